This design comes from an exercise in tuning for small area, a short achievable clock period and few clock cycles per item on the open sky130 flow, not from production work. At most, simulation tests tie the RTL to the original design; equivalence was not proved. Runs are listed by start time; runs that overlapped did not see each other's results, and the first one shown may already differ from the original design. Some runs may be left out. An edit can pass the tests and still lose a function that they never use. No functional check of the RTL was part of runs 6 to 12 and 15 to 17.

[flow/run.sh]
#!/bin/bash
# synth_recipe.tcl (not shown) runs the flow's synth.tcl, then flattens the netlist and writes it again
# the make line also repeats each setting of config.mk as NAME=value (left out here)
make -C /OpenROAD-flow-scripts/flow DESIGN_CONFIG=/design/flow/config.mk WORK_HOME=/design/flow/orfs CLKGATE_MAP_FILE= SYNTH_SCRIPT=/design/flow/synth_recipe.tcl finish
[flow/config.mk]
export PLATFORM = sky130hd
export DESIGN_NAME = ELA
export DESIGN_NICKNAME = ELA
export VERILOG_FILES = /design/flow/design.v
export SDC_FILE = /design/flow/constraint.sdc
export NUM_CORES = 4
export LEC_CHECK = 0
export CAP_MARGIN = 20
export CORE_MARGIN = 2
export CORE_UTILIZATION = 40
export SLEW_MARGIN = 20
[flow/constraint.sdc]
create_clock -name core_clock -period 6.0 [get_ports {clk}]
set_input_delay 1.2000 -clock core_clock [delete_from_list [all_inputs] [get_ports {clk}]]
set_output_delay 1.2000 -clock core_clock [all_outputs]
set_load 0.01 [all_outputs]
[flow/design.v]
`timescale 1ns/10ps
module ELA(clk, rst, in_data, data_rd, req, wen, addr, data_wr, done);
	input				clk;
	input				rst;
	input		[7:0]	in_data;
	input		[7:0]	data_rd;
	output				req;
	output				wen;
	output		[9:0]	addr;
	output		[7:0]	data_wr;
	output				done;
	reg ready, req, wen, done;
	reg [3:0] save_num;
	reg [4:0] count;
	reg [7:0] data_wr, a, b, c, d, e, f, d1, d2, d3, min, result;
	reg [9:0] addr, addr_count, addr_read;
	reg [1:0] currentstate, nextstate;
	parameter [1:0] req_high = 0, save_data = 1, read_data = 2, output_data = 3;
	always @(posedge clk or posedge rst) begin
		if (rst) begin
			currentstate <= req_high;
		end
		else begin
			currentstate <= nextstate;
		end
	end
	always @(*) begin
		case(currentstate)
			req_high: begin
				nextstate = save_data;
			end
			save_data: begin
				if(count == 31 && addr_count != 991)
					nextstate = req_high;
				else if (addr_count == 991)
					nextstate = read_data;
				else
					nextstate = save_data;
			end
			read_data: begin
				if (ready==1) begin
					nextstate = output_data;
				end
				else
					nextstate = read_data;
			end
			output_data:begin
				nextstate = read_data;
			end
		endcase
	end
	always @(posedge clk or posedge rst) begin
		if (rst) begin
			req <= 1'b0;
			wen <= 1'b0;
			done <= 1'b0;
			addr <= 10'b0;
			count <= 4'b0;
			save_num <= 0;
			addr_count <= 10'b0;
			addr_read <= 10'd32;
			data_wr <= 8'b0;
			ready <= 1'b0;
		end
		else begin
			case(currentstate)
				req_high: begin
					req <= 1'b1;
					wen <= 1'b0;
					done <= 1'b0;
					data_wr <= 8'b0;
					if(addr_count!=0)
						addr_count <= addr_count + 32;
				end
				save_data: begin
					req <= 1'b0;
					wen <= 1'b1;
					done <= 1'b0;
					data_wr <= in_data;
					addr <= addr_count;
					addr_count <= addr_count + 1;
					count <= count + 1;
				end
				read_data: begin
					wen <= 1'b0;
					req <= 1'b0;
					done <= 1'b0;
					if(count == 0) begin
						if (save_num == 0) begin
							ready <= 0;
							save_num <= 1;
							addr <= addr_read - 32;
						end
						else if (save_num == 1) begin
							ready <= 0;
							b <= data_rd;
							save_num <= 2;
							addr <= addr_read + 32;
						end
						else if (save_num == 2) begin
							ready <= 0;
							e <= data_rd;
							save_num <=3;
							addr <= addr_read - 31;
						end
						else if (save_num == 3) begin
							ready <= 1;
							c <= data_rd;
							save_num <= 4;
							addr <= addr_read + 33;
						end
						else if (save_num == 4) begin
							ready <= 0;
							f <= data_rd;
							save_num <= 0;
						end
					end
					else begin
						case(save_num)
							0: begin
								a <= b;
								d <= e;
								b <= c;
								e <= f;
								ready <= 0;
								save_num <= 1;
								addr <= addr_read - 31;
							end
							1: begin
								ready <= 1;
								c <= data_rd;
								save_num <= 2;
								addr <= addr_read + 33;
							end
							2:begin
								ready <= 0;
								f <= data_rd;
								save_num <= 0;
							end
						endcase
					end
				end
				output_data: begin
					req <= 1'b0;
					wen <= 1'b1;
					ready <= 1'b0;
					addr <= addr_read;
					if (addr_read > 959) begin
						done <= 1'b1;
					end
					if (count==0 || count==31)
						data_wr <= (b+e)/2;
					else begin
						data_wr <= result;
					end
					if (count == 31) begin
						addr_read <= addr_read + 33;
					end
					else begin
						addr_read <= addr_read + 1;
					end
					count <= count + 1;
				end
			endcase
		end
	end
always@(*) begin
	d1 = (a < f) ? f - a : a - f;
	d2 = (b < e) ? e - b : b - e;
	d3 = (c < d) ? d - c : c - d;
	min = d1<d2 ? d1<d3 ? d1:d3 : d2<d3 ? d2:d3;
	result = min == d2 ? (b+e) / 2 : min == d1 ? (a+f) / 2 : (c+d) / 2;
end
endmodule
==> metrics.md, run 1 <==
| Metric | Value |
|---|---|
| Status | complete, no violations |
| Worst setup EP type | flop |
| RSZ-0062 raised after global routing | false |
| Unique cell type count in the Yosys netlist | 84 |
| Worst-Margin Slew | 1.05 ns |
| H-tree depth | 3 |
| Vias | between 7000 and 8000 |
| Vias per inst | approximately 5.6 |
| Synth top area share | 0.158 |
| All-Layer GR Usage | 0.211 |
| Synthesis-stage register bit count | 100 |
| FF-to-FF Start | b[0] |
| Grt total ovfl | 0 |
| Fillers | 2239 |
| Gpl congestion | between 0.9 and 1 |
| Proportion of layout cells with a drive suffix above 1 | 0.0622 |
| Startpoint Class | flop |
| Reg2reg end | data_wr[6] |
| First-pass DRT Iterations | 7 |
| Final setup fails | 0 |
| Area grow syn2layout | 10.5% |
| Avg Cell Area, Syn | approximately 9.0 um2 |
| Final hold vios | 0 |
| WHS Endpoint | addr[2] |
| Ys flop type | dfrtp_1 |
| Number of DRC markers in iteration 0 | between 500 and 600 |
| Max Root-Sink Buffers | 2 |
| Syn Nets | 1153 |
| # DRC | 0 |
| Clock Latency Late Sink | approximately 0.36 ns |
| CTS hold repair buffers | 0 |
| Nets@finish | around 1200 |
| CTS buffer count | 9 |
| Yosys warning total | 1 |
| Busiest grt layer | met2 |
| Worst slew margin | 0.291 |
| Crit path kind | reg -> reg |
| Worst-path maximum fanout | 8 |
| GRT met3 Usage | 0.0376 |
| Port bufs | 38 |
| IO Pins | 39 |
| Post-DRT Antenna Nets | 0 |
| Fin. max-slew vios | 0 |
| Clock tree root buffer cell | clkbuf_16 |
| Hold Crit Depth | 2 |
| Clock Pin Slew Worst Setup and Hold Paths | roughly 0.080 ns |
| Synth top area cells | edfxtp_1, ha_1, dfrtp_1 |
| M2 GR Usage | 0.339 |
| Worst Path Buf+Inv | 2 |
| Synth async-reset ratio | 0.520 |
| Met1 Usage GRT | 0.277 |
| Final min period | roughly 5.6 ns |
| CTS tree | built |
| EDFF count, synth | 48 |
| Vias in the first global route | 7284 |
| Routed wire length | approximately 25 mm |
| Slowest cell on the critical path | a21oi_1 |
| Post-synth top area cell | edfxtp_1 |
| Max Clock Skew | around 0.012 ns |
| CTS Sinks | 100 |
| ANT cells | 0 |
| Die height | 155 um |
| Die Wd | around 160 um |
| Post-Syn Area | 9150 um2 |
| Post-Synthesis Cells | about 1000 |
| Critical-path cell list | inv_1 -> ha_1 -> inv_1 -> fa_1 -> a211o_1 -> a21oi_2 -> a21o_1 -> mux2i_2 -> xnor2_4 -> ha_1 -> nand3_1 -> a21boi_0 -> o211ai_1 -> a21oi_1 -> mux2i_1 -> xnor2_1 -> o41a_1 -> or2_1 -> a2111o_1 -> nand3_1 |
| DP HPWL | between 15 and 20 mm |
| Fin Setup TNS | 0 ns |
| Core footprint | ~23000 um2 |
| Post-cts gate resize count | 0 |
| Critical path's top delay family | compound AO/OA/AOI/OAI gates |
| Seq/Total Area, Yosys | 0.300 |
| F_max | between 150 and 200 MHz |
| Hold Crit Class | reg -> reg |
| R2R depth | 20 |
| Hold Startpoint | addr[2] |
| Largest net degree at the start of global routing | between 50 and 60 |
| Period utilisation layout | 0.938 |
| # rows | 55 |
| Area of the die | 24100 um2 |
| Crit path DAT | 5.91 ns |
| DR WL/cell | between 15 and 20 um |
| Post-CTS Setup Inserts | 0 |
| R2r setup slk | about 0.37 ns |
| Critical Path Max Stage Delay | between 0.5 and 0.6 ns |
| Initial antenna violation count | 0 |
| First-pass GRT wire length | ~40 mm |
| Critical path data required time | between 6 and 7 ns |
| Max-cap viol count | 0 |
| Starting Density | 0.405 |
## worst max-delay path by stage
stage	cells past startpoint	slack (ns)	from	to
floorplan	22	1.08	b[0]	data_wr[6]
global route	24	0.03	c[0]	data_wr[4]
CTS	20	0.43	b[0]	data_wr[3]
detailed placement	20	0.48	b[0]	data_wr[3]
global placement	19	0.57	b[0]	data_wr[6]
finish	20	0.37	b[0]	data_wr[6]
## synth_stat cells, types with 13 or more instances
library cell and number:
mux2i_1 15, nand2_1 81, clkbuf_1 28, nand3_1 19, edfxtp_1 48, ha_1 104
nor2_1 52, o21ai_0 68, a21o_1 13, a21oi_1 74, nand4_1 15, o21bai_1 13
xnor2_1 67, inv_1 101, nor3_1 17, xor2_1 21, dfrtp_1 51
## routing by layer
layer	up-vias	wire length, um
met3	44	1340
met1	3531	10900
met4	0	1060
li1	3672	-
met5	-	0
met2	210	11600
## state kept, by name, indices dropped and copies added (netlist names), 2 cells and up
register / cells
a: 8
addr: 10
addr_count: 10
addr_read: 10
b: 8
c: 8
count: 5
currentstate: 2
d: 8
data_wr: 8
e: 8
f: 8
save_num: 3
## per-stage QoR
step	area, um2	worst slack, ns	hold slack, ns	std cells	util
after floorplan	9150	1.08	0.450	1022	-
after global placement	9800	0.568	0.464	1314	0.434
after detailed placement	9800	0.482	0.469	1314	0.434
after CTS	10100	0.432	0.484	1330	0.448
after global routing	10100	0.0298	0.519	1330	0.448
final	10100	0.373	0.477	1330	0.448
## tightest hold or removal path, cell delays in order, from the launching register on
cell	delay, ns
dfrtp_1	0.34
nand2_1	0.05
o21ai_0	0.06
## kinds of logic (layout without fill, tap and decap cells)
logic type,count (synthesis),in the layout,share of synthesized area
xor+xnor,94,94,0.0975
fa+ha+maj,114,114,0.163
compound gates,298,298,0.219
flops,100,100,0.300
buf+inv,149,172,0.0655
simple gates,248,248,0.133
mux,19,19,0.0216
## placed cells by master (no fill, tap or decap), types with 15 or more instances in the layout
cell type,instances
ha_1,104
inv_1,100
nand2_1,81
a21oi_1,74
o21ai_0,68
xnor2_1,67
nor2_1,52
dfrtp_1,51
edfxtp_1,48
clkdlybuf4s50_1,38
xor2_1,21
nand3_1,19
buf_4,17
nor3_1,16
nand4_1,15
mux2i_1,15
## cell type report
type,count,area (um2),share of cell area
clock buffer,9,225,0.0223
clock inverter,7,80.1,0.00792
inverter,101,379,0.0375
multi-input combinational,773,5820,0.575
sequential,100,2740,0.271
tap,285,357,0.0353
timing repair buffer,55,508,0.0502
Testbench counts, summed over its fixed seeds: cycles 119,280, frames 48.
Power of run 1 is not shown: the default activity estimate is doubtful for this run.
==> run 2, diff against run 1 <==
==> flow/design.v (replaced) <==
`timescale 1ns/10ps
module ELA(clk, rst, in_data, data_rd, req, wen, addr, data_wr, done);
	input				clk;
	input				rst;
	input		[7:0]	in_data;
	input		[7:0]	data_rd;
	output	reg			req;
	output	reg			wen;
	output	reg	[9:0]	addr;
	output	reg	[7:0]	data_wr;
	output	reg			done;
	reg interp;		 
	reg rdD;		 
	reg [7:0] x;	 
	reg [7:0] a, b, d, e;	 
	wire [8:0] v = {addr[9:6], addr[4:0]};
	reg  [8:0] inc;
	always @(*) begin
		if (!interp)
			inc = (wen) ? 9'd1 : 9'd0;
		else if (wen)
			inc = 9'd2;			 
		else if (rdD)
			inc = 9'd479;		 
		else
			inc = 9'd32;		 
	end
	wire [9:0] vsum = {1'b0, v} + {1'b0, inc};
	wire [7:0] c = x;
	wire [7:0] f = data_rd;
	wire [7:0] d1 = (a < f) ? f - a : a - f;
	wire [7:0] d2 = (b < e) ? e - b : b - e;
	wire [7:0] d3 = (c < d) ? d - c : c - d;
	wire edge_col = (addr[4:1] == 4'd0);	 
	wire sel2 = edge_col || (d2 <= d1 && d2 <= d3);
	wire sel1 = d1 <= d3;
	wire [8:0] sum = sel2 ? {1'b0, b} + {1'b0, e} :
	                 sel1 ? {1'b0, a} + {1'b0, f} : {1'b0, c} + {1'b0, d};
	always @(posedge clk or posedge rst) begin
		if (rst) begin
			req <= 1'b0;
			wen <= 1'b0;
			interp <= 1'b0;
			rdD <= 1'b0;
			done <= 1'b0;
			addr <= 10'd0;
		end else begin
			req <= 1'b1;
			done <= done | (addr == 10'd959);
			if (!interp) begin
				if (req) wen <= 1'b1;
				addr <= {vsum[8:5], 1'b0, vsum[4:0]};
				if (vsum[9]) begin
					interp <= 1'b1;
					wen <= 1'b0;
				end
			end else begin
				addr <= {vsum[8:5], rdD, vsum[4:0]};
				wen <= rdD;
				rdD <= !wen && !rdD;
			end
		end
	end
	always @(posedge clk) begin
		x <= data_rd;
		data_wr <= interp ? sum[8:1] : in_data;
		if (rdD) begin
			a <= b;
			b <= x;
			d <= e;
			e <= data_rd;
		end
	end
endmodule
==> metrics.md, run 2 <==
| Metric | Value |
|---|---|
| F_max | ~180 MHz |
| Crit path DAT | roughly 5.7 ns |
| Proportion of layout cells with a drive suffix above 1 | 0.0589 |
| Worst-Margin Slew | ~0.93 ns |
| Crit path kind | in -> reg |
| Max Root-Sink Buffers | 2 |
| Post-CTS Setup Inserts | 0 |
| Period utilisation layout | 0.915 |
| Slowest cell on the critical path | a211oi_1 |
| Vias in the first global route | about 4500 |
| # DRC | 0 |
| Vias per inst | around 5.3 |
| RSZ-0062 raised after global routing | false |
| Crit-path most repeated cell | o21ai_0 |
| Worst slack at placement | between 0.2 and 0.3 ns |
| Routed wire length | ~14 mm |
| Hold Crit Class | reg -> reg |
| Clock tree root buffer cell | clkbuf_16 |
| Fin Setup TNS | 0 ns |
| Area grow syn2layout | 15.7% |
| Final setup fails | 0 |
| Grt total ovfl | 0 |
| Critical Path Max Stage Delay | around 0.8 ns |
| Die height | 123 um |
| CTS Sinks | 63 |
| Post-Synthesis Cells | 583 |
| Starting Density | 0.409 |
| Unique cell type count in the Yosys netlist | between 50 and 60 |
| Largest net degree at the start of global routing | 37 |
| First-pass DRT Iterations | 4 |
| Post-cts gate resize count | 0 |
| Core footprint | around 14000 um2 |
| Syn Nets | 713 |
| Final hold vios | 0 |
| EDFF count, synth | 32 |
| Synth top area cells | ha_1, edfxtp_1, dfrtp_1 |
| Post-Syn Area | around 5700 um2 |
| Post-synth top area cell | ha_1 |
| Post-synth top cells | ha_1, inv_1, a21oi_1 |
| Reg with most FFs | addr |
| Max Clock Skew | 0.00762 ns |
| Initial antenna violation count | 0 |
| Worst-path maximum fanout | 8 |
| Critical path data required time | 6.22 ns |
| Clock Pin Slew Worst Setup and Hold Paths | around 0.050 ns |
| Ys flop type | edfxtp_1 |
| H-tree depth | 3 |
| Most frequent cells in the layout | ha_1, inv_1, a21oi_1 |
| CTS hold repair buffers | 0 |
| Gpl congestion | just under 0.9 |
| Number of DRC markers in iteration 0 | between 200 and 250 |
| Area of the die | approximately 15000 um2 |
| Clock Latency Late Sink | ~0.34 ns |
| CTS buffer count | 9 |
| Status | complete, no violations |
| # rows | 43 |
| Final min period | 5.49 ns |
| DP HPWL | roughly 11 mm |
| IO Pins | 39 |
| Number of flip-flops in the largest register | 10 |
| DR WL/cell | ~17 um |
| Yosys warning total | 1 |
| ANT cells | 0 |
| CTS tree | built |
| Seq/Total Area, Yosys | 0.293 |
| All-Layer GR Usage | 0.196 |
| Worst setup EP type | flop |
| Fin. max-slew vios | 0 |
| Avg Cell Area, Syn | approximately 9.7 um2 |
| Cell with the most instances after synthesis | ha_1 |
| Die Wd | about 120 um |
| Fillers | between 1000 and 1500 |
| Nets@finish | around 750 |
| Port bufs | 38 |
| Most common cell after layout, fill and taps aside | ha_1 |
| Synth top area share | 0.226 |
| Synthesis-stage register bit count | 63 |
| Worst slew margin | 0.377 |
| Max-cap viol count | 0 |
| First-pass GRT wire length | roughly 22 mm |
| Vias | around 4200 |
| Startpoint Class | input port |
| Synth async-reset ratio | 0.238 |
| Post-DRT Antenna Nets | 0 |
| Critical-path cell list | clkdlybuf4s50_1 -> inv_1 -> fa_1 -> a21o_1 -> a21oi_2 -> o21ai_2 -> o41ai_4 -> buf_4 -> mux2i_1 -> xor2_1 -> ha_1 -> nand4_1 -> or2_2 -> o21ai_0 -> a211oi_1 -> o21ai_0 -> o221a_2 |
| Fin worst setup slack | 0.509 ns |
run 2: cell types whose count changed after synthesis, sizes merged, moves of 18 or more:
cell / previous run / this run
xnor2: 71 / 34
dfrtp: 51 / 15
buf: 20 / 2
clkbuf: 28 / 10
o21ai: 70 / 17
nand3: 19 / 0
nand2: 82 / 18
a21oi: 79 / 47
nor2: 52 / 27
run 2: worst paths after layout:
path                            start    endpoint  slack (ns)  cells past startpoint
hold / removal                   done        done        0.47                      1
setup reg to reg                 b[0]  data_wr[7]        0.85                     17
hold reg to reg                  done        done        0.47                      1
setup / recovery           data_rd[1]  data_wr[7]        0.51                     17
max in group asynchronous         rst     addr[2]        4.35                      2
min in group asynchronous         rst         req        1.24                      2
run 2: metal layers:
| metal | track usage | share of wire | wire [um] | up-vias |
|---|---|---|---|---|
| met5 | 0 | 0 | 0 | - |
| met3 | 0.0358 | 0.040 | 558 | 14 |
| met2 | 0.323 | 0.46 | 6350 | 73 |
| li1 | - | - | - | 2114 |
| met1 | 0.264 | 0.48 | 6680 | 2046 |
| met4 | 0.0546 | 0.016 | 215 | 0 |
run 2: layout make-up:
cell class	instances	area, um2	area share
Clock buffer	13	272	0.0415
Clock inverter	3	38.8	0.00594
Inverter	86	323	0.0494
Multi-Input combinational cell	422	3620	0.554
Sequential cell	63	1660	0.253
Tap cell	180	225	0.0345
Timing Repair Buffer	41	403	0.0617
run 2: kinds of logic after synthesis:
kind of cell             count (synthesis)  share of synthesized area
AO/OA/AOI/OAI                          136                      0.173
XOR/XNOR                                43                     0.0667
adder cells (fa/ha/maj)                112                      0.261
buffers and inverters                   98                     0.0667
flip-flops                              63                      0.293
multiplexers                            25                     0.0450
other                                    1                   0.000664
AND/OR/NAND/NOR                        105                     0.0937
run 2: critical path, delay by kind of cell:
kind	cells	cell delay [ns]
and+or+nand+nor	2	0.23
muxes	1	0.32
xor gates and xnor gates	1	0.19
adders and majority gates	2	0.71
buffers and inverters	3	0.97
AOI/OAI and AO/OA	8	2.11
run 2: metrics by stage:
step	std cells	util	instance area, um2	hold WS (ns)
6_report	808	0.473	6540	0.466
5_1_grt	808	0.473	6540	0.507
4_1_cts	808	0.473	6540	0.473
3_5_place_dp	792	0.450	6220	0.456
3_3_place_gp	792	0.450	6220	0.458
2_1_floorplan	583	-	5650	0.443
Testbench counts for the RTL of run 2, summed over its fixed seeds: cycles 93,984, frames 48.
Power of run 2 is not shown: the default activity estimate is doubtful for this run.
==> run 3, diff against run 2 <==
==> flow/design.v (replaced) <==
`timescale 1ns/10ps
module ELA(clk, rst, in_data, data_rd, req, wen, addr, data_wr, done);
	input				clk;
	input				rst;
	input		[7:0]	in_data;
	input		[7:0]	data_rd;
	output	reg			req;
	output	reg			wen;
	output	reg	[9:0]	addr;
	output	reg	[7:0]	data_wr;
	output	reg			done;
	reg interp;		 
	reg rdD;		 
	reg [7:0] x;	 
	reg [7:0] a, b, d, e, f;	 
	reg [7:0] m, hs;
	reg edg;		 
	wire ru = interp & ~wen & ~rdD;
	wire [8:0] v = {addr[9:6], addr[4:0]};
	reg  [8:0] inc;
	always @(*) begin
		if (!interp)
			inc = (!wen) ? 9'd0 : (&v) ? 9'd33 : 9'd1;
		else if (wen)
			inc = 9'd2;			 
		else if (rdD)
			inc = 9'd478;		 
		else
			inc = 9'd33;		 
	end
	wire [8:0] vn = v + inc;
	wire [7:0] P = wen ? b : rdD ? x : a;
	wire [7:0] Q = wen ? e : rdD ? d : f;
	wire [8:0] t = {1'b0, P} - {1'b0, Q};
	wire [7:0] ad = t[8] ? -t[7:0] : t[7:0];
	wire [8:0] sm = {1'b0, P} + {1'b0, Q};
	wire ge = ({1'b0, P} >= {1'b0, Q} + {1'b0, m}) | ({1'b0, Q} >= {1'b0, P} + {1'b0, m});	 
	wire le = ge | edg;
	wire edge_col = &addr[4:1];		 
	always @(posedge clk or posedge rst) begin
		if (rst) begin
			req <= 1'b0;
			wen <= 1'b0;
			interp <= 1'b0;
			rdD <= 1'b0;
			done <= 1'b0;
			addr <= 10'd0;
		end else begin
			req <= 1'b1;
			done <= done | (addr == 10'd959);
			if (!interp) begin
				if (req) wen <= 1'b1;
				addr <= {vn[8:5], 1'b0, vn[4:0]};
				if (wen && (&v)) begin
					interp <= 1'b1;
					wen <= 1'b0;
					rdD <= 1'b1;
				end
			end else begin
				addr <= {vn[8:5], rdD, vn[4:0]};
				wen <= rdD;
				rdD <= ru;
			end
		end
	end
	always @(posedge clk) begin
		x <= data_rd;
		data_wr <= !interp ? in_data : le ? hs : sm[8:1];
		if (wen || !le) begin
			m <= ad;
			hs <= sm[8:1];
		end
		if (wen) edg <= edge_col;
		if (rdD) begin
			a <= b;
			b <= x;
			d <= e;
			e <= f;
			f <= data_rd;
		end
	end
endmodule
==> metrics.md, run 3 <==
| Metric | Value |
|---|---|
| Hold Crit Class | reg -> reg |
| Worst slew margin | 0.418 |
| Core footprint | between 10000 and 15000 um2 |
| Critical Path Max Stage Delay | between 0.6 and 0.7 ns |
| Initial antenna violation count | 0 |
| # DRC | 0 |
| Synthesis-stage register bit count | between 80 and 90 |
| Fin area | between 6000 and 7000 um2 |
| Yosys warning total | 1 |
| Largest family of logic cells by synthesized area | adder cells |
| First-pass GRT wire length | 18.0 mm |
| Vias in the first global route | 3638 |
| # rows | 41 |
| DR WL/cell | between 15 and 20 um |
| F_max | approximately 200 MHz |
| Critical path data required time | between 5 and 6 ns |
| Final min period | ~5 ns |
| Worst-Margin Slew | 0.874 ns |
| Final hold slack | approximately 0.44 ns |
| Final setup fails | 0 |
| Port bufs | 38 |
| Synth Area in Adders | 0.154 |
| IO Pins | 39 |
| Slowest cell on the critical path | or2_1 |
| Ys flop type | edfxtp_1 |
| CP Launch Point | rdD |
| DP HPWL | about 8.4 mm |
| Simple-gate share of the synthesized area | 0.112 |
| Status | complete, no violations |
| Max Clock Skew | roughly 0.0090 ns |
| CTS Sinks | between 80 and 90 |
| Worst setup EP type | flop |
| Crit path DAT | roughly 5.0 ns |
| Area post-placement | 5840 um2 |
| Critical path's top delay family | compound AO/OA/AOI/OAI gates |
| Post-DRT Antenna Nets | 0 |
| Proportion of layout cells with a drive suffix above 1 | 0.0785 |
| Clock Latency Late Sink | approximately 0.35 ns |
| Complex-gate fraction of the synthesized area | 0.143 |
| Nets@finish | a little under 600 |
| Synth Area in XOR/XNOR | 0.0548 |
| Startpoint Class | flop |
| Post-CTS Setup Inserts | 0 |
| Gpl congestion | about 0.85 |
| CTS hold repair buffers | 0 |
| Fillers | ~1200 |
| Avg Cell Area, Syn | about 11 um2 |
| Post-cts gate resize count | 0 |
| Syn Nets | around 560 |
| Starting Density | 0.414 |
| Post-synth top area cell | edfxtp_1 |
| Post-Synthesis Cells | between 400 and 500 |
| Final core utilization | 0.484 |
| Most frequent cells in the layout | ha_1, edfxtp_1, inv_1 |
| Fin Setup TNS | 0 ns |
| Die Wd | around 120 um |
| All-Layer GR Usage | 0.163 |
| CTS tree | built |
| Synth top area cells | edfxtp_1, ha_1, dfrtp_1 |
| Routed wire length | approximately 11 mm |
| Period utilisation layout | 0.836 |
| EDFF count, synth | 57 |
| Mux contribution to synthesized area | 0.0347 |
| Number of DRC markers in iteration 0 | between 150 and 200 |
| RSZ-0062 raised after global routing | false |
| Vias per inst | slightly above 5 |
| Final hold vios | 0 |
| Max-cap viol count | 0 |
| Seq/Total Area, Yosys | 0.457 |
| Number of flip-flops in the largest register | 10 |
| Area grow syn2layout | 16.7% |
| Crit path kind | reg -> reg |
| Post-Syn Area | between 5000 and 6000 um2 |
| Reg with most FFs | addr |
| First-pass DRT Iterations | 4 |
| ANT cells | 0 |
| Unique cell type count in the Yosys netlist | 61 |
| H-tree depth | 3 |
| Die height | 119 um |
| Worst-path maximum fanout | 18 |
| Hold Startpoint | x[4] |
| Vias | 3502 |
| Synth async-reset ratio | 0.170 |
| FF-to-FF Start | rdD |
| Area of the die | around 14000 um2 |
| Post-synth top cells | edfxtp_1, ha_1, inv_1 |
| Largest net degree at the start of global routing | 31 |
| Clock tree root buffer cell | clkbuf_16 |
| Synth top area share | 0.325 |
| Fin. max-slew vios | 0 |
| Clock Pin Slew Worst Setup and Hold Paths | about 0.060 ns |
| Worst Path Buf+Inv | 1 |
| CTS buffer count | 9 |
| Critical-path cell list | mux2i_1 -> o21a_1 -> inv_1 -> ha_1 -> a21o_1 -> a21oi_1 -> nor2b_1 -> o21a_1 -> o41ai_2 -> xor2_1 -> ha_1 -> and3_1 -> a221oi_2 -> o21ai_1 -> and3_4 -> nor2_4 -> or2_1 |
| Grt total ovfl | 0 |
| Max Root-Sink Buffers | 2 |
## run 3: cell count changes after synthesis, sizes merged, moves of 6 or more
| cell | previous run | this run |
|---|---|---|
| ha | 102 | 57 |
| o21bai | 16 | 4 |
| inv | 86 | 42 |
| a221oi | 8 | 1 |
| mux2i | 22 | 16 |
| nor3 | 19 | 8 |
| xnor2 | 34 | 22 |
| a21oi | 47 | 21 |
| o21a | 2 | 16 |
| nand2 | 18 | 32 |
| nand3 | 0 | 9 |
| a21o | 16 | 9 |
| edfxtp | 32 | 57 |
| buf | 2 | 8 |
## run 3: final timing paths
check | to | depth (start not counted) | slack (ns)
max in group asynchronous | rdD | 2 | 4.33
worst max register to register | m[3] | 17 | 0.99
min in group asynchronous | done | 2 | 1.23
worst max-delay path | m[3] | 17 | 0.99
worst min register to register | b[4] | 0 | 0.44
worst min-delay path | b[4] | 0 | 0.44
## run 3: layout make-up
cell class	count	area, um2	area share
multi-input cells	332	2630	0.428
clock buffers	10	229	0.0372
flip-flops and latches	88	2410	0.391
repair buffers	44	425	0.0691
inverters	42	158	0.0256
clock inverters	6	83.8	0.0136
well taps	172	215	0.0350
## run 3: kinds of logic after synthesis
family / after synthesis
buf+inv: 57
simple gates: 117
mux: 18
flops: 88
xor+xnor: 33
fa+ha+maj: 62
other cells: 1
compound gates: 101
## run 3: stage by stage
stage          instances  setup WS, ns
2_1_floorplan        477         0.669
3_3_place_gp         678          1.17
3_5_place_dp         678         0.992
4_1_cts              694         0.941
5_1_grt              694         0.515
6_report             694         0.987
## run 3: metal layers
metal / GRT usage / wire length [um] / vias to the layer above
met5: 0 / 0 / -
met2: 0.256 / 4840 / 47
met1: 0.210 / 5150 / 1649
met4: 0.0789 / 344 / 0
li1: - / - / 1783
met3: 0.0396 / 307 / 23
Testbench counts for the RTL of run 3, summed over its fixed seeds: cycles 94,080, frames 48.
Power of run 3 is not shown: the default activity estimate is doubtful for this run.
==> run 4, diff against run 3 <==
--- a/flow/config.mk
+++ b/flow/config.mk
@@ -8,4 +8,5 @@
 export CAP_MARGIN = 20
 export CORE_MARGIN = 2
 export CORE_UTILIZATION = 40
+export SETUP_SLACK_MARGIN = 2.5
 export SLEW_MARGIN = 20
==> metrics.md, run 4 <==
| Metric | Value |
|---|---|
| Slowest cell on the critical path | dfrtp_4 |
| Unique cell type count in the Yosys netlist | 61 |
| H-tree depth | 3 |
| Clock tree root buffer cell | clkbuf_16 |
| Area grow syn2layout | 24.7% |
| Clock Latency Late Sink | around 0.34 ns |
| CTS Sinks | 88 |
| Fin. max-slew vios | 0 |
| Worst-Margin Slew | 0.887 ns |
| Fillers | around 1200 |
| Nets@finish | ~630 |
| Worst slack at placement | 1.19 ns |
| Period utilisation layout | 0.643 |
| Final setup fails | 0 |
| Startpoint Class | flop |
| Post-synth top area cell | edfxtp_1 |
| Largest family of logic cells by synthesized area | adder cells |
| Max Root-Sink Buffers | 2 |
| Synth top area cells | edfxtp_1, ha_1, dfrtp_1 |
| DP HPWL | about 8 mm |
| Crit-path most repeated cell | and3_4 |
| Grt total ovfl | 0 |
| All-Layer GR Usage | 0.171 |
| Gpl congestion | between 0.8 and 0.9 |
| Placed cell count | between 600 and 700 |
| CTS buffer count | 9 |
| CTS hold repair buffers | 0 |
| Critical-path cell list | mux2i_1 -> o21a_2 -> inv_2 -> ha_4 -> a21o_1 -> a21oi_2 -> nor2b_1 -> o21a_1 -> o41ai_2 -> xor2_1 -> ha_1 -> and3_4 -> a221oi_4 -> o21ai_2 -> and3_4 -> nor2_4 -> or2_4 |
| Post-synth top cells | edfxtp_1, ha_1, inv_1 |
| Critical path's top delay family | compound AO/OA/AOI/OAI gates |
| First-pass DRT Iterations | 5 |
| Status | complete, no violations |
| Critical Path Max Stage Delay | around 0.53 ns |
| RSZ-0062 raised after global routing | true |
| Number of flip-flops in the largest register | 10 |
| # rows | 41 |
| First-pass GRT wire length | about 19 mm |
| Most common cell after layout, fill and taps aside | edfxtp_1 |
| Vias per inst | 5.05 |
| Critical path data required time | 6.05 ns |
| Simple-gate share of the synthesized area | 0.112 |
| Most frequent cells in the layout | edfxtp_1, ha_1, clkdlybuf4s50_1 |
| Hold Crit Class | reg -> reg |
| Complex-gate fraction of the synthesized area | 0.143 |
| Synth Area in Adders | 0.154 |
| Die Wd | ~120 um |
| Final hold vios | 0 |
| Synth Area in XOR/XNOR | 0.0548 |
| Worst-path maximum fanout | 8 |
| Largest net degree at the start of global routing | 31 |
| CTS tree | built |
| Worst Path Buf+Inv | 1 |
| Max Clock Skew | between 0.008 and 0.009 ns |
| EDFF count, synth | 57 |
| Fin worst setup slack | between 2 and 2.5 ns |
| Synthesis-stage register bit count | 88 |
| Worst setup EP type | flop |
| Area of the die | 14100 um2 |
| Routed wire length | ~11 mm |
| Syn Nets | roughly 560 |
| Clock Pin Slew Worst Setup and Hold Paths | about 0.06 ns |
| Finished Layout Cells | 725 |
| Fin Setup TNS | 0 ns |
| Post-Syn Area | 5270 um2 |
| Synth top area share | 0.325 |
| Avg Cell Area, Syn | around 11 um2 |
| Starting Density | 0.414 |
| Crit path kind | reg -> reg |
| Post-Synthesis Cells | 477 |
| Initial antenna violation count | 0 |
| Ys flop type | edfxtp_1 |
| Die height | between 100 and 150 um |
| Max-cap viol count | 0 |
| Seq/Total Area, Yosys | 0.457 |
| Core footprint | about 13000 um2 |
| Crit path DAT | 3.91 ns |
| F_max | ~260 MHz |
| Post-DRT Antenna Nets | 0 |
| Port bufs | 38 |
| Yosys warning total | 1 |
| Vias in the first global route | around 3600 |
| Worst slew margin | 0.409 |
| Number of DRC markers in iteration 0 | 187 |
| Reg with most FFs | addr |
| # DRC | 0 |
| Proportion of layout cells with a drive suffix above 1 | 0.203 |
| DR WL/cell | 15.8 um |
| IO Pins | 39 |
| Final min period | slightly below 4 ns |
| Vias | roughly 3700 |
| Final hold slack | ~0.43 ns |
| Mux contribution to synthesized area | 0.0347 |
| Synth async-reset ratio | 0.170 |
| ANT cells | 0 |
run 4: worst register-to-register path: cells and delay by family, from the launching register on:
| family | cells | cell delay, ns |
|---|---|---|
| xor+xnor | 1 | 0.18 |
| flops | 1 | 0.53 |
| fa+ha+maj | 2 | 0.48 |
| simple gates | 5 | 0.80 |
| mux | 1 | 0.14 |
| compound gates | 7 | 1.35 |
| buf+inv | 1 | 0.07 |
run 4: what timing repair did:
| item | CTS | global route |
|---|---|---|
| setup buffers | 27 | 8 |
| gates cloned | 1 | 0 |
| endpoints found under the setup margin | 27 | 24 |
| gates resized for setup | 42 | 6 |
| pin swaps | 28 | 3 |
run 4: logic make-up after synthesis:
logic type / Yosys count
AO/OA/AOI/OAI: 101
other: 1
XOR/XNOR: 33
AND/OR/NAND/NOR: 117
adder cells (fa/ha/maj): 62
buffers and inverters: 57
flip-flops: 88
multiplexers: 18
run 4: per-stage QoR:
step	instance area [um2]	util
after global routing	6570	0.517
after floorplan	5310	-
after detailed placement	5830	0.458
after CTS	6480	0.510
final	6570	0.517
after global placement	5830	0.458
run 4: routing by layer:
metal  GRT usage  routed length [um]
met2       0.280                5590
met5           0                   0
met4      0.0692                 257
met1       0.221                5390
met3      0.0352                 247
run 4: path summary, 6_finish.rpt:
kind	start	endpoint	slack [ns]	cells after the start
max in group asynchronous	rst	rdD	4.32	2
min in group asynchronous	rst	req	1.22	2
hold reg to reg	x[2]	b[2]	0.43	0
hold / removal	x[2]	b[2]	0.43	0
setup reg to reg	rdD	m[0]	2.14	17
setup / recovery	rdD	m[0]	2.14	17
run 4: layout make-up:
type | count | area (um2) | share of cell area
clock buffers | 11 | 253 | 0.0384
clock inverters | 5 | 31.3 | 0.00476
inverters | 42 | 160 | 0.0244
multi-input cells | 333 | 2820 | 0.429
flip-flops and latches | 88 | 2410 | 0.367
well taps | 172 | 215 | 0.0327
repair buffers | 74 | 679 | 0.103
Power of run 4 is not shown: the default activity estimate is doubtful for this run.
==> run 5, diff against run 4 <==
--- a/flow/config.mk
+++ b/flow/config.mk
@@ -8,5 +8,5 @@
 export CAP_MARGIN = 20
 export CORE_MARGIN = 2
 export CORE_UTILIZATION = 40
-export SETUP_SLACK_MARGIN = 2.5
+export SETUP_SLACK_MARGIN = 3.5
 export SLEW_MARGIN = 20
==> metrics.md, run 5 <==
| Metric | Value |
|---|---|
| Number of DRC markers in iteration 0 | 150 |
| Worst setup EP type | flop |
| Worst-path maximum fanout | 8 |
| F_max | around 260 MHz |
| Hold Crit Class | reg -> reg |
| First-pass GRT wire length | roughly 20 mm |
| Number of flip-flops in the largest register | 10 |
| Ys flop type | edfxtp_1 |
| Reg with most FFs | addr |
| Clock Pin Slew Worst Setup and Hold Paths | 0.06 ns |
| Area grow syn2layout | 34.7% |
| Max-cap viol count | 0 |
| EDFF count, synth | 57 |
| Slowest cell on the critical path | dfrtp_4 |
| Worst-Margin Slew | ~0.7 ns |
| Critical path data required time | ~6.1 ns |
| Final hold vios | 0 |
| Crit-path most repeated cell | and3_4 |
| Final min period | slightly below 4 ns |
| First-pass DRT Iterations | 4 |
| Post-synth top cells | edfxtp_1, ha_1, inv_1 |
| Critical Path Max Stage Delay | 0.53 ns |
| Critical-path cell list | mux2i_1 -> o21a_2 -> inv_2 -> ha_4 -> a21o_1 -> a21oi_2 -> nor2b_1 -> o21a_1 -> o41ai_2 -> xor2_1 -> ha_1 -> and3_4 -> a221oi_2 -> o21ai_2 -> and3_4 -> nor2_4 -> or2_4 |
| CTS buffer count | 9 |
| Synth top area cells | edfxtp_1, ha_1, dfrtp_1 |
| Complex-gate fraction of the synthesized area | 0.143 |
| Core footprint | roughly 13000 um2 |
| Fin Setup TNS | 0 ns |
| Vias per inst | 5.08 |
| Routed wire length | 12.2 mm |
| Fillers | approximately 1100 |
| Status | complete, no violations |
| Avg Cell Area, Syn | about 11 um2 |
| Most frequent cells in the layout | edfxtp_1, buf_4, ha_1 |
| Starting Density | 0.414 |
| Port bufs | 38 |
| Synth Area in XOR/XNOR | 0.0548 |
| IO Pins | 39 |
| Post-synth top area cell | edfxtp_1 |
| Clock tree root buffer cell | clkbuf_16 |
| Die height | between 100 and 150 um |
| Most common cell after layout, fill and taps aside | edfxtp_1 |
| RSZ-0062 raised after global routing | true |
| Area taken by multi-input logic gates | 3110 um2 |
| Unique cell type count in the Yosys netlist | a little over 60 |
| Synth Area in Adders | 0.154 |
| CTS hold repair buffers | 0 |
| Max Clock Skew | a little over 0.009 ns |
| Worst slew margin | 0.516 |
| Max Root-Sink Buffers | 2 |
| Area of the die | between 10000 and 15000 um2 |
| Synth top area share | 0.325 |
| CTS Sinks | slightly below 90 |
| ANT cells | 0 |
| Seq/Total Area, Yosys | 0.457 |
| Gpl congestion | roughly 0.9 |
| CTS tree | built |
| Synth async-reset ratio | 0.170 |
| Die Wd | 119 um |
| Post-Synthesis Cells | 477 |
| # rows | 41 |
| Initial antenna violation count | 0 |
| Largest net degree at the start of global routing | 31 |
| Area post-placement | 5830 um2 |
| Proportion of layout cells with a drive suffix above 1 | 0.315 |
| H-tree depth | 3 |
| All-Layer GR Usage | 0.180 |
| Yosys warning total | 1 |
| Period utilisation layout | 0.650 |
| DP HPWL | 8.13 mm |
| Fin area | a little over 7000 um2 |
| Clock Latency Late Sink | between 0.3 and 0.4 ns |
| # DRC | 0 |
| Reg area | 2420 um2 |
| Vias | between 3000 and 4000 |
| Mux contribution to synthesized area | 0.0347 |
| DR WL/cell | roughly 16 um |
| Vias in the first global route | between 3000 and 4000 |
| Startpoint Class | flop |
| Nets@finish | 653 |
| Synthesis-stage register bit count | 88 |
| Grt total ovfl | 0 |
| Crit path kind | reg -> reg |
| Final setup fails | 0 |
| Fin. max-slew vios | 0 |
| Simple-gate share of the synthesized area | 0.112 |
| Post-Syn Area | between 5000 and 6000 um2 |
| Post-DRT Antenna Nets | 0 |
| Crit path DAT | between 3 and 4 ns |
| Syn Nets | ~560 |
| Largest family of logic cells by synthesized area | adder cells |
run 5: cell count changes in the layout (fill, tap and decap cells not counted), sizes merged:
cell           change
clkdlybuf4s50      -9
dlymetal6s2s       +6
buf               +26
clkbuf             -1
clkinvlp           +1
dlygate4sd2        +2
run 5: what timing repair did:
action,in CTS,in global routing
hold endpoints to repair,0,0
pin swaps,47,20
cloned,1,0
gates resized for setup,98,35
setup buffers,46,14
setup endpoints to repair,48,50
run 5: worst max-delay path: cells and delay by family (launching register included):
family,cells,cell delay (ns)
compound gates,7,1.37
simple gates,5,0.83
flops,1,0.53
fa+ha+maj,2,0.47
xor+xnor,1,0.19
mux,1,0.14
buf+inv,1,0.08
run 5: worst paths after layout:
check	startpoint	end	slack (ns)	depth (start not counted)
worst max-delay path	rdD	m[0]	2.10	17
worst min-delay path	x[7]	b[7]	0.44	0
worst max register to register	rdD	m[0]	2.10	17
worst min register to register	x[7]	b[7]	0.44	0
max in group asynchronous	rst	rdD	4.30	2
min in group asynchronous	rst	done	1.23	2
run 5: per-stage QoR:
| stage | setup slack [ns] | hold WS (ns) | std cells | utilization |
|---|---|---|---|---|
| global placement | 1.31 | 0.418 | 673 | 0.458 |
| finish | 2.10 | 0.437 | 750 | 0.558 |
| CTS | 2.17 | 0.438 | 736 | 0.538 |
| global route | 1.97 | 0.454 | 750 | 0.558 |
| floorplan | 1.76 | 0.408 | 477 | - |
| detailed placement | 1.18 | 0.422 | 673 | 0.458 |
run 5: area by class of cell:
class,instances,area share
multi-input cells,333,0.438
flip-flops and latches,88,0.341
repair buffers,99,0.130
clock buffers,10,0.0337
well taps,172,0.0303
inverters,42,0.0226
clock inverters,6,0.00494
run 5: cell families (layout without fill, tap and decap cells):
group           after synthesis  after routing
buf+inv                      57            157
other cells                   1              1
fa+ha+maj                    62             62
compound gates              101            101
mux                          18             18
xor+xnor                     33             33
simple gates                117            118
flops                        88             88
run 5: layer usage:
metal / vias to the layer above / wire length, um / track usage
met2: 59 / 5870 / 0.288
met4: 0 / 348 / 0.0841
li1: 1895 / - / -
met3: 21 / 456 / 0.0391
met1: 1836 / 5550 / 0.232
met5: - / 0 / 0
Power of run 5 is not shown: the default activity estimate is doubtful for this run.
==> run 6, diff against run 5 <==
--- a/flow/design.v
+++ b/flow/design.v
@@ -15,7 +15,7 @@
 	reg [7:0] a, b, d, e, f;	 
 	reg [7:0] m, hs;
 	reg edg;		 
-	wire ru = interp & ~wen & ~rdD;
+	reg ru;			 
 	wire [8:0] v = {addr[9:6], addr[4:0]};
 	reg  [8:0] inc;
 	always @(*) begin
@@ -29,12 +29,17 @@
 			inc = 9'd33;		 
 	end
 	wire [8:0] vn = v + inc;
-	wire [7:0] P = wen ? b : rdD ? x : a;
-	wire [7:0] Q = wen ? e : rdD ? d : f;
+	wire [7:0] P = ({8{wen}} & b) | ({8{ru}} & a) | ({8{rdD}} & x);
+	wire [7:0] Q = ({8{wen}} & e) | ({8{ru}} & f) | ({8{rdD}} & d);
 	wire [8:0] t = {1'b0, P} - {1'b0, Q};
 	wire [7:0] ad = t[8] ? -t[7:0] : t[7:0];
 	wire [8:0] sm = {1'b0, P} + {1'b0, Q};
-	wire ge = ({1'b0, P} >= {1'b0, Q} + {1'b0, m}) | ({1'b0, Q} >= {1'b0, P} + {1'b0, m});	 
+	wire [7:0] cs_s = P ^ Q ^ m;
+	wire [7:0] cs_1 = (P & ~Q) | (P & ~m) | (~Q & ~m);
+	wire [7:0] cs_2 = (Q & ~P) | (Q & ~m) | (~P & ~m);
+	wire [9:0] r1 = {2'b0, cs_s} + {1'b0, cs_1, 1'b0} + 10'd2;
+	wire [9:0] r2 = {2'b0, cs_s} + {1'b0, cs_2, 1'b0} + 10'd2;
+	wire ge = r1[9] | r2[9];
 	wire le = ge | edg;
 	wire edge_col = &addr[4:1];		 
 	always @(posedge clk or posedge rst) begin
@@ -43,6 +48,7 @@
 			wen <= 1'b0;
 			interp <= 1'b0;
 			rdD <= 1'b0;
+			ru <= 1'b0;
 			done <= 1'b0;
 			addr <= 10'd0;
 		end else begin
@@ -60,6 +66,7 @@
 				addr <= {vn[8:5], rdD, vn[4:0]};
 				wen <= rdD;
 				rdD <= ru;
+				ru <= wen;
 			end
 		end
 	end
==> metrics.md, run 6 <==
| Metric | Value |
|---|---|
| Cell with the most instances after synthesis | edfxtp_1 |
| Vias in the first global route | between 3000 and 4000 |
| Initial antenna violation count | 0 |
| Fin area | 6920 um2 |
| Largest net degree at the start of global routing | 31 |
| Routed wire length | 11.5 mm |
| Complex-gate fraction of the synthesized area | 0.139 |
| Final hold vios | 0 |
| Max Clock Skew | between 0.007 and 0.008 ns |
| Worst setup EP type | flop |
| Proportion of layout cells with a drive suffix above 1 | 0.335 |
| Crit path DAT | between 3 and 4 ns |
| EDFF count, synth | 57 |
| CTS hold repair buffers | 0 |
| Number of DRC markers in iteration 0 | ~240 |
| Ys flop type | edfxtp_1 |
| Post-DRT Antenna Nets | 0 |
| Syn Nets | about 500 |
| Status | complete, no violations |
| Yosys warning total | 1 |
| Startpoint Class | flop |
| Met1 Usage GRT | 0.255 |
| Fin Setup TNS | 0 ns |
| RSZ-0062 raised after global routing | true |
| CTS buffer count | 9 |
| DP HPWL | around 7.3 mm |
| Nets@finish | about 620 |
| Post-synth top area cell | edfxtp_1 |
| ANT cells | 0 |
| Final min period | about 3.7 ns |
| Synth top area share | 0.349 |
| Vias per inst | roughly 5.2 |
| Clock Latency Late Sink | ~0.34 ns |
| Mux contribution to synthesized area | 0.0222 |
| Fillers | 977 |
| Post-Syn Area | between 4000 and 5000 um2 |
| Fin. max-slew vios | 0 |
| Port bufs | 38 |
| Final setup fails | 0 |
| DR WL/cell | 16.6 um |
| Worst-path maximum fanout | 6 |
| IO Pins | 39 |
| First-pass DRT Iterations | 5 |
| Period utilisation layout | 0.619 |
| CTS tree | built |
| Synth Area in XOR/XNOR | 0.0517 |
| H-tree depth | 3 |
| Worst slew margin | 0.586 |
| M2 GR Usage | 0.294 |
| Post-Synthesis Cells | roughly 420 |
| Number of flip-flops in the largest register | 10 |
| Simple-gate share of the synthesized area | 0.0803 |
| Die height | 115 um |
| Vias | 3607 |
| Synthesis-stage register bit count | between 80 and 90 |
| Seq/Total Area, Yosys | 0.495 |
| Max Root-Sink Buffers | 2 |
| First-pass GRT wire length | ~19 mm |
| Area of the die | 13200 um2 |
| Gpl congestion | between 0.8 and 0.9 |
| Final core utilization | 0.576 |
| Crit path kind | reg -> reg |
| Starting Density | 0.409 |
| Reg with most FFs | addr |
| Hold Crit Class | reg -> reg |
| Unique cell type count in the Yosys netlist | 53 |
| Max-cap viol count | 0 |
| Largest family of logic cells by synthesized area | adder cells |
| Area post-placement | between 5000 and 6000 um2 |
| GRT met3 Usage | 0.0332 |
| Worst slack at placement | ~1.1 ns |
| Hold Crit Depth | 0 |
| Avg Cell Area, Syn | around 12 um2 |
| # DRC | 0 |
| Critical path data required time | 6.23 ns |
| Synth top area cells | edfxtp_1, ha_1, dfrtp_1 |
| R2R depth | 15 |
| Area grow syn2layout | 41.0% |
| Die Wd | about 110 um |
| Worst-Margin Slew | between 0.6 and 0.7 ns |
| Synth Area in Adders | 0.166 |
| All-Layer GR Usage | 0.183 |
| Post-synth top cells | edfxtp_1, ha_1, inv_1 |
| Synth async-reset ratio | 0.180 |
| Fin worst setup slack | 2.28 ns |
| # rows | 40 |
| Grt total ovfl | 0 |
| Core footprint | about 12000 um2 |
| Most common cell after layout, fill and taps aside | buf_4 |
| F_max | roughly 270 MHz |
| CTS Sinks | just under 90 |
| Busiest grt layer | met2 |
| Most frequent cells in the layout | buf_4, edfxtp_1, inv_1 |
| Clock tree root buffer cell | clkbuf_16 |
| Clock Pin Slew Worst Setup and Hold Paths | approximately 0.070 ns |
## run 6: cell types whose count changed in the layout (fill, tap and decap cells not counted), sizes merged, moves of 6 or more
| cell | delta |
|---|---|
| nand4 | -6 |
| o221ai | -7 |
| inv | +7 |
| buf | +18 |
| nand2 | -18 |
| a222oi | +12 |
| ha | -8 |
| a21o | -6 |
| o21a | -13 |
| o21ai | -6 |
| mux2i | -10 |
## run 6: critical path: stages, from the launching register on
cell and delay [ns]:
dfrtp_4 0.52, a222oi_1 0.40, inv_1 0.16, buf_4 0.17, nand2_1 0.14, a21oi_2 0.08, ha_1 0.30, ha_1 0.30
o21a_1 0.17, o211ai_1 0.25, nor2_1 0.07, o31a_1 0.14, nor3_4 0.23, buf_12 0.14, mux2_4 0.29, mux2_4 0.25
## run 6: final timing paths
kind / startpoint / slack, ns / to
min reg2reg: x[2] / 0.44 / b[2]
max reg2reg: rdD / 2.28 / data_wr[2]
max in group asynchronous: rst / 4.30 / rdD
min in group asynchronous: rst / 1.23 / req
max: rdD / 2.28 / data_wr[2]
min: x[2] / 0.44 / b[2]
## run 6: repair_timing
item / CTS / global route
gates resized for setup: 66 / 36
setup endpoints to repair: 46 / 47
setup buffers: 59 / 18
pin swaps: 60 / 35
cloned: 1 / 0
## run 6: per-stage QoR
stage,std cells,hold WS (ns)
finish,694,0.444
CTS,676,0.444
global route,694,0.466
floorplan,421,0.408
detailed placement,600,0.422
global placement,600,0.427
## run 6: area by class of cell
type	count	area (um2)	share of cell area
tap	147	184	0.0266
timing repair buffer	118	1080	0.156
inverter	47	186	0.0269
sequential	89	2440	0.352
clock inverter	5	87.6	0.0127
clock buffer	11	233	0.0336
multi-input combinational	277	2710	0.392
## run 6: kinds of logic (layout without fill, tap and decap cells)
| kind of cell | after synthesis | after routing |
|---|---|---|
| compound gates | 95 | 95 |
| flops | 89 | 89 |
| simple gates | 82 | 83 |
| fa+ha+maj | 59 | 59 |
| buf+inv | 56 | 181 |
| xor+xnor | 29 | 29 |
| mux | 10 | 10 |
| other cells | 1 | 1 |
## run 6: layer usage
| metal | vias to the layer above | part of all wire |
|---|---|---|
| met2 | 74 | 0.50 |
| met3 | 12 | 0.033 |
| met5 | - | 0 |
| li1 | 1754 | - |
| met1 | 1767 | 0.46 |
| met4 | 0 | 0.013 |
Power of run 6 is not shown: the default activity estimate is doubtful for this run.
==> run 7, diff against run 6 <==
--- a/flow/config.mk
+++ b/flow/config.mk
@@ -8,5 +8,5 @@
 export CAP_MARGIN = 20
 export CORE_MARGIN = 2
 export CORE_UTILIZATION = 40
-export SETUP_SLACK_MARGIN = 3.5
+export SETUP_SLACK_MARGIN = 2.5
 export SLEW_MARGIN = 20
==> metrics.md, run 7 <==
| Metric | Value |
|---|---|
| Status | complete, no violations |
| Area grow syn2layout | 31.3% |
| Fin area | approximately 6400 um2 |
| Number of flip-flops in the largest register | 10 |
| Ys flop type | edfxtp_1 |
| F_max | 267 MHz |
| Post-synth top cells | edfxtp_1, ha_1, inv_1 |
| # DRC | 0 |
| Critical path data required time | between 6 and 7 ns |
| Worst slew margin | 0.590 |
| Hold Crit Class | reg -> reg |
| FF-to-FF Start | rdD |
| Unique cell type count in the Yosys netlist | 53 |
| Worst-path maximum fanout | 7 |
| Clock Latency Late Sink | around 0.35 ns |
| Area post-placement | roughly 5500 um2 |
| Syn Nets | approximately 500 |
| Grt total ovfl | 0 |
| Die height | between 100 and 150 um |
| Vias in the first global route | approximately 3500 |
| EDFF count, synth | 57 |
| Post-DRT Antenna Nets | 0 |
| Die Wd | about 110 um |
| Most frequent cells in the layout | edfxtp_1, buf_4, inv_1 |
| Synth top area share | 0.349 |
| Routed wire length | between 10 and 15 mm |
| Synth top area cells | edfxtp_1, ha_1, dfrtp_1 |
| H-tree depth | 3 |
| Post-Synthesis Cells | around 420 |
| Clock tree root buffer cell | clkbuf_16 |
| Vias | ~3500 |
| Startpoint Class | flop |
| Proportion of layout cells with a drive suffix above 1 | 0.230 |
| RSZ-0062 raised after global routing | true |
| Worst slack at placement | around 1.4 ns |
| Port bufs | 38 |
| Gpl congestion | roughly 0.83 |
| IO Pins | 39 |
| CTS tree | built |
| Fin worst setup slack | around 2.3 ns |
| Final setup fails | 0 |
| Max-cap viol count | 0 |
| Nets@finish | 594 |
| Area of the die | ~13000 um2 |
| Largest net degree at the start of global routing | 31 |
| First-pass GRT wire length | roughly 18 mm |
| Fin. max-slew vios | 0 |
| CTS hold repair buffers | 0 |
| CP Launch Point | rdD |
| Synthesis-stage register bit count | 89 |
| Post-synth top area cell | edfxtp_1 |
| Seq/Total Area, Yosys | 0.495 |
| Yosys warning total | 1 |
| Core footprint | roughly 12000 um2 |
| CTS buffer count | 9 |
| Cell with the most instances after synthesis | edfxtp_1 |
| Crit path DAT | just under 4 ns |
| Fin Setup TNS | 0 ns |
| Final min period | between 3 and 4 ns |
| Most common cell after layout, fill and taps aside | edfxtp_1 |
| ANT cells | 0 |
| Reg with most FFs | addr |
| Final hold vios | 0 |
| All-Layer GR Usage | 0.173 |
| Number of DRC markers in iteration 0 | between 150 and 200 |
| Starting Density | 0.409 |
| First-pass DRT Iterations | 7 |
| Worst-Margin Slew | 0.614 ns |
| Crit path kind | reg -> reg |
| Synth async-reset ratio | 0.180 |
| Max Clock Skew | 0.00614 ns |
| DR WL/cell | approximately 16 um |
| # rows | 40 |
| Period utilisation layout | 0.623 |
| Avg Cell Area, Syn | about 12 um2 |
| DP HPWL | between 7 and 8 mm |
| Vias per inst | roughly 5.2 |
| Max Root-Sink Buffers | 2 |
| Hold Startpoint | x[2] |
| Clock Pin Slew Worst Setup and Hold Paths | roughly 0.070 ns |
| Post-Syn Area | between 4000 and 5000 um2 |
| CTS Sinks | just under 90 |
| Worst setup EP type | flop |
| Initial antenna violation count | 0 |
run 7: cell counts after synthesis:
Identical to the previous run, type by type.
run 7: metrics by stage:
stage / cells / hold WS [ns] / util
CTS: 662 / 0.443 / 0.527
global placement: 601 / 0.423 / 0.462
global route: 669 / 0.460 / 0.537
floorplan: 421 / 0.408 / -
detailed placement: 601 / 0.426 / 0.462
finish: 669 / 0.442 / 0.537
run 7: what timing repair did:
item	4_1_cts	5_1_grt
setup endpoints to repair	31	33
buffers inserted	44	7
pin swaps	34	19
resized for setup	35	13
cloned	1	0
run 7: metal layers:
metal | part of all wire | track usage
met1 | 0.47 | 0.229
met2 | 0.49 | 0.287
met3 | 0.031 | 0.0395
met4 | 0.0094 | 0.0498
met5 | 0 | 0
run 7: cell type report:
type | count | area [um2]
tap | 147 | 184
timing repair buffer | 93 | 852
sequential | 89 | 2440
inverter | 47 | 179
clock inverter | 5 | 42.5
fill | 1042 | 5560
clock buffer | 11 | 254
multi-input combinational | 277 | 2490
run 7: kinds of logic after synthesis:
kind of cell               synth area share
AOI/OAI and AO/OA                     0.139
xor gates and xnor gates             0.0517
adders and majority gates             0.166
buffers and inverters                0.0451
DFF                                   0.495
muxes                                0.0222
other                              0.000764
and+or+nand+nor                      0.0803
run 7: final timing paths:
path                               to  slack, ns  depth (start not counted)
min                              b[2]       0.44                          0
max reg2reg                data_wr[4]       2.26                         17
min in group asynchronous          ru       1.22                          2
max                        data_wr[4]       2.26                         17
max in group asynchronous         rdD       4.32                          2
min reg2reg                      b[2]       0.44                          0
run 7: worst max-delay path, stage by stage, from the launching register on:
cell and delay [ns]:
dfrtp_4 0.52, a222oi_1 0.40, inv_1 0.18, ha_4 0.21
inv_4 0.06, o31ai_4 0.07, xnor2_1 0.13, buf_4 0.16
buf_6 0.12, xnor2_2 0.13, ha_1 0.27, o21a_1 0.17
o2111ai_1 0.17, a21oi_1 0.07, nor3_2 0.26, buf_6 0.16
mux2_4 0.29, mux2_4 0.25
Power of run 7 is not shown: the default activity estimate is doubtful for this run.
==> run 8, diff against run 7 <==
--- a/flow/design.v
+++ b/flow/design.v
@@ -11,11 +11,11 @@
 	output	reg			done;
 	reg interp;		 
 	reg rdD;		 
-	reg [7:0] x;	 
+	reg ru;			 
 	reg [7:0] a, b, d, e, f;	 
+	reg [7:0] P, Q;	 
 	reg [7:0] m, hs;
 	reg edg;		 
-	reg ru;			 
 	wire [8:0] v = {addr[9:6], addr[4:0]};
 	reg  [8:0] inc;
 	always @(*) begin
@@ -29,8 +29,6 @@
 			inc = 9'd33;		 
 	end
 	wire [8:0] vn = v + inc;
-	wire [7:0] P = ({8{wen}} & b) | ({8{ru}} & a) | ({8{rdD}} & x);
-	wire [7:0] Q = ({8{wen}} & e) | ({8{ru}} & f) | ({8{rdD}} & d);
 	wire [8:0] t = {1'b0, P} - {1'b0, Q};
 	wire [7:0] ad = t[8] ? -t[7:0] : t[7:0];
 	wire [8:0] sm = {1'b0, P} + {1'b0, Q};
@@ -39,8 +37,7 @@
 	wire [7:0] cs_2 = (Q & ~P) | (Q & ~m) | (~P & ~m);
 	wire [9:0] r1 = {2'b0, cs_s} + {1'b0, cs_1, 1'b0} + 10'd2;
 	wire [9:0] r2 = {2'b0, cs_s} + {1'b0, cs_2, 1'b0} + 10'd2;
-	wire ge = r1[9] | r2[9];
-	wire le = ge | edg;
+	wire le = r1[9] | r2[9] | edg;
 	wire edge_col = &addr[4:1];		 
 	always @(posedge clk or posedge rst) begin
 		if (rst) begin
@@ -55,12 +52,14 @@
 			req <= 1'b1;
 			done <= done | (addr == 10'd959);
 			if (!interp) begin
-				if (req) wen <= 1'b1;
+				ru <= req;
+				wen <= ru;
 				addr <= {vn[8:5], 1'b0, vn[4:0]};
 				if (wen && (&v)) begin
 					interp <= 1'b1;
 					wen <= 1'b0;
 					rdD <= 1'b1;
+					ru <= 1'b0;
 				end
 			end else begin
 				addr <= {vn[8:5], rdD, vn[4:0]};
@@ -71,16 +70,23 @@
 		end
 	end
 	always @(posedge clk) begin
-		x <= data_rd;
-		data_wr <= !interp ? in_data : le ? hs : sm[8:1];
-		if (wen || !le) begin
+		data_wr <= le ? hs : sm[8:1];
+		if (wen || !interp || !le) begin
 			m <= ad;
-			hs <= sm[8:1];
+			hs <= interp ? sm[8:1] : in_data;
 		end
-		if (wen) edg <= edge_col;
+		if (!interp)
+			edg <= 1'b1;
+		else if (wen)
+			edg <= edge_col;
+		if (ru)
+			P <= data_rd;
+		else if (wen)
+			P <= a;
+		Q <= ru ? d : f;
 		if (rdD) begin
 			a <= b;
-			b <= x;
+			b <= P;
 			d <= e;
 			e <= f;
 			f <= data_rd;
--- a/flow/config.mk
+++ b/flow/config.mk
@@ -8,5 +8,5 @@
 export CAP_MARGIN = 20
 export CORE_MARGIN = 2
 export CORE_UTILIZATION = 40
-export SETUP_SLACK_MARGIN = 2.5
+export SETUP_SLACK_MARGIN = 3.8
 export SLEW_MARGIN = 20
==> metrics.md, run 8 <==
| Metric | Value |
|---|---|
| CTS Sinks | 97 |
| Most common cell after layout, fill and taps aside | edfxtp_1 |
| Area grow syn2layout | 33.8% |
| Starting Density | 0.410 |
| Routed wire length | 11.0 mm |
| Final min period | ~2.9 ns |
| IO Pins | 39 |
| Status | complete, no violations |
| Gpl congestion | between 0.8 and 0.9 |
| EDFF count, synth | 64 |
| Initial antenna violation count | 0 |
| First-pass DRT Iterations | 4 |
| Clock Pin Slew Worst Setup and Hold Paths | around 0.070 ns |
| Die Wd | about 120 um |
| Post-synth top area cell | edfxtp_1 |
| Reg2reg end | data_wr[6] |
| Synth async-reset ratio | 0.165 |
| WHS Endpoint | d[4] |
| CTS hold repair buffers | 0 |
| Clock Latency Late Sink | roughly 0.36 ns |
| Syn Nets | 492 |
| Post-DRT Antenna Nets | 0 |
| Synthesis-stage register bit count | between 90 and 100 |
| Hold Crit Class | reg -> reg |
| Reg with most FFs | addr |
| Largest net degree at the start of global routing | 23 |
| Simple-gate share of the synthesized area | 0.0625 |
| Fin Setup TNS | 0 ns |
| Port bufs | 38 |
| Crit-path most repeated cell | ha_4 |
| R2r setup slk | 3.14 ns |
| Die height | ~120 um |
| Fin. max-slew vios | 0 |
| Critical-path cell list | inv_2 -> fa_2 -> ha_4 -> ha_4 -> nand3_1 -> nand4_1 -> a221oi_4 -> o21ai_2 -> a31oi_4 -> buf_6 -> mux2_4 |
| Post-Synthesis Cells | ~400 |
| Slowest cell on the critical path | fa_2 |
| RSZ-0062 raised after global routing | true |
| Max Root-Sink Buffers | 2 |
| Vias | ~3300 |
| Startpoint Class | flop |
| Max Clock Skew | between 0.01 and 0.015 ns |
| Critical path data required time | roughly 6.3 ns |
| Worst setup EP type | flop |
| Crit path kind | reg -> reg |
| Vias in the first global route | between 3000 and 4000 |
| Worst Path Buf+Inv | 2 |
| Complex-gate fraction of the synthesized area | 0.0775 |
| DR WL/cell | between 15 and 20 um |
| Worst-path maximum fanout | 3 |
| Unique cell type count in the Yosys netlist | 45 |
| R2R depth | 11 |
| # rows | 41 |
| Grt total ovfl | 0 |
| Post-Syn Area | between 5000 and 6000 um2 |
| Vias per inst | about 4.8 |
| Synth Area in XOR/XNOR | 0.0493 |
| Yosys warning total | 1 |
| Crit path DAT | between 3 and 4 ns |
| All-Layer GR Usage | 0.163 |
| Number of DRC markers in iteration 0 | ~240 |
| Core footprint | between 10000 and 15000 um2 |
| Ys flop type | edfxtp_1 |
| Critical Path Max Stage Delay | around 0.62 ns |
| Largest family of logic cells by synthesized area | adder cells |
| ANT cells | 0 |
| DP HPWL | around 7 mm |
| Avg Cell Area, Syn | roughly 13 um2 |
| Worst-Margin Slew | 0.824 ns |
| Critical path's top delay family | adder cells |
| # DRC | 0 |
| Mux contribution to synthesized area | 0.0579 |
| Post-synth top cells | edfxtp_1, ha_1, inv_1 |
| CTS tree | built |
| F_max | about 350 MHz |
| Clock tree root buffer cell | clkbuf_16 |
| Nets@finish | about 590 |
| Worst slew margin | 0.451 |
| Final hold vios | 0 |
| Seq/Total Area, Yosys | 0.517 |
| Final setup fails | 0 |
| Area of the die | 13800 um2 |
| Hold Startpoint | e[4] |
| Synth Area in Adders | 0.195 |
| Cell with the most instances after synthesis | edfxtp_1 |
| Synth top area cells | edfxtp_1, ha_1, dfrtp_1 |
| Most frequent cells in the layout | edfxtp_1, buf_4, ha_1 |
| FF-to-FF Start | P[7] |
| H-tree depth | 3 |
| Period utilisation layout | 0.477 |
| Number of flip-flops in the largest register | 10 |
| CTS buffer count | 9 |
| Synth top area share | 0.373 |
| First-pass GRT wire length | roughly 17 mm |
| Proportion of layout cells with a drive suffix above 1 | 0.356 |
| Max-cap viol count | 0 |
| Hold Crit Depth | 0 |
==> run 8: cell types whose count changed in the layout (fill, tap and decap cells not counted), moves of 8 or more <==
cell | previous run | this run
clkbuf_2 | 0 | 10
o21ai_0 | 13 | 4
a21oi_1 | 23 | 12
clkdlybuf4s50_1 | 38 | 17
a222oi_1 | 12 | 0
mux2_2 | 0 | 18
dlygate4sd2_1 | 0 | 8
==> run 8: layout make-up <==
class	count	area, um2
timing repair buffer	94	798
tap	172	215
clock buffer	14	275
multi-input combinational	254	2730
sequential	97	2670
fill	1068	5680
inverter	48	183
clock inverter	2	11.3
==> run 8: per-stage QoR <==
stage | std cells | hold slack (ns) | area [um2] | setup WS (ns) | util
final | 681 | 0.419 | 6890 | 3.14 | 0.548
after global routing | 681 | 0.424 | 6890 | 3.04 | 0.548
after CTS | 665 | 0.420 | 6550 | 3.15 | 0.521
after detailed placement | 608 | 0.406 | 5780 | 2.71 | 0.460
after global placement | 608 | 0.404 | 5780 | 2.77 | 0.460
after floorplan | 404 | 0.400 | 5210 | 3.03 | -
==> run 8: cell families after synthesis <==
logic type,Yosys count
buffers and inverters,54
other,1
AO/OA/AOI/OAI,59
AND/OR/NAND/NOR,67
flip-flops,97
XOR/XNOR,29
adder cells (fa/ha/maj),70
multiplexers,27
==> run 8: repair_timing <==
action / in CTS / in global routing
gates resized for setup: 73 / 53
gates cloned: 1 / 0
pin swaps: 19 / 33
endpoints found under the setup margin: 62 / 50
setup buffers: 40 / 16
==> run 8: worst max-delay path by stage <==
stage | from | endpoint | slack [ns] | cells after the start
2_1_floorplan | P[7] | hs[0] | 3.03 | 9
3_3_place_gp | P[7] | m[3] | 2.77 | 10
3_5_place_dp | P[7] | m[3] | 2.71 | 10
4_1_cts | m[6] | data_wr[6] | 3.15 | 9
5_1_grt | P[6] | data_wr[6] | 3.04 | 11
6_report | P[7] | data_wr[6] | 3.14 | 11
==> run 8: worst register-to-register path, stage by stage, from the launching register on <==
cell and delay [ns]:
edfxtp_1 0.36, inv_2 0.06, fa_2 0.62, ha_4 0.23, ha_4 0.24, nand3_1 0.10
nand4_1 0.17, a221oi_4 0.23, o21ai_2 0.10, a31oi_4 0.21, buf_6 0.15, mux2_4 0.29
==> run 8: layer usage <==
layer  share of wire  global-route usage
met2            0.50               0.267
met4           0.020              0.0648
met1            0.45               0.205
met3           0.035              0.0438
met5               0                   0
Power of run 8 is not shown: the default activity estimate is doubtful for this run.
==> run 9, diff against run 8 <==
--- a/flow/config.mk
+++ b/flow/config.mk
@@ -8,5 +8,5 @@
 export CAP_MARGIN = 20
 export CORE_MARGIN = 2
 export CORE_UTILIZATION = 40
-export SETUP_SLACK_MARGIN = 3.8
+export SETUP_SLACK_MARGIN = 3.0
 export SLEW_MARGIN = 20
==> metrics.md, run 9 <==
| Metric | Value |
|---|---|
| Initial antenna violation count | 0 |
| Startpoint Class | flop |
| IO Pins | 39 |
| Number of flip-flops in the largest register | 10 |
| CTS tree | built |
| Period utilisation layout | 0.483 |
| Crit-path most repeated cell | ha_1 |
| Total stage count of the critical path | 12 |
| Critical path's top delay family | adder cells |
| Post-synth top area cell | edfxtp_1 |
| Fillers | between 1000 and 1500 |
| Reg area | ~2700 um2 |
| CTS Sinks | between 90 and 100 |
| Max Root-Sink Buffers | 2 |
| Grt total ovfl | 0 |
| Fin. max-slew vios | 0 |
| First-pass GRT wire length | ~16 mm |
| Status | complete, no violations |
| Post-DRT Antenna Nets | 0 |
| Critical Path Max Stage Delay | approximately 0.40 ns |
| Nets@finish | around 550 |
| CTS buffer count | 9 |
| CTS hold repair buffers | 0 |
| Critical-path cell list | buf_4 -> fa_2 -> inv_1 -> ha_1 -> ha_1 -> nand3_1 -> nand4_1 -> a221oi_4 -> o21ai_2 -> a31oi_4 -> buf_6 -> mux2_4 |
| Area grow syn2layout | 21.5% |
| Vias in the first global route | 3285 |
| Crit path DAT | approximately 3.1 ns |
| Worst Path Buf+Inv | 3 |
| Fin area | approximately 6300 um2 |
| Avg Cell Area, Syn | between 10 and 15 um2 |
| Largest net degree at the start of global routing | 46 |
| Worst-path maximum fanout | 5 |
| Area of the die | 13800 um2 |
| F_max | about 350 MHz |
| Core footprint | around 13000 um2 |
| Ys flop type | edfxtp_1 |
| Starting Density | 0.410 |
| Area taken by multi-input logic gates | roughly 2400 um2 |
| Most common cell after layout, fill and taps aside | edfxtp_1 |
| Clock Latency Late Sink | 0.35 ns |
| Clock tree root buffer cell | clkbuf_16 |
| RSZ-0062 raised after global routing | false |
| Yosys warning total | 1 |
| Fin Setup TNS | 0 ns |
| Port bufs | 38 |
| First-pass DRT Iterations | 4 |
| Critical path data required time | 6.24 ns |
| Final min period | just under 3 ns |
| Worst slew margin | 0.462 |
| Slowest cell on the critical path | edfxtp_1 |
| Synth top area cells | edfxtp_1, ha_1, dfrtp_1 |
| Gpl congestion | between 0.8 and 0.9 |
| Hold Crit Class | reg -> reg |
| Clock Pin Slew Worst Setup and Hold Paths | about 0.07 ns |
| Hold Crit Depth | 0 |
| Post-Synthesis Cells | ~400 |
| Worst-Margin Slew | approximately 0.8 ns |
| Die Wd | 117 um |
| Proportion of layout cells with a drive suffix above 1 | 0.146 |
| Reg with most FFs | addr |
| Routed wire length | between 9 and 10 mm |
| All-Layer GR Usage | 0.150 |
| H-tree depth | 3 |
| Unique cell type count in the Yosys netlist | 45 |
| CP Launch Point | P[6] |
| Seq/Total Area, Yosys | 0.517 |
| Max-cap viol count | 0 |
| Syn Nets | between 400 and 500 |
| Worst setup path endpoint | data_wr[6] |
| # DRC | 0 |
| Crit path kind | reg -> reg |
| FF-to-FF Start | P[6] |
| Synth async-reset ratio | 0.165 |
| ANT cells | 0 |
| R2r setup slk | 3.10 ns |
| Max Clock Skew | roughly 0.0088 ns |
| Vias per inst | between 4 and 5 |
| # rows | between 40 and 50 |
| Number of DRC markers in iteration 0 | around 140 |
| Final setup fails | 0 |
| Synthesis-stage register bit count | 97 |
| Most frequent cells in the layout | edfxtp_1, ha_1, inv_1 |
| Final hold vios | 0 |
| R2R depth | 12 |
| Reg2reg end | data_wr[6] |
| DP HPWL | between 6 and 7 mm |
| Cell with the most instances after synthesis | edfxtp_1 |
| Post-synth top cells | edfxtp_1, ha_1, inv_1 |
| Vias | 3044 |
| Worst setup EP type | flop |
| Final core utilization | 0.498 |
| Die height | approximately 120 um |
| Post-Syn Area | roughly 5000 um2 |
| Synth top area share | 0.373 |
| EDFF count, synth | 64 |
| DR WL/cell | 15.0 um |
| Area post-placement | ~5800 um2 |
run 9: cell types whose count changed in the layout (fill, tap and decap cells not counted), moves of 5 or more:
cell | previous run | this run
a21oi_1 | 12 | 18
buf_4 | 48 | 9
clkbuf_2 | 10 | 0
clkdlybuf4s50_1 | 17 | 38
dlygate4sd2_1 | 8 | 0
fa_1 | 11 | 16
fa_2 | 6 | 1
ha_1 | 40 | 50
ha_4 | 10 | 3
inv_1 | 38 | 44
inv_2 | 9 | 4
run 9: final cells by class:
class | instances | share of cell area
inverter | 48 | 0.0288
sequential | 97 | 0.427
multi-input combinational | 254 | 0.381
clock buffer | 9 | 0.0360
tap | 172 | 0.0344
timing repair buffer | 50 | 0.0784
clock inverter | 7 | 0.0150
run 9: repair_timing:
item                       in CTS  in global routing
gates cloned                    0                  1
setup endpoints to repair      17                 27
pin swaps                       0                  2
buffers inserted                4                  7
gates resized for setup         0                 15
run 9: layer usage:
metal  track usage  up-vias  routed length, um
met2         0.255       52               4840
met1         0.180     1481               4180
li1              -     1500                  -
met4        0.0452        0                172
met5             0        -                  0
met3        0.0511       11                369
run 9: stage by stage:
| stage | hold slack [ns] | cells | setup slack (ns) |
|---|---|---|---|
| finish | 0.421 | 637 | 3.10 |
| CTS | 0.423 | 629 | 3.00 |
| floorplan | 0.400 | 404 | 3.00 |
| global route | 0.429 | 637 | 2.98 |
| global placement | 0.401 | 609 | 2.78 |
| detailed placement | 0.412 | 609 | 2.71 |
run 9: how the worst min path moves through the flow:
stage	to	slack [ns]	start
floorplan	a[0]	0.40	b[0]
global placement	d[5]	0.40	e[5]
detailed placement	d[1]	0.41	e[1]
CTS	a[4]	0.42	b[4]
global route	d[1]	0.43	e[1]
finish	a[4]	0.42	b[4]
run 9: kinds of logic after synthesis:
logic type / after synthesis / synth area share
flops: 97 / 0.517
mux: 27 / 0.0579
buf+inv: 54 / 0.0399
other cells: 1 / 0.000729
simple gates: 67 / 0.0625
xor+xnor: 29 / 0.0493
compound gates: 59 / 0.0775
fa+ha+maj: 70 / 0.195
Power of run 9 is not shown: the default activity estimate is doubtful for this run.
==> run 10, diff against run 9 <==
--- a/flow/design.v
+++ b/flow/design.v
@@ -14,7 +14,8 @@
 	reg ru;			 
 	reg [7:0] a, b, d, e, f;	 
 	reg [7:0] P, Q;	 
-	reg [7:0] m, hs;
+	reg [8:0] m;
+	reg [7:0] hs;
 	reg edg;		 
 	wire [8:0] v = {addr[9:6], addr[4:0]};
 	reg  [8:0] inc;
@@ -30,14 +31,26 @@
 	end
 	wire [8:0] vn = v + inc;
 	wire [8:0] t = {1'b0, P} - {1'b0, Q};
-	wire [7:0] ad = t[8] ? -t[7:0] : t[7:0];
 	wire [8:0] sm = {1'b0, P} + {1'b0, Q};
-	wire [7:0] cs_s = P ^ Q ^ m;
-	wire [7:0] cs_1 = (P & ~Q) | (P & ~m) | (~Q & ~m);
-	wire [7:0] cs_2 = (Q & ~P) | (Q & ~m) | (~P & ~m);
-	wire [9:0] r1 = {2'b0, cs_s} + {1'b0, cs_1, 1'b0} + 10'd2;
-	wire [9:0] r2 = {2'b0, cs_s} + {1'b0, cs_2, 1'b0} + 10'd2;
-	wire le = r1[9] | r2[9] | edg;
+	wire [7:0] X = m[8] ? m[7:0] : ~m[7:0];
+	wire [7:0] cs_s = P ^ ~Q ^ X;
+	wire [7:0] cs_1 = (P & ~Q) | (P & X) | (~Q & X);
+	wire [7:0] cs_2 = (~P & Q) | (~P & X) | (Q & X);
+	wire [8:0] y1 = {cs_1, ~m[8]};
+	wire [8:0] y2 = {cs_2, ~m[8]};
+	reg c1, c2;
+	integer i;
+	always @(*) begin
+		c1 = 1'b1;
+		c2 = 1'b1;
+		for (i = 0; i < 8; i = i + 1) begin
+			c1 = (cs_s[i] & y1[i]) | ((cs_s[i] | y1[i]) & c1);
+			c2 = (cs_s[i] & y2[i]) | ((cs_s[i] | y2[i]) & c2);
+		end
+		c1 = y1[8] & c1;
+		c2 = y2[8] & c2;
+	end
+	wire le = c1 | c2 | edg;
 	wire edge_col = &addr[4:1];		 
 	always @(posedge clk or posedge rst) begin
 		if (rst) begin
@@ -72,7 +85,7 @@
 	always @(posedge clk) begin
 		data_wr <= le ? hs : sm[8:1];
 		if (wen || !interp || !le) begin
-			m <= ad;
+			m <= t;
 			hs <= interp ? sm[8:1] : in_data;
 		end
 		if (!interp)
--- a/flow/config.mk
+++ b/flow/config.mk
@@ -8,5 +8,5 @@
 export CAP_MARGIN = 20
 export CORE_MARGIN = 2
 export CORE_UTILIZATION = 40
-export SETUP_SLACK_MARGIN = 3.0
+export SETUP_SLACK_MARGIN = 3.4
 export SLEW_MARGIN = 20
==> metrics.md, run 10 <==
| Metric | Value |
|---|---|
| Status | complete, no violations |
| Grt total ovfl | 0 |
| Area grow syn2layout | 23.5% |
| Fillers | 1043 |
| Core footprint | 12000 um2 |
| Initial antenna violation count | 0 |
| Vias per inst | slightly below 5 |
| Die Wd | between 100 and 150 um |
| Worst setup EP type | flop |
| Hold Startpoint | b[6] |
| Clock tree root buffer cell | clkbuf_16 |
| # DRC | 0 |
| Vias | ~2800 |
| Post-synth top area cell | edfxtp_1 |
| ANT cells | 0 |
| Startpoint Class | flop |
| Max Clock Skew | around 0.010 ns |
| Yosys warning total | 1 |
| Post-DRT Antenna Nets | 0 |
| Largest net degree at the start of global routing | 23 |
| Starting Density | 0.409 |
| Synth async-reset ratio | 0.163 |
| All-Layer GR Usage | 0.157 |
| Regs by FF count | addr (10), m (9) |
| Ys flop type | edfxtp_1 |
| Gpl congestion | 0.896 |
| Most common cell after layout, fill and taps aside | edfxtp_1 |
| RSZ-0062 raised after global routing | true |
| First-pass GRT wire length | roughly 16 mm |
| CTS tree | built |
| DP HPWL | 6.43 mm |
| Syn Nets | between 400 and 500 |
| Die height | 115 um |
| Hold Crit Depth | 0 |
| Final setup fails | 0 |
| Slowest cell on the critical path | fa_1 |
| CTS Sinks | 98 |
| Period utilisation layout | 0.510 |
| Synth top area share | 0.397 |
| Post-synth top cells | edfxtp_1, inv_1, ha_1 |
| R2R depth | 8 |
| Hold Crit Class | reg -> reg |
| FF-to-FF Start | m[8] |
| Final hold vios | 0 |
| Critical-path cell list | buf_12 -> xnor2_2 -> fa_1 -> a222oi_1 -> o21ai_1 -> a221o_1 -> a221oi_4 -> nand2b_4 |
| Critical Path Max Stage Delay | between 0.5 and 0.6 ns |
| Worst-Margin Slew | ~0.80 ns |
| Clock Pin Slew Worst Setup and Hold Paths | around 0.070 ns |
| EDFF count, synth | 65 |
| Fin. max-slew vios | 0 |
| Synthesis-stage register bit count | slightly below 100 |
| Post-Synthesis Cells | 370 |
| Routed wire length | a little over 9 mm |
| WHS Endpoint | a[6] |
| Critical path data required time | about 6.1 ns |
| Seq/Total Area, Yosys | 0.548 |
| Vias in the first global route | ~3100 |
| Final min period | 3.06 ns |
| Max-cap viol count | 0 |
| Crit path kind | reg -> reg |
| Most frequent cells in the layout | edfxtp_1, inv_1, clkdlybuf4s50_1 |
| Final hold slack | roughly 0.42 ns |
| Proportion of layout cells with a drive suffix above 1 | 0.185 |
| Post-Syn Area | slightly below 5000 um2 |
| First-pass DRT Iterations | 4 |
| F_max | between 300 and 400 MHz |
| Cell with the most instances after synthesis | edfxtp_1 |
| Number of DRC markers in iteration 0 | approximately 180 |
| DR WL/cell | 15.9 um |
| Max Root-Sink Buffers | 2 |
| Worst slew margin | 0.468 |
| Number of flip-flops in the largest register | 10 |
| R2r setup slk | just under 3 ns |
| Nets@finish | ~500 |
| Worst-path maximum fanout | 9 |
| Reg2reg end | m[0] |
| H-tree depth | 3 |
| Reg with most FFs | addr |
| # rows | 40 |
| Fin Setup TNS | 0 ns |
| CTS buffer count | 9 |
| Clock Latency Late Sink | about 0.35 ns |
| Unique cell type count in the Yosys netlist | just over 50 |
| IO Pins | 39 |
| Avg Cell Area, Syn | ~13 um2 |
| Area of the die | between 10000 and 15000 um2 |
| Port bufs | 38 |
| Crit path DAT | 3.11 ns |
| Synth top area cells | edfxtp_1, dfrtp_1, ha_1 |
run 10: changes by cell type in the layout (fill, tap and decap cells not counted), moves of 4 or more:
| cell | previous run | this run |
|---|---|---|
| o21a_1 | 4 | 0 |
| ha_1 | 50 | 31 |
| o21ai_0 | 7 | 13 |
| nor2_1 | 31 | 16 |
| nand2_1 | 5 | 9 |
| xor2_1 | 10 | 3 |
run 10: logic make-up after synthesis:
kind of cell | count (synthesis) | share of synthesized area
DFF | 98 | 0.548
AOI/OAI and AO/OA | 61 | 0.0841
adders and majority gates | 53 | 0.163
and+or+nand+nor | 53 | 0.0561
buffers and inverters | 52 | 0.0413
muxes | 27 | 0.0617
xor gates and xnor gates | 25 | 0.0446
other | 1 | 0.000764
run 10: per-layer routing:
layer  GRT usage  vias to the layer above  wire [um]
met5           0                        -          0
met4      0.0426                        0        140
met3      0.0501                       14        354
met2       0.260                       41       4590
met1       0.199                     1396       4180
li1            -                     1395          -
run 10: area by class of cell:
type,count,area [um2],area share
Clock inverter,7,70.1,0.0116
Sequential cell,98,2700,0.445
Inverter,47,176,0.0291
Multi-Input combinational cell,221,2150,0.354
Tap cell,147,184,0.0303
Timing Repair Buffer,55,561,0.0924
Clock buffer,9,225,0.0371
run 10: worst max-delay path by stage:
| stage | from | to | slack, ns | cells past startpoint |
|---|---|---|---|---|
| floorplan | m[8] | hs[0] | 2.82 | 9 |
| global placement | m[8] | hs[0] | 2.10 | 7 |
| detailed placement | m[8] | m[1] | 2.05 | 8 |
| CTS | m[8] | m[0] | 2.94 | 9 |
| global route | m[8] | data_wr[0] | 2.79 | 11 |
| finish | m[8] | m[0] | 2.94 | 8 |
run 10: through the flow:
step	setup WS, ns	cells	cell area (um2)	utilization
after floorplan	2.82	370	5010	-
after global placement	2.10	550	5540	0.461
after detailed placement	2.05	550	5540	0.461
after CTS	2.94	579	6010	0.500
after global routing	2.79	584	6070	0.505
final	2.94	584	6070	0.505
run 10: critical path, delay by kind of cell, from the launching register on:
family                   cells  cell delay (ns)
AO/OA/AOI/OAI                4             1.12
XOR/XNOR                     1             0.22
adder cells (fa/ha/maj)      1             0.52
buffers and inverters        1             0.19
flip-flops                   1             0.42
AND/OR/NAND/NOR              1             0.27
run 10: repair_timing:
item / 4_1_cts / 5_1_grt
endpoints found under the setup margin: 30 / 31
hold buffers: 0 / 0
setup buffers: 12 / 5
gates resized for setup: 10 / 10
gates cloned: 1 / 0
pin swaps: 1 / 3
Power of run 10 is not shown: the default activity estimate is doubtful for this run.
==> run 11, diff against run 10 <==
--- a/flow/config.mk
+++ b/flow/config.mk
@@ -8,5 +8,5 @@
 export CAP_MARGIN = 20
 export CORE_MARGIN = 2
 export CORE_UTILIZATION = 40
-export SETUP_SLACK_MARGIN = 3.4
+export SETUP_SLACK_MARGIN = 3.0
 export SLEW_MARGIN = 20
==> metrics.md, run 11 <==
| Metric | Value |
|---|---|
| Yosys warning total | 1 |
| Nets@finish | 499 |
| Max-cap viol count | 0 |
| R2R depth | 9 |
| Crit path kind | reg -> reg |
| Slowest cell on the critical path | fa_1 |
| Clock tree root buffer cell | clkbuf_16 |
| Fin. max-slew vios | 0 |
| Vias per inst | between 4 and 5 |
| Worst Path Buf+Inv | 1 |
| Syn Nets | 439 |
| Reg with most FFs | addr |
| Fillers | 1066 |
| Hold Startpoint | b[7] |
| Final hold vios | 0 |
| All-Layer GR Usage | 0.152 |
| Grt total ovfl | 0 |
| Critical Path Max Stage Delay | ~0.5 ns |
| Fin Setup TNS | 0 ns |
| Post-DRT Antenna Nets | 0 |
| Max Clock Skew | 0.00792 ns |
| Area taken by multi-input logic gates | approximately 2200 um2 |
| Clock Pin Slew Worst Setup and Hold Paths | 0.06 ns |
| Final min period | roughly 3.1 ns |
| Finished Layout Cells | about 580 |
| Synth async-reset ratio | 0.163 |
| Worst slack at placement | between 2 and 2.5 ns |
| CP Launch Point | m[8] |
| Synth top area cells | edfxtp_1, dfrtp_1, ha_1 |
| Die height | roughly 110 um |
| Period utilisation layout | 0.515 |
| RSZ-0062 raised after global routing | true |
| Number of DRC markers in iteration 0 | approximately 160 |
| Avg Cell Area, Syn | ~13 um2 |
| FF-to-FF Start | m[8] |
| Area grow syn2layout | 23.3% |
| Unique cell type count in the Yosys netlist | between 50 and 60 |
| Routed wire length | roughly 9.2 mm |
| R2r setup slk | roughly 2.9 ns |
| # rows | 40 |
| CTS tree | built |
| Critical-path cell list | buf_12 -> xnor2_4 -> fa_1 -> nor2b_4 -> o32ai_2 -> o21ai_1 -> a221o_1 -> a221oi_4 -> nand2b_4 |
| Largest net degree at the start of global routing | between 40 and 50 |
| # DRC | 0 |
| Most common cell after layout, fill and taps aside | edfxtp_1 |
| ANT cells | 0 |
| Port bufs | 38 |
| Worst-path maximum fanout | 9 |
| Max Root-Sink Buffers | 2 |
| Starting Density | 0.409 |
| Status | complete, no violations |
| Initial antenna violation count | 0 |
| Crit path DAT | approximately 3.1 ns |
| Post-synth top area cell | edfxtp_1 |
| Clock Latency Late Sink | around 0.35 ns |
| First-pass GRT wire length | ~15 mm |
| Startpoint Class | flop |
| Die Wd | 115 um |
| Synth top area share | 0.397 |
| Critical path data required time | between 6 and 7 ns |
| Critical path's top delay family | compound AO/OA/AOI/OAI gates |
| DP HPWL | 6.49 mm |
| Area of the die | 13200 um2 |
| First-pass DRT Iterations | 5 |
| Most frequent cells in the layout | edfxtp_1, inv_1, clkdlybuf4s50_1 |
| Regs by FF count | addr (10), m (9) |
| Worst slew margin | 0.467 |
| EDFF count, synth | 65 |
| Post-synth top cells | edfxtp_1, inv_1, ha_1 |
| Fin worst setup slack | around 2.9 ns |
| Vias in the first global route | roughly 2900 |
| Ys flop type | edfxtp_1 |
| DR WL/cell | roughly 16 um |
| Number of flip-flops in the largest register | 10 |
| Hold Crit Class | reg -> reg |
| CTS Sinks | 98 |
| F_max | roughly 320 MHz |
| Proportion of layout cells with a drive suffix above 1 | 0.170 |
| Placed cell count | 550 |
| CTS buffer count | 9 |
| Vias | about 2800 |
| H-tree depth | 3 |
| Reg area | roughly 2700 um2 |
| Cell with the most instances after synthesis | edfxtp_1 |
| Core footprint | around 12000 um2 |
| Total stage count of the critical path | 9 |
| Reg2reg end | m[0] |
| Gpl congestion | 0.885 |
| Seq/Total Area, Yosys | 0.548 |
| WHS Endpoint | a[7] |
| Synthesis-stage register bit count | 98 |
| Hold Crit Depth | 0 |
| Worst-Margin Slew | 0.800 ns |
| Post-Synthesis Cells | between 300 and 400 |
| Final setup fails | 0 |
| Post-Syn Area | 4910 um2 |
| Worst setup EP type | flop |
| IO Pins | 39 |
[run 11: cell counts after synthesis]
No cell type changed its count.
[run 11: cell families (layout without fill, tap and decap cells)]
| family | after synthesis | in the layout | synth area share |
|---|---|---|---|
| DFF | 98 | 98 | 0.548 |
| adders and majority gates | 53 | 53 | 0.163 |
| AOI/OAI and AO/OA | 61 | 61 | 0.0841 |
| other | 1 | 1 | 0.000764 |
| muxes | 27 | 27 | 0.0617 |
| xor gates and xnor gates | 25 | 25 | 0.0446 |
| and+or+nand+nor | 53 | 54 | 0.0561 |
| buffers and inverters | 52 | 116 | 0.0413 |
[run 11: worst max-delay path by stage]
stage	end
finish	m[0]
global route	data_wr[2]
CTS	m[0]
detailed placement	m[0]
global placement	hs[6]
floorplan	hs[0]
[run 11: worst reg2reg max path, cell delays in order, from the launching register on]
cell and delay, ns:
edfxtp_1 0.43, buf_12 0.18, xnor2_4 0.16, fa_1 0.51, nor2b_4 0.15, o32ai_2 0.25
o21ai_1 0.09, a221o_1 0.37, a221oi_4 0.37, nand2b_4 0.28
[run 11: repair_timing]
item                                    CTS  global route
gates resized for setup                  10             7
hold buffers                              0             0
cloned                                    1             0
pin swaps                                 1             7
setup buffers                             9             6
endpoints found under the setup margin   28            28
[run 11: area by class of cell]
type                       count  area share
timing repair buffer          53      0.0883
clock inverter                 3     0.00682
inverter                      47      0.0291
clock buffer                  13      0.0413
tap                          147      0.0304
sequential                    98       0.446
multi-input combinational    221       0.358
[run 11: metal layers]
layer | global-route usage | part of all wire
met1 | 0.189 | 0.46
met2 | 0.256 | 0.49
met3 | 0.0364 | 0.028
met4 | 0.0635 | 0.020
met5 | 0 | 0
[run 11: per-stage QoR]
step           hold WS, ns  utilization  cell area, um2
6_report             0.420        0.504            6050
5_1_grt              0.428        0.504            6050
4_1_cts              0.421        0.497            5970
3_5_place_dp         0.405        0.461            5540
3_3_place_gp         0.401        0.461            5540
2_1_floorplan        0.400            -            5010
Power of run 11 is not shown: the default activity estimate is doubtful for this run.
==> run 12, diff against run 11 <==
--- a/flow/design.v
+++ b/flow/design.v
@@ -12,7 +12,8 @@
 	reg interp;		 
 	reg rdD;		 
 	reg ru;			 
-	reg [7:0] a, b, d, e, f;	 
+	reg [7:0] a;		 
+	reg [7:0] d, e, f;	 
 	reg [7:0] P, Q;	 
 	reg [8:0] m;
 	reg [7:0] hs;
@@ -94,12 +95,12 @@
 			edg <= edge_col;
 		if (ru)
 			P <= data_rd;
-		else if (wen)
+		else if (wen) begin
 			P <= a;
+			a <= P;
+		end
 		Q <= ru ? d : f;
 		if (rdD) begin
-			a <= b;
-			b <= P;
 			d <= e;
 			e <= f;
 			f <= data_rd;
==> metrics.md, run 12 <==
| Metric | Value |
|---|---|
| Status | complete, no violations |
| Synthesis-stage register bit count | 90 |
| Unique cell type count in the Yosys netlist | 51 |
| CP Launch Point | m[8] |
| Vias in the first global route | 2995 |
| Critical-path cell list | buf_12 -> xnor2_4 -> fa_1 -> nand2b_4 -> maj3_2 -> o211ai_1 -> a311oi_2 -> a211oi_4 -> buf_6 -> mux2_4 |
| Synth async-reset ratio | 0.178 |
| Avg Cell Area, Syn | 12.8 um2 |
| Largest net degree at the start of global routing | 29 |
| Routed wire length | approximately 9 mm |
| Worst-path maximum fanout | 9 |
| Cell with the most instances after synthesis | edfxtp_1 |
| Most frequent cells in the layout | edfxtp_1, inv_1, clkdlybuf4s50_1 |
| H-tree depth | 3 |
| Final min period | 2.95 ns |
| Hold Crit Depth | 0 |
| Slowest cell on the critical path | fa_1 |
| Post-synth top area cell | edfxtp_1 |
| Die Wd | 112 um |
| Yosys warning total | 1 |
| Hold Startpoint | e[2] |
| R2R depth | 10 |
| Max-cap viol count | 0 |
| Grt total ovfl | 0 |
| Most common cell after layout, fill and taps aside | edfxtp_1 |
| Core footprint | 11400 um2 |
| # DRC | 0 |
| Number of DRC markers in iteration 0 | ~110 |
| Initial antenna violation count | 0 |
| F_max | 339 MHz |
| # rows | 39 |
| Area grow syn2layout | 20.0% |
| Worst-Margin Slew | 0.780 ns |
| CTS Sinks | 90 |
| Worst slew margin | 0.480 |
| Number of flip-flops in the largest register | 10 |
| Post-Synthesis Cells | between 300 and 400 |
| IO Pins | 39 |
| First-pass DRT Iterations | 4 |
| Proportion of layout cells with a drive suffix above 1 | 0.135 |
| Vias | approximately 2800 |
| Critical Path Max Stage Delay | between 0.5 and 0.6 ns |
| Clock Pin Slew Worst Setup and Hold Paths | about 0.06 ns |
| Period utilisation layout | 0.492 |
| Startpoint Class | flop |
| CTS tree | built |
| Max Clock Skew | about 0.0056 ns |
| Crit path DAT | around 3.2 ns |
| Post-Syn Area | between 4000 and 5000 um2 |
| Vias per inst | 5.01 |
| FF-to-FF Start | m[8] |
| Final hold vios | 0 |
| Regs by FF count | addr (10), m (9) |
| Fin Setup TNS | 0 ns |
| ANT cells | 0 |
| Final setup fails | 0 |
| Post-synth top cells | edfxtp_1, inv_1, ha_1 |
| DR WL/cell | 15.5 um |
| Starting Density | 0.410 |
| Gpl congestion | 0.834 |
| Port bufs | 38 |
| All-Layer GR Usage | 0.148 |
| Clock Latency Late Sink | roughly 0.34 ns |
| Clock tree root buffer cell | clkbuf_16 |
| Critical path data required time | roughly 6.2 ns |
| Die height | 112 um |
| Crit path kind | reg -> reg |
| Hold Crit Class | reg -> reg |
| Syn Nets | ~430 |
| Post-DRT Antenna Nets | 0 |
| Synth top area share | 0.365 |
| CTS buffer count | 9 |
| Reg with most FFs | addr |
| RSZ-0062 raised after global routing | true |
| Nets@finish | slightly below 500 |
| Fin. max-slew vios | 0 |
| CTS hold repair buffers | 0 |
| Max Root-Sink Buffers | 2 |
| Synth top area cells | edfxtp_1, dfrtp_1, ha_1 |
| First-pass GRT wire length | approximately 15 mm |
| Worst setup EP type | flop |
| Ys flop type | edfxtp_1 |
| EDFF count, synth | 57 |
| DP HPWL | about 6.3 mm |
| Area of the die | around 13000 um2 |
| Seq/Total Area, Yosys | 0.524 |
run 12: worst max-delay path: cells and delay by family (launching register included):
family,cells,cell delay (ns)
compound gates,3,0.59
xor+xnor,1,0.15
fa+ha+maj,2,0.83
buf+inv,2,0.39
flops,1,0.42
mux,1,0.30
simple gates,1,0.17
run 12: path summary, 6_finish.rpt:
kind                         endpoint  slack, ns
max in group asynchronous      interp       4.32
max                        data_wr[6]       3.05
max reg2reg                data_wr[6]       3.05
min                              d[2]       0.42
min reg2reg                      d[2]       0.42
min in group asynchronous     addr[5]       1.23
run 12: final cells by class:
| type | instances | area [um2] |
|---|---|---|
| Clock inverter | 6 | 33.8 |
| Fill cell | 1048 | 5800 |
| Timing Repair Buffer | 44 | 442 |
| Multi-Input combinational cell | 225 | 2110 |
| Tap cell | 143 | 179 |
| Inverter | 46 | 173 |
| Sequential cell | 90 | 2450 |
| Clock buffer | 10 | 229 |
run 12: routing by layer:
| layer | global-route usage | vias up | share of wire |
|---|---|---|---|
| met5 | 0 | - | 0 |
| met4 | 0.0789 | 0 | 0.029 |
| met3 | 0.0351 | 18 | 0.032 |
| met2 | 0.241 | 56 | 0.48 |
| met1 | 0.184 | 1404 | 0.46 |
| li1 | - | 1349 | - |
run 12: through the flow:
stage / worst slack (ns) / hold slack [ns] / instance area (um2) / util / std cells
3_5_place_dp: 2.54 / 0.405 / 5240 / 0.459 / 542
3_3_place_gp: 2.62 / 0.402 / 5240 / 0.459 / 542
4_1_cts: 3.01 / 0.418 / 5530 / 0.484 / 560
6_report: 3.05 / 0.418 / 5620 / 0.492 / 564
5_1_grt: 2.92 / 0.429 / 5620 / 0.492 / 564
2_1_floorplan: 3.04 / 0.400 / 4700 / - / 365
run 12: timing repair:
item	4_1_cts	5_1_grt
buffers inserted	2	3
resized for setup	0	10
pin swaps	1	3
cloned	0	1
setup endpoints to repair	25	27
run 12: kinds of logic after synthesis:
group | share of synthesized area
simple gates | 0.0625
buf+inv | 0.0425
other cells | 0.000801
fa+ha+maj | 0.172
compound gates | 0.0876
xor+xnor | 0.0468
mux | 0.0647
flops | 0.524
Power of run 12 is not shown: the default activity estimate is doubtful for this run.
==> run 13, diff against run 12 <==
--- a/flow/design.v
+++ b/flow/design.v
@@ -33,12 +33,12 @@
 	wire [8:0] vn = v + inc;
 	wire [8:0] t = {1'b0, P} - {1'b0, Q};
 	wire [8:0] sm = {1'b0, P} + {1'b0, Q};
-	wire [7:0] X = m[8] ? m[7:0] : ~m[7:0];
+	wire [7:0] X = m[7:0];
 	wire [7:0] cs_s = P ^ ~Q ^ X;
 	wire [7:0] cs_1 = (P & ~Q) | (P & X) | (~Q & X);
 	wire [7:0] cs_2 = (~P & Q) | (~P & X) | (Q & X);
-	wire [8:0] y1 = {cs_1, ~m[8]};
-	wire [8:0] y2 = {cs_2, ~m[8]};
+	wire [8:0] y1 = {cs_1, m[8]};
+	wire [8:0] y2 = {cs_2, m[8]};
 	reg c1, c2;
 	integer i;
 	always @(*) begin
@@ -86,7 +86,7 @@
 	always @(posedge clk) begin
 		data_wr <= le ? hs : sm[8:1];
 		if (wen || !interp || !le) begin
-			m <= t;
+			m <= {~t[8], t[7:0] ^ {8{~t[8]}}};
 			hs <= interp ? sm[8:1] : in_data;
 		end
 		if (!interp)
==> metrics.md, run 13 <==
| Metric | Value |
|---|---|
| Clock Pin Slew Worst Setup and Hold Paths | about 0.07 ns |
| Final min period | 2.92 ns |
| Die Wd | between 100 and 150 um |
| Max Clock Skew | ~0.0074 ns |
| Final setup fails | 0 |
| CTS tree | built |
| First-pass DRT Iterations | 5 |
| DP HPWL | approximately 6.4 mm |
| Number of DRC markers in iteration 0 | about 150 |
| Post-synth top cells | edfxtp_1, inv_1, ha_1 |
| ANT cells | 0 |
| Seq/Total Area, Yosys | 0.513 |
| Port bufs | 38 |
| Fillers | slightly above 1000 |
| Worst-Margin Slew | approximately 0.8 ns |
| Slowest cell on the critical path | fa_1 |
| Clock tree root buffer cell | clkbuf_16 |
| Proportion of layout cells with a drive suffix above 1 | 0.129 |
| Synth top area share | 0.358 |
| Final hold vios | 0 |
| Synth top area cells | edfxtp_1, dfrtp_1, ha_1 |
| Critical path data required time | roughly 6 ns |
| # rows | 39 |
| Nets@finish | approximately 500 |
| Critical path's top delay family | adder cells |
| CTS Sinks | 90 |
| Area taken by multi-input logic gates | roughly 2100 um2 |
| Startpoint Class | flop |
| Area of the die | around 13000 um2 |
| Starting Density | 0.414 |
| Most common cell after layout, fill and taps aside | edfxtp_1 |
| Crit path DAT | 2.94 ns |
| Syn Nets | 454 |
| Number of flip-flops in the largest register | 10 |
| Critical-path cell list | inv_1 -> fa_1 -> maj3_2 -> o21ai_1 -> a21oi_1 -> and4b_2 -> nand2b_2 |
| Vias in the first global route | between 3000 and 4000 |
| Cell with the most instances after synthesis | edfxtp_1 |
| F_max | 343 MHz |
| Crit path kind | reg -> reg |
| Initial antenna violation count | 0 |
| Unique cell type count in the Yosys netlist | 52 |
| EDFF count, synth | 57 |
| H-tree depth | 3 |
| Period utilisation layout | 0.486 |
| Post-Synthesis Cells | between 300 and 400 |
| Post-synth top area cell | edfxtp_1 |
| Most frequent cells in the layout | edfxtp_1, inv_1, clkdlybuf4s50_1 |
| Synth async-reset ratio | 0.178 |
| Core footprint | ~12000 um2 |
| Max Root-Sink Buffers | 2 |
| All-Layer GR Usage | 0.152 |
| Die height | about 110 um |
| Critical Path Max Stage Delay | ~0.54 ns |
| CTS buffer count | 9 |
| Final hold slack | between 0.4 and 0.5 ns |
| Max-cap viol count | 0 |
| Vias | approximately 2900 |
| Regs by FF count | addr (10), m (9) |
| Worst-path maximum fanout | 10 |
| Worst slew margin | 0.468 |
| Reg with most FFs | addr |
| Area grow syn2layout | 18.0% |
| Largest net degree at the start of global routing | 30 |
| Post-CTS Setup Inserts | 0 |
| Post-Syn Area | roughly 4800 um2 |
| Worst Path Buf+Inv | 1 |
| Ys flop type | edfxtp_1 |
| RSZ-0062 raised after global routing | true |
| Post-DRT Antenna Nets | 0 |
| First-pass GRT wire length | 15.3 mm |
| Yosys warning total | 1 |
| Synthesis-stage register bit count | 90 |
| Worst setup EP type | flop |
| Reg area | between 2000 and 2500 um2 |
| CTS hold repair buffers | 0 |
| Status | complete, no violations |
| Fin. max-slew vios | 0 |
| DR WL/cell | roughly 15 um |
| # DRC | 0 |
| Vias per inst | approximately 5 |
| Fin Setup TNS | 0 ns |
| IO Pins | 39 |
| Gpl congestion | 0.877 |
| Avg Cell Area, Syn | 12.4 um2 |
| Final core utilization | 0.488 |
| Clock Latency Late Sink | 0.34 ns |
| Routed wire length | 8.90 mm |
| Grt total ovfl | 0 |
| Hold Crit Class | reg -> reg |
-- run 13: logic make-up after synthesis --
logic type / after synthesis / synth area share
other cells: 1 / 0.000784
compound gates: 63 / 0.0900
buf+inv: 62 / 0.0505
mux: 28 / 0.0654
xor+xnor: 25 / 0.0458
flops: 90 / 0.513
simple gates: 64 / 0.0693
fa+ha+maj: 52 / 0.166
-- run 13: path summary, 6_finish.rpt --
kind | slack, ns | from | depth (start not counted) | to
setup / recovery | 3.08 | P[1] | 7 | m[5]
hold / removal | 0.42 | e[7] | 0 | d[7]
setup reg to reg | 3.08 | P[1] | 7 | m[5]
hold reg to reg | 0.42 | e[7] | 0 | d[7]
max in group asynchronous | 4.26 | rst | 2 | interp
min in group asynchronous | 1.25 | rst | 2 | addr[7]
-- run 13: routing by layer --
layer	track usage	vias to the layer above	share of wire
met2	0.258	62	0.49
li1	-	1388	-
met3	0.0375	6	0.032
met5	0	-	0
met4	0.0431	0	0.0083
met1	0.193	1413	0.47
-- run 13: timing repair --
item                                    CTS  global route
endpoints found under the setup margin   20            19
resized for setup                         5             3
gates cloned                              0             1
-- run 13: area by class of cell --
| cell class | instances | share of cell area |
|---|---|---|
| clock buffers | 9 | 0.0399 |
| clock inverters | 7 | 0.0146 |
| inverters | 55 | 0.0366 |
| multi-input cells | 234 | 0.375 |
| flip-flops and latches | 90 | 0.435 |
| well taps | 143 | 0.0317 |
| repair buffers | 38 | 0.0674 |
-- run 13: stage by stage --
step                      instance area, um2  worst slack (ns)  instances
after floorplan                         4780              3.15        385
after global routing                    5650              2.92        576
final                                   5650              3.08        576
after global placement                  5310              2.57        559
after detailed placement                5310              2.49        559
after CTS                               5630              3.07        575
Testbench counts for the RTL of run 13, summed over its fixed seeds: cycles 94,128, frames 48.
Power of run 13 is not shown: the default activity estimate is doubtful for this run.
==> run 14, diff against run 13 <==
--- a/flow/config.mk
+++ b/flow/config.mk
@@ -7,6 +7,6 @@
 export LEC_CHECK = 0
 export CAP_MARGIN = 20
 export CORE_MARGIN = 2
-export CORE_UTILIZATION = 40
+export CORE_UTILIZATION = 60
 export SETUP_SLACK_MARGIN = 3.0
 export SLEW_MARGIN = 20
==> metrics.md, run 14 <==
| Metric | Value |
|---|---|
| M2 GR Usage | 0.351 |
| Synth async-reset ratio | 0.178 |
| Unique cell type count in the Yosys netlist | 52 |
| CTS Sinks | 90 |
| Max Root-Sink Buffers | 2 |
| Fin. max-slew vios | 0 |
| Worst setup EP type | flop |
| Synth top area share | 0.358 |
| GRT met3 Usage | 0.0588 |
| Initial antenna violation count | 0 |
| Fillers | about 570 |
| Routed wire length | between 8 and 9 mm |
| # DRC | 0 |
| Vias per inst | 5.37 |
| Simple-gate share of the synthesized area | 0.0693 |
| Max-cap viol count | 0 |
| DR WL/cell | approximately 17 um |
| Proportion of layout cells with a drive suffix above 1 | 0.125 |
| Fin Setup TNS | 0 ns |
| Cell with the most instances after synthesis | edfxtp_1 |
| Startpoint Class | flop |
| All-Layer GR Usage | 0.226 |
| Clock Pin Slew Worst Setup and Hold Paths | roughly 0.090 ns |
| Critical path data required time | about 6 ns |
| Regs by FF count | addr (10), m (9) |
| Clock tree root buffer cell | clkbuf_8 |
| Most common cell after layout, fill and taps aside | edfxtp_1 |
| Starting Density | 0.619 |
| Vias | between 2000 and 3000 |
| IO Pins | 39 |
| Grt total ovfl | 0 |
| Post-Synthesis Cells | around 390 |
| Synthesis-stage register bit count | 90 |
| Area grow syn2layout | 14.1% |
| Status | complete, no violations |
| Worst-path maximum fanout | 17 |
| H-tree depth | 3 |
| Final setup fails | 0 |
| CTS tree | built |
| Busiest grt layer | met2 |
| Final hold vios | 0 |
| ANT cells | 0 |
| Hold Crit Class | reg -> reg |
| Final min period | 2.87 ns |
| Worst-Margin Slew | between 0.8 and 0.9 ns |
| Nets@finish | ~500 |
| Worst slew margin | 0.429 |
| Largest family of logic cells by synthesized area | adder cells |
| DP HPWL | 6.51 mm |
| Die height | between 90 and 100 um |
| RSZ-0062 raised after global routing | true |
| EDFF count, synth | 57 |
| First-pass GRT wire length | 14.8 mm |
| Met1 Usage GRT | 0.324 |
| F_max | roughly 350 MHz |
| Most frequent cells in the layout | edfxtp_1, inv_1, clkdlybuf4s50_1 |
| # rows | 32 |
| Port bufs | 38 |
| Vias in the first global route | 2929 |
| Seq/Total Area, Yosys | 0.513 |
| Post-DRT Antenna Nets | 0 |
| Number of flip-flops in the largest register | 10 |
| Largest net degree at the start of global routing | 25 |
| Post-Syn Area | 4780 um2 |
| Complex-gate fraction of the synthesized area | 0.0900 |
| Synth top area cells | edfxtp_1, dfrtp_1, ha_1 |
| Area of the die | a little under 9000 um2 |
| Mux contribution to synthesized area | 0.0654 |
| CTS buffer count | 9 |
| Crit path kind | reg -> reg |
| Syn Nets | between 400 and 500 |
| Period utilisation layout | 0.479 |
| Post-synth top area cell | edfxtp_1 |
| Gpl congestion | about 0.84 |
| Die Wd | 93.3 um |
| Max Clock Skew | 0.0130 ns |
| Core footprint | 7730 um2 |
| First-pass DRT Iterations | 7 |
| Crit path DAT | 2.92 ns |
| Yosys warning total | 1 |
| Synth Area in Adders | 0.166 |
| Reg with most FFs | addr |
| Synth Area in XOR/XNOR | 0.0458 |
| Post-synth top cells | edfxtp_1, inv_1, ha_1 |
| Clock Latency Late Sink | approximately 0.37 ns |
| Ys flop type | edfxtp_1 |
| Avg Cell Area, Syn | 12.4 um2 |
| Number of DRC markers in iteration 0 | between 150 and 200 |
## run 14: area by class of cell
cell class	count	area, um2	area share
sequential	90	2460	0.450
clock buffer	10	128	0.0234
clock inverter	6	47.5	0.00871
tap	102	128	0.0234
multi-input combinational	233	2110	0.386
inverter	55	206	0.0378
timing repair buffer	39	388	0.0711
## run 14: stage by stage
step	utilization	hold WS, ns	instances	setup slack, ns	cell area, um2
final	0.706	0.434	535	3.13	5460
after global routing	0.706	0.448	535	2.98	5460
after CTS	0.705	0.433	535	3.09	5450
after detailed placement	0.681	0.407	519	2.57	5260
after global placement	0.681	0.403	519	2.69	5260
after floorplan	-	0.400	385	3.15	4780
## run 14: repair_timing
item | in CTS | in global routing
gates cloned | 0 | 0
endpoints found under the setup margin | 17 | 19
resized for setup | 4 | 3
setup buffers | 0 | 0
hold buffers | 0 | 0
pin swaps | 0 | 0
## run 14: cells by family (layout without fill, tap and decap cells)
group,count (synthesis),count (layout)
and+or+nand+nor,64,64
other,1,1
AOI/OAI and AO/OA,63,63
muxes,28,28
adders and majority gates,52,52
xor gates and xnor gates,25,25
DFF,90,90
buffers and inverters,62,110
## run 14: worst max-delay path: stages (launching register included)
cell	delay, ns
edfxtp_1	0.50
inv_1	0.17
fa_1	0.55
maj3_2	0.33
o21ai_1	0.12
a21oi_1	0.08
and4b_2	0.47
nand2b_4	0.34
## run 14: path summary, 6_finish.rpt
path / startpoint / to / slack, ns / cells past startpoint
max: P[1] / m[4] / 3.13 / 7
max reg2reg: P[1] / m[4] / 3.13 / 7
max in group asynchronous: rst / interp / 4.34 / 2
min in group asynchronous: rst / addr[0] / 1.20 / 2
min: e[5] / d[5] / 0.43 / 0
min reg2reg: e[5] / d[5] / 0.43 / 0
## run 14: per-layer routing
layer / vias up / routed length (um)
met4: 0 / 65
met1: 1409 / 4230
met2: 75 / 4160
met5: - / 0
li1: 1386 / -
met3: 5 / 375
Power of run 14 is not shown: the default activity estimate is doubtful for this run.
==> run 15, diff against run 14 <==
--- a/flow/design.v
+++ b/flow/design.v
@@ -16,7 +16,6 @@
 	reg [7:0] d, e, f;	 
 	reg [7:0] P, Q;	 
 	reg [8:0] m;
-	reg [7:0] hs;
 	reg edg;		 
 	wire [8:0] v = {addr[9:6], addr[4:0]};
 	reg  [8:0] inc;
@@ -66,8 +65,7 @@
 			req <= 1'b1;
 			done <= done | (addr == 10'd959);
 			if (!interp) begin
-				ru <= req;
-				wen <= ru;
+				wen <= req;
 				addr <= {vn[8:5], 1'b0, vn[4:0]};
 				if (wen && (&v)) begin
 					interp <= 1'b1;
@@ -84,14 +82,11 @@
 		end
 	end
 	always @(posedge clk) begin
-		data_wr <= le ? hs : sm[8:1];
 		if (wen || !interp || !le) begin
 			m <= {~t[8], t[7:0] ^ {8{~t[8]}}};
-			hs <= interp ? sm[8:1] : in_data;
+			data_wr <= interp ? sm[8:1] : in_data;
 		end
-		if (!interp)
-			edg <= 1'b1;
-		else if (wen)
+		if (wen)
 			edg <= edge_col;
 		if (ru)
 			P <= data_rd;
--- a/flow/config.mk
+++ b/flow/config.mk
@@ -7,6 +7,6 @@
 export LEC_CHECK = 0
 export CAP_MARGIN = 20
 export CORE_MARGIN = 2
-export CORE_UTILIZATION = 60
+export CORE_UTILIZATION = 40
 export SETUP_SLACK_MARGIN = 3.0
 export SLEW_MARGIN = 20
==> metrics.md, run 15 <==
| Metric | Value |
|---|---|
| Status | complete, no violations |
| Number of DRC markers in iteration 0 | approximately 120 |
| Max Clock Skew | 0.00649 ns |
| DR WL/cell | between 15 and 20 um |
| Critical Path Max Stage Delay | 0.55 ns |
| Post-Syn Area | 4640 um2 |
| Syn Nets | ~440 |
| Slowest cell on the critical path | fa_1 |
| Port bufs | 38 |
| Clock Pin Slew Worst Setup and Hold Paths | around 0.060 ns |
| Unique cell type count in the Yosys netlist | 63 |
| DP HPWL | around 6.4 mm |
| Final min period | about 2.8 ns |
| Fillers | 1008 |
| Area grow syn2layout | 17.8% |
| # rows | 39 |
| Post-DRT Antenna Nets | 0 |
| Post-synth top cells | edfxtp_1, inv_1, ha_1 |
| Worst Path Buf+Inv | 2 |
| Clock Latency Late Sink | roughly 0.34 ns |
| Crit path kind | reg -> reg |
| # DRC | 0 |
| Vias in the first global route | between 2000 and 3000 |
| Proportion of layout cells with a drive suffix above 1 | 0.108 |
| Synth top area cells | edfxtp_1, dfrtp_1, ha_1 |
| Yosys warning total | 1 |
| Most frequent cells in the layout | edfxtp_1, inv_1, clkdlybuf4s50_1 |
| Synth top area share | 0.375 |
| Hold Crit Depth | 0 |
| Total stage count of the critical path | 7 |
| Vias | roughly 2800 |
| Synthesis-stage register bit count | 82 |
| Critical path's top delay family | compound AO/OA/AOI/OAI gates |
| Fin. max-slew vios | 0 |
| ANT cells | 0 |
| Die Wd | 112 um |
| CTS tree | built |
| Post-Synthesis Cells | between 300 and 400 |
| CTS Sinks | 82 |
| Die height | 112 um |
| F_max | 364 MHz |
| Largest net degree at the start of global routing | 29 |
| Critical-path cell list | inv_1 -> fa_1 -> a221oi_1 -> a221oi_1 -> o41a_1 -> o21bai_4 -> buf_12 |
| Starting Density | 0.408 |
| Vias per inst | about 5 |
| H-tree depth | 3 |
| First-pass DRT Iterations | 5 |
| Critical path data required time | between 6 and 7 ns |
| R2R depth | 7 |
| Gpl congestion | between 0.8 and 0.9 |
| Max-cap viol count | 0 |
| Hold Crit Class | reg -> reg |
| R2r setup slk | about 3.2 ns |
| Nets@finish | 480 |
| Post-synth top area cell | edfxtp_1 |
| First-pass GRT wire length | ~15 mm |
| Routed wire length | ~9 mm |
| RSZ-0062 raised after global routing | false |
| Most common cell after layout, fill and taps aside | edfxtp_1 |
| Fin Setup TNS | 0 ns |
| Worst setup EP type | flop |
| Avg Cell Area, Syn | ~12 um2 |
| Cell with the most instances after synthesis | edfxtp_1 |
| Area of the die | 12500 um2 |
| Initial antenna violation count | 0 |
| Final setup fails | 0 |
| Number of flip-flops in the largest register | 10 |
| Worst-Margin Slew | ~0.77 ns |
| EDFF count, synth | 58 |
| Worst-path maximum fanout | 17 |
| Final hold vios | 0 |
| Final core utilization | 0.481 |
| All-Layer GR Usage | 0.155 |
| Synth async-reset ratio | 0.195 |
| Crit-path most repeated cell | a221oi_1 |
| Core footprint | 11400 um2 |
| Ys flop type | edfxtp_1 |
| Regs by FF count | addr (10), m (9) |
| Startpoint Class | flop |
| Max Root-Sink Buffers | 2 |
| Seq/Total Area, Yosys | 0.496 |
| Period utilisation layout | 0.458 |
| Grt total ovfl | 0 |
| Clock tree root buffer cell | clkbuf_16 |
| IO Pins | 39 |
| Crit path DAT | 2.80 ns |
| Reg with most FFs | addr |
| Worst slew margin | 0.486 |
| CTS buffer count | 9 |
run 15: area by class of cell:
class,count,area (um2),area share
Multi-Input combinational cell,239,2130,0.389
Sequential cell,82,2310,0.422
Inverter,40,150,0.0274
Tap cell,143,179,0.0327
Clock inverter,5,61.3,0.0112
Clock buffer,11,243,0.0444
Timing Repair Buffer,39,400,0.0732
run 15: path summary, 6_finish.rpt:
kind,from,end
min in group asynchronous,rst,addr[0]
max in group asynchronous,rst,rdD
worst min-delay path,e[7],d[7]
worst max register to register,P[1],m[0]
worst min register to register,e[7],d[7]
worst max-delay path,P[1],m[0]
run 15: timing repair:
action	CTS	global route
pin swaps	1	0
endpoints found under the hold margin	0	0
endpoints found under the setup margin	19	1
hold buffers	0	0
gates resized for setup	3	1
setup buffers	1	0
run 15: cells by family after synthesis:
kind of cell	after synthesis	synth area share
DFF	82	0.496
and+or+nand+nor	76	0.0884
AOI/OAI and AO/OA	70	0.110
adders and majority gates	52	0.170
buffers and inverters	52	0.0477
xor gates and xnor gates	21	0.0412
muxes	19	0.0453
other	1	0.000808
run 15: per-layer routing:
metal	track usage	routed length (um)	share of wire	vias to the layer above
met1	0.200	4080	0.46	1375
met4	0.0815	323	0.036	0
met5	0	0	0	-
li1	-	-	-	1377
met3	0.0414	293	0.033	18
met2	0.241	4270	0.48	61
run 15: stage by stage:
stage          instances  cell area [um2]  hold WS, ns  setup WS [ns]
2_1_floorplan        373             4650        0.400           3.17
3_3_place_gp         542             5130        0.403           2.78
3_5_place_dp         542             5130        0.405           2.68
4_1_cts              559             5470        0.416           3.15
5_1_grt              559             5470        0.424           3.02
6_report             559             5470        0.419           3.25
Power of run 15 is not shown: the default activity estimate is doubtful for this run.
==> run 16, diff against run 15 <==
--- a/flow/config.mk
+++ b/flow/config.mk
@@ -7,6 +7,6 @@
 export LEC_CHECK = 0
 export CAP_MARGIN = 20
 export CORE_MARGIN = 2
-export CORE_UTILIZATION = 40
+export CORE_UTILIZATION = 60
 export SETUP_SLACK_MARGIN = 3.0
 export SLEW_MARGIN = 20
==> metrics.md, run 16 <==
| Metric | Value |
|---|---|
| Status | complete, no violations |
| Routed wire length | 8.54 mm |
| Initial antenna violation count | 0 |
| Largest family of logic cells by synthesized area | adder cells |
| Fillers | roughly 570 |
| First-pass DRT Iterations | 4 |
| Largest net degree at the start of global routing | 29 |
| Die height | roughly 90 um |
| Final min period | between 2 and 3 ns |
| EDFF count, synth | 58 |
| CTS hold repair buffers | 0 |
| Syn Nets | between 400 and 500 |
| Nets@finish | between 400 and 500 |
| H-tree depth | 3 |
| Worst setup EP type | flop |
| Clock tree root buffer cell | clkbuf_8 |
| IO Pins | 39 |
| Cell with the most instances after synthesis | edfxtp_1 |
| Unique cell type count in the Yosys netlist | 63 |
| Clock Latency Late Sink | ~0.35 ns |
| ANT cells | 0 |
| Fin worst setup slack | roughly 3.3 ns |
| Fin area | 5340 um2 |
| Critical path data required time | between 6 and 7 ns |
| Reg area | approximately 2300 um2 |
| Synthesis-stage register bit count | 82 |
| Synth Area in Adders | 0.170 |
| Die Wd | between 90 and 100 um |
| CTS Sinks | around 80 |
| Fin Setup TNS | 0 ns |
| Core footprint | approximately 7600 um2 |
| Crit path DAT | ~2.8 ns |
| Vias per inst | approximately 5.4 |
| Ys flop type | edfxtp_1 |
| Post-synth top area cell | edfxtp_1 |
| Area post-placement | approximately 5100 um2 |
| Port bufs | 38 |
| Post-Syn Area | around 4600 um2 |
| DP HPWL | ~6.3 mm |
| # DRC | 0 |
| RSZ-0062 raised after global routing | false |
| F_max | approximately 370 MHz |
| Fin. max-slew vios | 0 |
| Area taken by multi-input logic gates | approximately 2100 um2 |
| DR WL/cell | 16.5 um |
| Hold Crit Class | reg -> reg |
| Clock Pin Slew Worst Setup and Hold Paths | ~0.080 ns |
| Area grow syn2layout | 15.0% |
| Seq/Total Area, Yosys | 0.496 |
| Vias | about 2800 |
| First-pass GRT wire length | around 14 mm |
| # rows | 32 |
| Post-DRT Antenna Nets | 0 |
| Synth async-reset ratio | 0.195 |
| Worst-path maximum fanout | 17 |
| Worst slew margin | 0.464 |
| Area of the die | about 8500 um2 |
| CTS buffer count | 9 |
| Grt total ovfl | 0 |
| Startpoint Class | flop |
| Synth top area cells | edfxtp_1, dfrtp_1, ha_1 |
| Yosys warning total | 1 |
| Number of DRC markers in iteration 0 | between 100 and 150 |
| CTS tree | built |
| Synth top area share | 0.375 |
| Slowest cell on the critical path | fa_1 |
| Worst Path Buf+Inv | 2 |
| Critical path's top delay family | compound AO/OA/AOI/OAI gates |
| Worst-Margin Slew | ~0.80 ns |
| Final hold slack | ~0.43 ns |
| Crit path kind | reg -> reg |
| Worst slack at placement | approximately 2.7 ns |
| Post-synth top cells | edfxtp_1, inv_1, ha_1 |
| Reg with most FFs | addr |
| Final setup fails | 0 |
| Complex-gate fraction of the synthesized area | 0.110 |
| All-Layer GR Usage | 0.223 |
| Regs by FF count | addr (10), m (9) |
| Mux contribution to synthesized area | 0.0453 |
| Gpl congestion | 0.833 |
| Most common cell after layout, fill and taps aside | edfxtp_1 |
| Most frequent cells in the layout | edfxtp_1, inv_1, clkdlybuf4s50_1 |
| Starting Density | 0.610 |
| Critical Path Max Stage Delay | 0.54 ns |
| Avg Cell Area, Syn | about 12 um2 |
| Max Clock Skew | 0.00689 ns |
| Synth Area in XOR/XNOR | 0.0412 |
| Final hold vios | 0 |
| Period utilisation layout | 0.453 |
| Vias in the first global route | between 2000 and 3000 |
| Critical-path cell list | inv_1 -> fa_1 -> a221oi_1 -> a221oi_1 -> o41a_1 -> o21bai_4 -> buf_12 |
| Proportion of layout cells with a drive suffix above 1 | 0.111 |
| Max-cap viol count | 0 |
| Post-Synthesis Cells | ~370 |
| Simple-gate share of the synthesized area | 0.0884 |
| Crit-path most repeated cell | a221oi_1 |
| Number of flip-flops in the largest register | 10 |
| Max Root-Sink Buffers | 2 |
==> run 16: cell count changes in the layout (fill, tap and decap cells not counted), sizes merged <==
cell | previous run | this run
clkbuf | 11 | 9
clkinv | 2 | 1
inv | 42 | 43
bufinv | 1 | 2
clkinvlp | 0 | 1
==> run 16: worst paths after layout <==
| check | depth (start not counted) | slack (ns) | start | end |
|---|---|---|---|---|
| setup / recovery | 7 | 3.28 | P[1] | m[0] |
| hold / removal | 0 | 0.43 | e[3] | d[3] |
| setup reg to reg | 7 | 3.28 | P[1] | m[0] |
| hold reg to reg | 0 | 0.43 | e[3] | d[3] |
| max in group asynchronous | 2 | 4.33 | rst | rdD |
| min in group asynchronous | 2 | 1.21 | rst | addr[6] |
==> run 16: final cells by class <==
| class | count | area share |
|---|---|---|
| clock inverters | 7 | 0.0185 |
| flip-flops and latches | 82 | 0.432 |
| repair buffers | 39 | 0.0750 |
| clock buffers | 9 | 0.0232 |
| well taps | 102 | 0.0239 |
| multi-input cells | 239 | 0.399 |
| inverters | 40 | 0.0281 |
==> run 16: layer usage <==
| layer | GRT usage | wire (um) | vias to the layer above |
|---|---|---|---|
| li1 | - | - | 1375 |
| met1 | 0.278 | 3710 | 1342 |
| met2 | 0.369 | 4260 | 67 |
| met3 | 0.0542 | 285 | 22 |
| met4 | 0.102 | 278 | 0 |
| met5 | 0 | 0 | - |
==> run 16: stage by stage <==
step           cells  utilization
2_1_floorplan    373            -
3_3_place_gp     501        0.668
3_5_place_dp     501        0.668
4_1_cts          517        0.699
5_1_grt          518        0.702
6_report         518        0.702
==> run 16: cell families after synthesis <==
group,Yosys count
multiplexers,19
AND/OR/NAND/NOR,76
XOR/XNOR,21
flip-flops,82
buffers and inverters,52
adder cells (fa/ha/maj),52
AO/OA/AOI/OAI,70
other,1
==> run 16: what timing repair did <==
item | 4_1_cts | 5_1_grt
endpoints found under the setup margin | 19 | 18
pin swaps | 0 | 1
resized for setup | 3 | 2
setup buffers | 0 | 1
Power of run 16 is not shown: the default activity estimate is doubtful for this run.
==> run 17, diff against run 16 <==
--- a/flow/config.mk
+++ b/flow/config.mk
@@ -7,6 +7,6 @@
 export LEC_CHECK = 0
 export CAP_MARGIN = 20
 export CORE_MARGIN = 2
-export CORE_UTILIZATION = 60
+export CORE_UTILIZATION = 70
 export SETUP_SLACK_MARGIN = 3.0
 export SLEW_MARGIN = 20
==> metrics.md, run 17 <==
| Metric | Value |
|---|---|
| Worst slew margin | 0.397 |
| DR WL/cell | roughly 19 um |
| Worst-path maximum fanout | 28 |
| Post-Synthesis Cells | approximately 370 |
| Starting Density | 0.727 |
| Proportion of layout cells with a drive suffix above 1 | 0.111 |
| CTS tree | built |
| Number of flip-flops in the largest register | 10 |
| # rows | 29 |
| Fillers | ~380 |
| Gpl congestion | between 0.8 and 0.9 |
| CP Launch Point | rdD |
| Post-synth top cells | edfxtp_1, inv_1, ha_1 |
| Worst-Margin Slew | between 0.9 and 1 ns |
| Post-Syn Area | 4640 um2 |
| Initial antenna violation count | 0 |
| Most frequent cells in the layout | edfxtp_1, inv_1, clkdlybuf4s50_1 |
| Clock Latency Late Sink | approximately 0.36 ns |
| Critical path's top delay family | simple AND/OR/NAND/NOR gates |
| Final min period | 2.79 ns |
| WHS Endpoint | d[5] |
| Startpoint Class | flop |
| Clock tree root buffer cell | clkbuf_8 |
| Vias in the first global route | 3018 |
| Fin. max-slew vios | 0 |
| Critical-path cell list | and2_1 -> nor2b_1 -> ha_1 -> nor2b_1 -> o21ai_0 -> a21oi_1 -> o41ai_1 -> xnor2_1 |
| FF-to-FF Start | rdD |
| F_max | 359 MHz |
| Reg with most FFs | addr |
| Synth top area share | 0.375 |
| Slowest cell on the critical path | dfrtp_4 |
| Fin Setup TNS | 0 ns |
| First-pass DRT Iterations | 5 |
| Hold Startpoint | e[5] |
| Routed wire length | roughly 9.2 mm |
| R2R depth | 8 |
| Critical path data required time | between 6 and 7 ns |
| DP HPWL | around 6.5 mm |
| Post-DRT Antenna Nets | 0 |
| H-tree depth | 3 |
| Period utilisation layout | 0.464 |
| Clock Pin Slew Worst Setup and Hold Paths | ~0.09 ns |
| Cell with the most instances after synthesis | edfxtp_1 |
| Core footprint | approximately 6400 um2 |
| Synth top area cells | edfxtp_1, dfrtp_1, ha_1 |
| Area of the die | around 7300 um2 |
| Seq/Total Area, Yosys | 0.496 |
| Worst setup EP type | flop |
| Vias per inst | 6.05 |
| Grt total ovfl | 0 |
| Post-synth top area cell | edfxtp_1 |
| Ys flop type | edfxtp_1 |
| Hold Crit Depth | 0 |
| Vias | approximately 3000 |
| R2r setup slk | roughly 3.2 ns |
| Most common cell after layout, fill and taps aside | edfxtp_1 |
| Port bufs | 38 |
| # DRC | 0 |
| Reg2reg end | addr[9] |
| ANT cells | 0 |
| Die Wd | around 85 um |
| Crit path DAT | 3.03 ns |
| CTS Sinks | between 80 and 90 |
| Crit-path most repeated cell | nor2b_1 |
| CTS buffer count | 9 |
| Area grow syn2layout | 14.0% |
| All-Layer GR Usage | 0.278 |
| Area post-placement | just over 5000 um2 |
| Status | complete, no violations |
| Number of DRC markers in iteration 0 | between 150 and 200 |
| EDFF count, synth | a little under 60 |
| Synth async-reset ratio | 0.195 |
| Max-cap viol count | 0 |
| Final hold vios | 0 |
| Die height | approximately 85 um |
| Max Clock Skew | about 0.005 ns |
| Max Root-Sink Buffers | 2 |
| Crit path kind | reg -> reg |
| RSZ-0062 raised after global routing | false |
| IO Pins | 39 |
| Final setup fails | 0 |
| Avg Cell Area, Syn | 12.4 um2 |
| Largest net degree at the start of global routing | 29 |
| Synthesis-stage register bit count | 82 |
| Worst Path Buf+Inv | 0 |
| Unique cell type count in the Yosys netlist | 63 |
| Critical Path Max Stage Delay | 0.66 ns |
| First-pass GRT wire length | between 10 and 15 mm |
| Yosys warning total | 1 |
| Syn Nets | around 440 |
| Regs by FF count | addr (10), m (9) |
| Hold Crit Class | reg -> reg |
| Nets@finish | 480 |
| Fin area | 5290 um2 |
-- run 17: metal layers --
layer	global-route usage	vias to the layer above	wire (um)
met5	0	-	0
met4	0.115	0	263
met3	0.0623	21	543
met2	0.456	115	4650
met1	0.360	1471	3780
li1	-	1376	-
-- run 17: final cells by class --
| cell class | count | area [um2] | share of cell area |
|---|---|---|---|
| clock buffers | 9 | 124 | 0.0234 |
| clock inverters | 7 | 81.3 | 0.0154 |
| inverters | 40 | 150 | 0.0284 |
| multi-input cells | 239 | 2130 | 0.403 |
| flip-flops and latches | 82 | 2310 | 0.436 |
| well taps | 77 | 96.3 | 0.0182 |
| repair buffers | 39 | 400 | 0.0757 |
-- run 17: kinds of logic after synthesis --
| family | count (synthesis) | share of synthesized area |
|---|---|---|
| adders and majority gates | 52 | 0.170 |
| other | 1 | 0.000808 |
| xor gates and xnor gates | 21 | 0.0412 |
| and+or+nand+nor | 76 | 0.0884 |
| muxes | 19 | 0.0453 |
| buffers and inverters | 52 | 0.0477 |
| AOI/OAI and AO/OA | 70 | 0.110 |
| DFF | 82 | 0.496 |
-- run 17: worst max path at each step --
stage | slack (ns) | depth (start not counted) | to
2_1_floorplan | 3.17 | 6 | data_wr[0]
3_3_place_gp | 2.85 | 6 | m[1]
3_5_place_dp | 2.76 | 6 | data_wr[5]
4_1_cts | 3.01 | 6 | data_wr[5]
5_1_grt | 3.05 | 8 | addr[9]
6_report | 3.21 | 8 | addr[9]
-- run 17: timing repair --
action / CTS / global route
buffers inserted: 0 / 1
gates resized for setup: 3 / 2
gates cloned: 0 / 0
endpoints found under the hold margin: 0 / 0
endpoints found under the setup margin: 19 / 18
hold buffers: 0 / 0
pin swaps: 0 / 1
-- run 17: metrics by stage --
step / hold slack [ns] / cells / worst slack, ns / utilization
after floorplan: 0.400 / 373 / 3.17 / -
after global placement: 0.403 / 476 / 2.85 / 0.791
after detailed placement: 0.407 / 476 / 2.76 / 0.791
after CTS: 0.422 / 492 / 3.01 / 0.825
after global routing: 0.438 / 493 / 3.05 / 0.829
final: 0.423 / 493 / 3.21 / 0.829
Power of run 17 is not shown: the default activity estimate is doubtful for this run.

re-timing with driven ports:
In the flow no input, the clock included, has a driving cell. The finished layouts below were timed again as built, in two steps.
Step 1 assumes that a clkbuf_16 drives the clock port and a buf_2 every other input.
Step 2, shift: input delay + t, output delay - t, t = (earliest + latest rising clock arrival at the registers) / 2. This alone moves slack from input paths to output paths.
a / b / c = no drivers / after step 1 / after step 2; a / b = the first two.
run | shift t [ns] | setup slack, ns | hold slack, ns | worst data-port slew with drivers (ns) | cell pins on the clock port's net
run 1 | 0.393 | 0.373 / 0.373 / 0.373 | 0.477 / 0.477 / 0.477 | 0.04 | 1
run 2 | 0.374 | 0.509 / 0.516 / 0.141 | 0.466 / 0.466 / 0.466 | 0.04 | 1
run 3 | 0.382 | 0.987 / 0.987 / 0.987 | 0.438 / 0.438 / 0.438 | 0.03 | 1
run 4 | 0.381 | 2.140 / 2.140 / 2.140 | 0.434 / 0.434 / 0.434 | 0.03 | 1
run 5 | 0.387 | 2.103 / 2.103 / 2.103 | 0.437 / 0.437 / 0.437 | 0.03 | 1
run 6 | 0.377 | 2.284 / 2.284 / 2.284 | 0.444 / 0.444 / 0.444 | 0.03 | 1
run 7 | 0.379 | 2.260 / 2.260 / 2.260 | 0.442 / 0.442 / 0.442 | 0.04 | 1
run 8 | 0.392 | 3.138 / 3.138 / 3.138 | 0.419 / 0.419 / 0.419 | 0.03 | 1
run 9 | 0.384 | 3.104 / 3.104 / 3.104 | 0.421 / 0.421 / 0.421 | 0.03 | 1
run 10 | 0.386 | 2.943 / 2.943 / 2.943 | 0.418 / 0.418 / 0.418 | 0.04 | 1
run 11 | 0.383 | 2.912 / 2.912 / 2.912 | 0.420 / 0.420 / 0.420 | 0.04 | 1
run 12 | 0.380 | 3.050 / 3.050 / 3.050 | 0.418 / 0.418 / 0.418 | 0.03 | 1
run 13 | 0.373 | 3.083 / 3.083 / 3.083 | 0.421 / 0.421 / 0.421 | 0.03 | 1
run 14 | 0.390 | 3.126 / 3.126 / 3.126 | 0.434 / 0.434 / 0.434 | 0.04 | 1
run 15 | 0.377 | 3.250 / 3.250 / 3.250 | 0.419 / 0.419 / 0.419 | 0.03 | 1
run 16 | 0.383 | 3.281 / 3.281 / 3.281 | 0.426 / 0.426 / 0.426 | 0.04 | 1
run 17 | 0.393 | 3.214 / 3.214 / 3.214 | 0.423 / 0.423 / 0.423 | 0.04 | 1
After both steps every run listed still meets setup and hold. For run 2, which loses most, drivers alone change the setup slack by +0.007 ns; drivers and shift together by -0.368 ns.
